From an optimization exercise on the open Yosys and OpenROAD flow, aimed at small area and a short achievable clock period; shortcuts taken in it are not production practice.
The RTL was checked by simulation tests, not by an equivalence proof against the original design.
Order is by start time. A run may have started before the one above it ended, and the first run may already hold edits.
The series may have gaps, and a smaller design here may also do less where the tests do not look.
No activity file was given, so power comes from the tool's default toggle rates.

==> flow/design.v <==
module node
#(
    parameter DATA_WIDTH = 8,
    parameter LOW_MUX = 1,  
    parameter HI_MUX = 1  
)(
    input [DATA_WIDTH-1:0] data_a,
    input [DATA_WIDTH-1:0] data_b,
    output reg [DATA_WIDTH-1:0] data_hi,
    output reg [DATA_WIDTH-1:0] data_lo
);
    reg sel0;
    always @(*)
    begin : comparator
        if(data_a < data_b) begin
            sel0 = 1'b0;  
        end else begin
            sel0 = 1'b1;  
        end
    end
    always @(*)
    begin : mux_lo_hi
        data_lo = {DATA_WIDTH{1'b0}};
        data_hi = {DATA_WIDTH{1'b0}};
        case (sel0)
            1'b0 :
            begin
                if(LOW_MUX == 1)
                    data_lo = data_a;
                if(HI_MUX == 1)
                    data_hi = data_b;
            end
            1'b1 :
            begin
                if(LOW_MUX == 1)
                    data_lo = data_b;
                if(HI_MUX == 1)
                    data_hi = data_a;
            end
            default :
            begin
                data_lo = {DATA_WIDTH{1'b0}};
                data_hi = {DATA_WIDTH{1'b0}};
            end
        endcase
    end
endmodule
module dff_3_pipe
#(
    parameter DATA_WIDTH = 8
)(
    input clk,
    input rst_n,
    input [DATA_WIDTH-1:0] d0,
    input [DATA_WIDTH-1:0] d1,
    input [DATA_WIDTH-1:0] d2,
    output reg [DATA_WIDTH-1:0] q0,
    output reg [DATA_WIDTH-1:0] q1,
    output reg [DATA_WIDTH-1:0] q2
);
always @(posedge clk or negedge rst_n)
begin : register_bank_3u
    if(~rst_n) begin
        q0 <= {DATA_WIDTH{1'b0}};
        q1 <= {DATA_WIDTH{1'b0}};
        q2 <= {DATA_WIDTH{1'b0}};
    end else begin
        q0 <= d0;
        q1 <= d1;
        q2 <= d2;
    end
end
endmodule
module common_network
#(
    parameter DATA_WIDTH = 8
)(
    input [DATA_WIDTH-1:0] x2_y1,
    input [DATA_WIDTH-1:0] x2_y0,
    input [DATA_WIDTH-1:0] x2_ym1,
    input [DATA_WIDTH-1:0] x1_y1,
    input [DATA_WIDTH-1:0] x1_y0,
    input [DATA_WIDTH-1:0] x1_ym1,
    input [DATA_WIDTH-1:0] x0_y1,
    input [DATA_WIDTH-1:0] x0_y0,
    input [DATA_WIDTH-1:0] x0_ym1,
    input [DATA_WIDTH-1:0] xm1_y1,
    input [DATA_WIDTH-1:0] xm1_y0,
    input [DATA_WIDTH-1:0] xm1_ym1,
    output [DATA_WIDTH-1:0] c3l,
    output [DATA_WIDTH-1:0] c3h,
    output [DATA_WIDTH-1:0] c3m,
    output [DATA_WIDTH-1:0] c2l,
    output [DATA_WIDTH-1:0] c2h,
    output [DATA_WIDTH-1:0] c2m,
    output [DATA_WIDTH-1:0] c1l,
    output [DATA_WIDTH-1:0] c1h,
    output [DATA_WIDTH-1:0] c1m,
    output [DATA_WIDTH-1:0] c0h,
    output [DATA_WIDTH-1:0] c0m,
    output [DATA_WIDTH-1:0] c0l
);
    wire [DATA_WIDTH-1:0] node_u0_hi;
    wire [DATA_WIDTH-1:0] node_u0_lo;
    wire [DATA_WIDTH-1:0] node_u1_hi;
    wire [DATA_WIDTH-1:0] node_u1_lo;
    wire [DATA_WIDTH-1:0] node_u2_hi;
    wire [DATA_WIDTH-1:0] node_u2_lo;
    wire [DATA_WIDTH-1:0] node_u3_hi;
    wire [DATA_WIDTH-1:0] node_u3_lo;
    wire [DATA_WIDTH-1:0] node_u4_hi;
    wire [DATA_WIDTH-1:0] node_u4_lo;
    wire [DATA_WIDTH-1:0] node_u5_hi;
    wire [DATA_WIDTH-1:0] node_u5_lo;
    wire [DATA_WIDTH-1:0] node_u6_hi;
    wire [DATA_WIDTH-1:0] node_u6_lo;
    wire [DATA_WIDTH-1:0] node_u7_hi;
    wire [DATA_WIDTH-1:0] node_u7_lo;
    wire [DATA_WIDTH-1:0] node_u8_hi;
    wire [DATA_WIDTH-1:0] node_u8_lo;
    wire [DATA_WIDTH-1:0] node_u9_hi;
    wire [DATA_WIDTH-1:0] node_u9_lo;
    wire [DATA_WIDTH-1:0] node_u10_hi;
    wire [DATA_WIDTH-1:0] node_u10_lo;
    wire [DATA_WIDTH-1:0] node_u11_hi;
    wire [DATA_WIDTH-1:0] node_u11_lo;
    wire [DATA_WIDTH-1:0] node_u12_hi;
    wire [DATA_WIDTH-1:0] node_u12_lo;
    assign c3l = node_u4_lo;
    assign c3h = node_u8_hi;
    assign c3m = node_u8_lo;
    assign c2l = node_u5_lo;
    assign c2h = node_u9_hi;
    assign c2m = node_u9_lo;
    assign c1l = node_u6_lo;
    assign c1h = node_u10_hi;
    assign c1m = node_u10_lo;
    assign c0h = node_u11_hi;
    assign c0m = node_u11_lo;
    assign c0l = node_u7_lo;
    node
    #(
        .DATA_WIDTH(DATA_WIDTH),
        .LOW_MUX(1),  
        .HI_MUX(1)  
    ) node_u0 (
        .data_a(x2_y1),
        .data_b(x2_y0),
        .data_hi(node_u0_hi),
        .data_lo(node_u0_lo)
    );
    node
    #(
        .DATA_WIDTH(DATA_WIDTH),
        .LOW_MUX(1),  
        .HI_MUX(1)  
    ) node_u1 (
        .data_a(x1_y1),
        .data_b(x1_y0),
        .data_hi(node_u1_hi),
        .data_lo(node_u1_lo)
    );
    node
    #(
        .DATA_WIDTH(DATA_WIDTH),
        .LOW_MUX(1),  
        .HI_MUX(1)  
    ) node_u2 (
        .data_a(x0_y1),
        .data_b(x0_y0),
        .data_hi(node_u2_hi),
        .data_lo(node_u2_lo)
    );
    node
    #(
        .DATA_WIDTH(DATA_WIDTH),
        .LOW_MUX(1),  
        .HI_MUX(1)  
    ) node_u3 (
        .data_a(xm1_y1),
        .data_b(xm1_y0),
        .data_hi(node_u3_hi),
        .data_lo(node_u3_lo)
    );
    node
    #(
        .DATA_WIDTH(DATA_WIDTH),
        .LOW_MUX(1),  
        .HI_MUX(1)  
    ) node_u4 (
        .data_a(node_u0_lo),
        .data_b(x2_ym1),
        .data_hi(node_u4_hi),
        .data_lo(node_u4_lo)
    );
    node
    #(
        .DATA_WIDTH(DATA_WIDTH),
        .LOW_MUX(1),  
        .HI_MUX(1)  
    ) node_u5 (
        .data_a(node_u1_lo),
        .data_b(x1_ym1),
        .data_hi(node_u5_hi),
        .data_lo(node_u5_lo)
    );
    node
    #(
        .DATA_WIDTH(DATA_WIDTH),
        .LOW_MUX(1),  
        .HI_MUX(1)  
    ) node_u6 (
        .data_a(node_u2_lo),
        .data_b(x0_ym1),
        .data_hi(node_u6_hi),
        .data_lo(node_u6_lo)
    );
    node
    #(
        .DATA_WIDTH(DATA_WIDTH),
        .LOW_MUX(1),  
        .HI_MUX(1)  
    ) node_u7 (
        .data_a(node_u3_lo),
        .data_b(xm1_ym1),
        .data_hi(node_u7_hi),
        .data_lo(node_u7_lo)
    );
    node
    #(
        .DATA_WIDTH(DATA_WIDTH),
        .LOW_MUX(1),  
        .HI_MUX(1)  
    ) node_u8 (
        .data_a(node_u0_hi),
        .data_b(node_u4_hi),
        .data_hi(node_u8_hi),
        .data_lo(node_u8_lo)
    );
    node
    #(
        .DATA_WIDTH(DATA_WIDTH),
        .LOW_MUX(1),  
        .HI_MUX(1)  
    ) node_u9 (
        .data_a(node_u1_hi),
        .data_b(node_u5_hi),
        .data_hi(node_u9_hi),
        .data_lo(node_u9_lo)
    );
    node
    #(
        .DATA_WIDTH(DATA_WIDTH),
        .LOW_MUX(1),  
        .HI_MUX(1)  
    ) node_u10 (
        .data_a(node_u2_hi),
        .data_b(node_u6_hi),
        .data_hi(node_u10_hi),
        .data_lo(node_u10_lo)
    );
    node
    #(
        .DATA_WIDTH(DATA_WIDTH),
        .LOW_MUX(1),  
        .HI_MUX(1)  
    ) node_u11 (
        .data_a(node_u3_hi),
        .data_b(node_u7_hi),
        .data_hi(node_u11_hi),
        .data_lo(node_u11_lo)
    );
endmodule
module pixel_network
#(
    parameter DATA_WIDTH = 8
)(
    input [DATA_WIDTH-1:0] c3h,
    input [DATA_WIDTH-1:0] c3m,
    input [DATA_WIDTH-1:0] c3l,
    input [DATA_WIDTH-1:0] c2h,
    input [DATA_WIDTH-1:0] c2m,
    input [DATA_WIDTH-1:0] c2l,
    input [DATA_WIDTH-1:0] c1h,
    input [DATA_WIDTH-1:0] c1m,
    input [DATA_WIDTH-1:0] c1l,
    output [DATA_WIDTH-1:0] median
);
    wire [DATA_WIDTH-1:0] node_u0_lo;
    wire [DATA_WIDTH-1:0] node_u1_hi;
    wire [DATA_WIDTH-1:0] node_u1_lo;
    wire [DATA_WIDTH-1:0] node_u2_hi;
    wire [DATA_WIDTH-1:0] node_u3_lo;
    wire [DATA_WIDTH-1:0] node_u4_hi;
    wire [DATA_WIDTH-1:0] node_u5_hi;
    wire [DATA_WIDTH-1:0] node_u6_lo;
    wire [DATA_WIDTH-1:0] node_u7_hi;
    wire [DATA_WIDTH-1:0] node_u7_lo;
    wire [DATA_WIDTH-1:0] node_u8_hi;
    node
    #(
        .DATA_WIDTH(DATA_WIDTH),
        .LOW_MUX(1),  
        .HI_MUX(0)  
    ) node_u0 (
        .data_a(c3h),
        .data_b(c2h),
        .data_lo(node_u0_lo)
    );
    node
    #(
        .DATA_WIDTH(DATA_WIDTH),
        .LOW_MUX(1),  
        .HI_MUX(1)  
    ) node_u1 (
        .data_a(c3m),
        .data_b(c2m),
        .data_hi(node_u1_hi),
        .data_lo(node_u1_lo)
    );
    node
    #(
        .DATA_WIDTH(DATA_WIDTH),
        .LOW_MUX(0),  
        .HI_MUX(1)  
    ) node_u2 (
        .data_a(c2l),
        .data_b(c1l),
        .data_hi(node_u2_hi)
    );
    node
    #(
        .DATA_WIDTH(DATA_WIDTH),
        .LOW_MUX(1),  
        .HI_MUX(0)  
    ) node_u3 (
        .data_a(node_u0_lo),
        .data_b(c1h),
        .data_lo(node_u3_lo)
    );
    node
    #(
        .DATA_WIDTH(DATA_WIDTH),
        .LOW_MUX(0),  
        .HI_MUX(1)  
    ) node_u4 (
        .data_a(node_u1_lo),
        .data_b(c1m),
        .data_hi(node_u4_hi)
    );
    node
    #(
        .DATA_WIDTH(DATA_WIDTH),
        .LOW_MUX(0),  
        .HI_MUX(1)  
    ) node_u5 (
        .data_a(c3l),
        .data_b(node_u2_hi),
        .data_hi(node_u5_hi)
    );
    node
    #(
        .DATA_WIDTH(DATA_WIDTH),
        .LOW_MUX(1),  
        .HI_MUX(0)  
    ) node_u6 (
        .data_a(node_u1_hi),
        .data_b(node_u4_hi),
        .data_lo(node_u6_lo)
    );
    node
    #(
        .DATA_WIDTH(DATA_WIDTH),
        .LOW_MUX(1),  
        .HI_MUX(1)  
    ) node_u7 (
        .data_a(node_u3_lo),
        .data_b(node_u6_lo),
        .data_hi(node_u7_hi),
        .data_lo(node_u7_lo)
    );
    node
    #(
        .DATA_WIDTH(DATA_WIDTH),
        .LOW_MUX(0),  
        .HI_MUX(1)  
    ) node_u8 (
        .data_a(node_u7_lo),
        .data_b(node_u5_hi),
        .data_hi(node_u8_hi)
    );
    node
    #(
        .DATA_WIDTH(DATA_WIDTH),
        .LOW_MUX(1),  
        .HI_MUX(0)  
    ) node_u9 (
        .data_a(node_u7_hi),
        .data_b(node_u8_hi),
        .data_lo(median)
    );
endmodule
module state_machine
#(
    parameter LUT_ADDR_WIDTH = 10,
    parameter IMG_WIDTH = 234,
    parameter IMG_HEIGHT = 234
)(
    input clk,  
    input rst_n,  
    output reg [LUT_ADDR_WIDTH-1:0] raddr_a,
    output reg [LUT_ADDR_WIDTH-1:0] raddr_b,
    output reg [LUT_ADDR_WIDTH-1:0] raddr_c,
    output reg [LUT_ADDR_WIDTH-1:0] waddr,
    output reg [1:0] window_line_counter,
    output reg [9:0] window_column_counter,
    output reg [9:0] memory_shift
);
    reg valid;
    always @(posedge clk or negedge rst_n)
    begin : out_memory_counter
        if(~rst_n) begin
            waddr <= {LUT_ADDR_WIDTH{1'b0}};
        end else if(valid) begin
            waddr <= waddr + 1'b1;
        end
    end
    always @(posedge clk or negedge rst_n)
    begin : addr_counter
        if(~rst_n) begin
            window_column_counter <= 10'd0;
            window_line_counter <= 2'b00;
            valid <= 1'b0;
            raddr_a <= {LUT_ADDR_WIDTH{1'b0}};
            raddr_b <= {LUT_ADDR_WIDTH{1'b0}};
            raddr_c <= {LUT_ADDR_WIDTH{1'b0}};
        end else begin
            if(window_column_counter != ((IMG_WIDTH/4)-1)) begin
                window_column_counter <= window_column_counter + 1'b1;
                valid <= 1'b1;
                raddr_a <= raddr_a + 1'b1;
                raddr_b <= raddr_b + 1'b1;
                raddr_c <= raddr_c + 1'b1;
            end else begin
                window_column_counter <= 10'd0;
                case (window_line_counter)
                    2'b00 :
                    begin
                        raddr_a <= raddr_a + 1'b1;
                        raddr_b <= raddr_b - window_column_counter;
                        raddr_c <= raddr_c - window_column_counter;
                        window_line_counter <= window_line_counter + 1'b1;
                    end
                    2'b01 :
                    begin
                        raddr_b <= raddr_b + 1'b1;
                        raddr_a <= raddr_a - window_column_counter;
                        raddr_c <= raddr_c - window_column_counter;
                        window_line_counter <= window_line_counter + 1'b1;
                    end
                    2'b10 :
                    begin
                        raddr_b <= raddr_b - window_column_counter;
                        raddr_a <= raddr_a - window_column_counter;
                        raddr_c <= raddr_c + 1'b1;
                        window_line_counter <= 2'b00;
                    end
                    default :
                    begin
                        raddr_a <= {LUT_ADDR_WIDTH{1'b0}};
                        raddr_b <= {LUT_ADDR_WIDTH{1'b0}};
                        raddr_c <= {LUT_ADDR_WIDTH{1'b0}};
                    end
                endcase
            end
        end
    end
endmodule
module median
#(
    parameter MEM_DATA_WIDTH = 32,
    parameter LUT_ADDR_WIDTH = 10,  
    parameter MEM_ADDR_WIDTH = 10,  
    parameter PIXEL_DATA_WIDTH = 8,
    parameter IMG_WIDTH  = 320,
    parameter IMG_HEIGHT = 320
)(
    input clk,  
    input rst_n,  
    input [31:0] word0,
    input [31:0] word1,
    input [31:0] word2,
    output [PIXEL_DATA_WIDTH-1:0] pixel1,
    output [PIXEL_DATA_WIDTH-1:0] pixel2,
    output [PIXEL_DATA_WIDTH-1:0] pixel3,
    output [PIXEL_DATA_WIDTH-1:0] pixel4,
    output [LUT_ADDR_WIDTH-1:0] raddr_a,
    output [LUT_ADDR_WIDTH-1:0] raddr_b,
    output [LUT_ADDR_WIDTH-1:0] raddr_c,
    output [MEM_ADDR_WIDTH-1:0] waddr
);
    wire [PIXEL_DATA_WIDTH-1:0] x2_y1;
    wire [PIXEL_DATA_WIDTH-1:0] x2_y0;
    wire [PIXEL_DATA_WIDTH-1:0] x2_ym1;
    wire [PIXEL_DATA_WIDTH-1:0] x1_y1;
    wire [PIXEL_DATA_WIDTH-1:0] x1_y0;
    wire [PIXEL_DATA_WIDTH-1:0] x1_ym1;
    wire [PIXEL_DATA_WIDTH-1:0] x0_y1;
    wire [PIXEL_DATA_WIDTH-1:0] x0_y0;
    wire [PIXEL_DATA_WIDTH-1:0] x0_ym1;
    wire [PIXEL_DATA_WIDTH-1:0] xm1_y1;
    wire [PIXEL_DATA_WIDTH-1:0] xm1_y0;
    wire [PIXEL_DATA_WIDTH-1:0] xm1_ym1;
    assign x2_y1   = word0[PIXEL_DATA_WIDTH-1:0];
    assign x2_y0   = word1[PIXEL_DATA_WIDTH-1:0];
    assign x2_ym1  = word2[PIXEL_DATA_WIDTH-1:0];
    assign x1_y1   = word0[(PIXEL_DATA_WIDTH*2)-1:PIXEL_DATA_WIDTH];
    assign x1_y0   = word1[(PIXEL_DATA_WIDTH*2)-1:PIXEL_DATA_WIDTH];
    assign x1_ym1  = word2[(PIXEL_DATA_WIDTH*2)-1:PIXEL_DATA_WIDTH];
    assign x0_y1   = word0[(PIXEL_DATA_WIDTH*3)-1:(PIXEL_DATA_WIDTH*2)];
    assign x0_y0   = word1[(PIXEL_DATA_WIDTH*3)-1:(PIXEL_DATA_WIDTH*2)];
    assign x0_ym1  = word2[(PIXEL_DATA_WIDTH*3)-1:(PIXEL_DATA_WIDTH*2)];
    assign xm1_y1  = word0[(PIXEL_DATA_WIDTH*4)-1:(PIXEL_DATA_WIDTH*3)];
    assign xm1_y0  = word1[(PIXEL_DATA_WIDTH*4)-1:(PIXEL_DATA_WIDTH*3)];
    assign xm1_ym1 = word2[(PIXEL_DATA_WIDTH*4)-1:(PIXEL_DATA_WIDTH*3)];
    wire [PIXEL_DATA_WIDTH-1:0] c3l;
    wire [PIXEL_DATA_WIDTH-1:0] c3h;
    wire [PIXEL_DATA_WIDTH-1:0] c3m;
    wire [PIXEL_DATA_WIDTH-1:0] c3l_reg;
    wire [PIXEL_DATA_WIDTH-1:0] c3h_reg;
    wire [PIXEL_DATA_WIDTH-1:0] c3m_reg;
    wire [PIXEL_DATA_WIDTH-1:0] c2l;
    wire [PIXEL_DATA_WIDTH-1:0] c2h;
    wire [PIXEL_DATA_WIDTH-1:0] c2m;
    wire [PIXEL_DATA_WIDTH-1:0] c2l_reg;
    wire [PIXEL_DATA_WIDTH-1:0] c2h_reg;
    wire [PIXEL_DATA_WIDTH-1:0] c2m_reg;
    wire [PIXEL_DATA_WIDTH-1:0] c1l;
    wire [PIXEL_DATA_WIDTH-1:0] c1h;
    wire [PIXEL_DATA_WIDTH-1:0] c1m;
    wire [PIXEL_DATA_WIDTH-1:0] c0h;
    wire [PIXEL_DATA_WIDTH-1:0] c0m;
    wire [PIXEL_DATA_WIDTH-1:0] c0l;
    wire [PIXEL_DATA_WIDTH-1:0] p1_sig;
    wire [PIXEL_DATA_WIDTH-1:0] p2_sig;
    wire [PIXEL_DATA_WIDTH-1:0] p3_sig;
    state_machine
    #(
        .LUT_ADDR_WIDTH(LUT_ADDR_WIDTH),
        .IMG_WIDTH(IMG_WIDTH),
        .IMG_HEIGHT(IMG_HEIGHT)
    ) window_contol (
        .clk(clk),  
        .rst_n(rst_n),  
        .raddr_a(raddr_a),
        .raddr_b(raddr_b),
        .raddr_c(raddr_c),
        .waddr(waddr)
    );
    common_network
    #(
        .DATA_WIDTH(PIXEL_DATA_WIDTH)
    ) common_network_u0 (
        .x2_y1(x2_y1),
        .x2_y0(x2_y0),
        .x2_ym1(x2_ym1),
        .x1_y1(x1_y1),
        .x1_y0(x1_y0),
        .x1_ym1(x1_ym1),
        .x0_y1(x0_y1),
        .x0_y0(x0_y0),
        .x0_ym1(x0_ym1),
        .xm1_y1(xm1_y1),
        .xm1_y0(xm1_y0),
        .xm1_ym1(xm1_ym1),
        .c3l(c3l),
        .c3h(c3h),
        .c3m(c3m),
        .c2l(c2l),
        .c2h(c2h),
        .c2m(c2m),
        .c1l(c1l),
        .c1h(c1h),
        .c1m(c1m),
        .c0h(c0h),
        .c0m(c0m),
        .c0l(c0l)
    );
    dff_3_pipe
    #(
        .DATA_WIDTH(PIXEL_DATA_WIDTH)
    ) dff_c3_pipe (
        .clk(clk),
        .rst_n(rst_n),
        .d0(c3h),
        .d1(c3m),
        .d2(c3l),
        .q0(c3h_reg),
        .q1(c3m_reg),
        .q2(c3l_reg)
    );
    dff_3_pipe
    #(
        .DATA_WIDTH(PIXEL_DATA_WIDTH)
    ) dff_c2_pipe (
        .clk(clk),
        .rst_n(rst_n),
        .d0(c2h),
        .d1(c2m),
        .d2(c2l),
        .q0(c2h_reg),
        .q1(c2m_reg),
        .q2(c2l_reg)
    );
    dff_3_pipe
    #(
        .DATA_WIDTH(PIXEL_DATA_WIDTH)
    ) dff_out_pipe (
        .clk(clk),
        .rst_n(rst_n),
        .d0(p1_sig),
        .d1(p2_sig),
        .d2(p3_sig),
        .q0(pixel1),
        .q1(pixel2),
        .q2(pixel3)
    );
    pixel_network
    #(
        .DATA_WIDTH(PIXEL_DATA_WIDTH)
    ) pixel_network_u0 (
        .c3h(c1h),
        .c3m(c1m),
        .c3l(c1l),
        .c2h(c0h),
        .c2m(c0m),
        .c2l(c0l),
        .c1h(c3h_reg),
        .c1m(c3m_reg),
        .c1l(c3l_reg),
        .median(p1_sig)
    );
    pixel_network
    #(
        .DATA_WIDTH(PIXEL_DATA_WIDTH)
    ) pixel_network_u1 (
        .c3h(c2h),
        .c3m(c2m),
        .c3l(c2l),
        .c2h(c1h),
        .c2m(c1m),
        .c2l(c1l),
        .c1h(c0h),
        .c1m(c0m),
        .c1l(c0l),
        .median(p2_sig)
    );
    pixel_network
    #(
        .DATA_WIDTH(PIXEL_DATA_WIDTH)
    ) pixel_network_u2 (
        .c3h(c3h),
        .c3m(c3m),
        .c3l(c3l),
        .c2h(c2h),
        .c2m(c2m),
        .c2l(c2l),
        .c1h(c1h),
        .c1m(c1m),
        .c1l(c1l),
        .median(p3_sig)
    );
    pixel_network
    #(
        .DATA_WIDTH(PIXEL_DATA_WIDTH)
    ) pixel_network_u3 (
        .c3h(c0h),
        .c3m(c0m),
        .c3l(c0l),
        .c2h(c3h_reg),
        .c2m(c3m_reg),
        .c2l(c3l_reg),
        .c1h(c2h_reg),
        .c1m(c2m_reg),
        .c1l(c2l_reg),
        .median(pixel4)
    );
endmodule
==> flow/run.sh <==
#!/bin/bash
# synth_recipe.tcl (not shown) runs the flow's synth.tcl, then flattens the netlist and writes it again
# the make line also repeats each setting of config.mk as NAME=value (left out here)
make -C /OpenROAD-flow-scripts/flow DESIGN_CONFIG=/design/flow/config.mk WORK_HOME=/design/flow/orfs CLKGATE_MAP_FILE= SYNTH_SCRIPT=/design/flow/synth_recipe.tcl finish
==> flow/config.mk <==
export PLATFORM = sky130hd
export DESIGN_NAME = median
export DESIGN_NICKNAME = median
export VERILOG_FILES = /design/flow/design.v
export SDC_FILE = /design/flow/constraint.sdc
export NUM_CORES = 4
export LEC_CHECK = 0
export CAP_MARGIN = 20
export CORE_MARGIN = 2
export CORE_UTILIZATION = 40
export SLEW_MARGIN = 20
==> flow/constraint.sdc <==
create_clock -name core_clock -period 26.0 [get_ports {clk}]
set_input_delay 5.2000 -clock core_clock [delete_from_list [all_inputs] [get_ports {clk}]]
set_output_delay 5.2000 -clock core_clock [all_outputs]
set_load 0.01 [all_outputs]
==> results of run 1 <==
## area by class of cell
cell class | instances | area, um^2 | area share [%]
diodes | 2 | 5.00 | 0.0189
clock buffers | 19 | 443 | 1.67
clock inverters | 13 | 203 | 0.765
inverters | 320 | 1200 | 4.53
multi-input cells | 2421 | 17900 | 67.7
flip-flops and latches | 125 | 3130 | 11.8
well taps | 748 | 936 | 3.53
repair buffers | 292 | 2650 | 9.99
## cell usage after synthesis, types with 20 or more instances
library cell  instances  area share [%]
o211ai_1             21            0.70
a21o_1              128             4.3
o21ai_1              20            0.45
o22ai_1              33            0.92
o21ai_0             187             4.2
nor3_1               42            0.94
nor2_1              299             5.0
nand2_1             226             3.8
nand3_1              55             1.2
inv_1               319             5.3
nand2b_1             29            0.81
a21oi_1             263             5.9
xnor2_1              48             1.9
a211oi_1             24            0.80
nand4_1              36             1.0
clkbuf_1             67             1.1
mux2_2               43             2.2
ha_1                375              21
dfrtp_1             125              14
mux2i_1             198             8.9
and3_1               21            0.59
nor2b_1              28            0.78
o21a_1               40             1.3
## how the worst max path moves through the flow
stage,from,endpoint,slack [ns],depth (start not counted)
2_1_floorplan,word1[31],pixel4[0],0.06,81
5_1_grt,word1[31],pixel4[0],-0.23,78
6_report,word1[30],pixel4[0],0.57,80
3_5_place_dp,word1[30],pixel4[0],-0.26,77
3_3_place_gp,word1[31],pixel4[0],0.13,77
4_1_cts,word1[30],pixel4[0],0.005,78
## logic make-up after synthesis
family | count (synthesis) | synth area share [%]
AO/OA/AOI/OAI | 905 | 26.7
AND/OR/NAND/NOR | 816 | 16.7
buffers and inverters | 409 | 7.03
adder cells (fa/ha/maj) | 389 | 21.7
multiplexers | 245 | 11.3
flip-flops | 125 | 14.0
XOR/XNOR | 66 | 2.58
## critical path: cells and delay by family
family | cells | cell delay (ns)
AND/OR/NAND/NOR | 12 | 1.83
buffers and inverters | 12 | 2.44
AO/OA/AOI/OAI | 41 | 7.10
multiplexers | 6 | 1.28
adder cells (fa/ha/maj) | 9 | 2.34
## routing by layer
metal	share of wire, %	global-route usage, %	routed length (um)	vias to the layer above
met5	0	0	0	-
met4	5.1	13.6	4130	0
met3	6.7	3.90	5380	190
met2	45	44.9	36100	915
met1	43	35.9	35000	10900
li1	-	-	-	11200
## state kept, by name (all words and copies together), names as in the netlist
name                                 count
window_contol.raddr_b                   10
window_contol.raddr_c                   10
window_contol.raddr_a                   10
dff_c2_pipe.q2                           8
dff_c2_pipe.q1                           8
dff_out_pipe.q2                          8
window_contol.window_column_counter     10
window_contol.waddr                     10
dff_c3_pipe.q2                           8
dff_c3_pipe.q1                           8
dff_out_pipe.q0                          8
window_contol.valid                      1
window_contol.window_line_counter        2
dff_c2_pipe.q0                           8
dff_out_pipe.q1                          8
dff_c3_pipe.q0                           8
## metrics by stage
step / setup WS (ns) / utilization (%) / cell area [um^2]
3_5_place_dp: -0.255 / 46.2 / 25500
6_report: 0.572 / 48.0 / 26500
2_1_floorplan: 0.0586 / - / 22400
5_1_grt: -0.233 / 48.0 / 26500
4_1_cts: 0.00547 / 47.5 / 26200
3_3_place_gp: 0.131 / 46.2 / 25500
## what timing repair did
item,4_1_cts,5_1_grt
pin swaps,0,10
setup buffers,1,15
setup endpoints to repair,8,9
resized for setup,8,48
gates cloned,0,2
hold buffers,0,0
==> results by group, run 1 <==
Logic synthesis
  • Net count after synthesis: between 3000 and 4000
  • Post-Syn Area: 0.0224 mm^2
  • Synth Flop Type: dfrtp_1
  • Number of synthesized flops with an enable pin: 0
  • Sequential area share after synthesis: between 10% and 20%
  • Gate Count Post-Synth: approximately 3000
  • Yosys cell types: approximately 110
  • Mapped Avg Cell Area: about 7.6 um^2
  • Yosys warnings: 5
  • Yosys reg bits: roughly 130
  • Synth async-reset ratio: 100%

Setup path
  • Critical Path AT: 20.23 ns
  • RR Endpoint: dff_out_pipe.q0[0]$_DFF_PN0_
  • Slack of the worst reg-to-reg path: approximately 16 ns
  • Crit path largest cell delay: 0.53 ns
  • CP max FO: 8
  • CP max-delay cell: clkdlybuf4s50_1
  • Critical path class: in -> out
  • Crit-path most repeated cell: a21o_1
  • CP Capture Type: output port
  • Worst Reg-to-Reg Cells: 39
  • Crit start category: primary input
  • Crit path required time: approximately 21 ns
  • R2R Path Start: dff_c3_pipe.q1[2]$_DFF_PN0_

STA
  • Slew Viols, Final: 0
  • Max Clock Freq: just under 40 MHz
  • Final Hold Viols: 0
  • Slew HR: 24.7%
  • Final worst-path cycle share: a little over nine tenths
  • Setup_tns: 0 ns
  • WHS: around 0.48 ns
  • RSZ-0062 raised after global routing: true
  • Final setup fails: 0
  • Clock skew: between 0.01 and 0.015 ns
  • Min Tclk post-route: between 20 and 30 ns
  • Least-Margin Pin Slew: ~1.1 ns

Layout
  • Share of cells above drive strength 1: under 10%
  • Most frequent cells in the layout: ha_1 (375), inv_1 (319), nor2_1 (298), a21oi_1 (252), nand2_1 (225)
  • Leading cell type in the layout, fill and taps excluded: ha_1
  • Nets: approximately 3700
  • Fillers: between 5000 and 6000
  • Final non-filler cell total: approximately 3900
  • Area delta synth->final: 18.4%

Clock tree
  • Max Buffers Root-to-Sink: 2
  • Register clock-pin slew on the reported worst setup and hold paths: 0.06 ns
  • CTS tree: built
  • Clock latency (worst-skew pair): between 0.4 and 0.5 ns
  • TritonCTS buffer count: 17
  • Root buf cell: clkbuf_16
  • H-tree depth: 4
  • Clk sink count: between 100 and 150

Floorplanning
  • Num rows: 86
  • Die width: approximately 240 um
  • Die height: between 200 and 250 um
  • IO Pins: between 150 and 200
  • Die area: a little under 0.06 mm^2
  • Core footprint: 0.0552 mm^2
  • Initial Util: 40.6%

Drt
  • Via-to-Cell Ratio: about 5.9
  • Antenna viol nets, final: 0
  • Wire per inst: 20.4 um
  • First-pass DRT Iterations: 8
  • DRC Markers: 0
  • Drt first-iter violations: about 1500
  • Final Routed Wirelength: approximately 80 mm
  • Vias: 23100

GRT
  • GRT Overall Usage: 27.7%
  • First-pass GRT wire length: approximately 120 mm
  • Vias in the first global route: between 20000 and 25000
  • Initial antenna violation count: 2
  • Largest net degree at the start of global routing: 64
  • GRT overflow: 0

Worst hold path
  • Hold Startpoint: window_contol.waddr[9]$_DFFE_PN0P_
  • Hold Path Class: reg -> reg
  • Hold depth: 1
  • Worst Hold Path EP: window_contol.waddr[9]$_DFFE_PN0P_

Placed design
  • GP Congestion: about 1.0
  • HPWL Detailed: about 67 mm
  • PortBufs: 169
  • Cells after DPL: 3887

Status
  • Status: timing/DRC/antenna clean

Flow run
  • Maximum capacitance violations: 0
Power of run 1 is left out: the tool's default activity adds up to more than one toggle a clock period on the data nets, which glitch-free logic cannot reach.
==> run 2, diff against run 1 <==
==> flow/design.v (replaced) <==
module sort3
#(
    parameter DATA_WIDTH = 8
)(
    input  [DATA_WIDTH-1:0] v0,
    input  [DATA_WIDTH-1:0] v1,
    input  [DATA_WIDTH-1:0] v2,
    output [DATA_WIDTH-1:0] lo,
    output [DATA_WIDTH-1:0] mid,
    output [DATA_WIDTH-1:0] hi
);
    wire c01; lt8 u_c01 (.a(v1), .b(v0), .y(c01));
    wire c02; lt8 u_c02 (.a(v2), .b(v0), .y(c02));
    wire c12; lt8 u_c12 (.a(v2), .b(v1), .y(c12));
    assign lo  = ({DATA_WIDTH{~c01 & ~c02}} & v0) |
                 ({DATA_WIDTH{ c01 & ~c12}} & v1) |
                 ({DATA_WIDTH{ c02 &  c12}} & v2);
    assign mid = ({DATA_WIDTH{c01 ^ c02}}   & v0) |
                 ({DATA_WIDTH{c01 ~^ c12}}  & v1) |
                 ({DATA_WIDTH{c02 ^ c12}}   & v2);
    assign hi  = ({DATA_WIDTH{ c01 &  c02}} & v0) |
                 ({DATA_WIDTH{~c01 &  c12}} & v1) |
                 ({DATA_WIDTH{~c02 & ~c12}} & v2);
endmodule
module lt8
#(
    parameter DATA_WIDTH = 8
)(
    input  [DATA_WIDTH-1:0] a,
    input  [DATA_WIDTH-1:0] b,
    output y
);
    wire [DATA_WIDTH:0] c;
    assign c[0] = 1'b0;
    genvar i;
    generate
        for (i = 0; i < DATA_WIDTH; i = i + 1) begin : bit_lt
            assign c[i+1] = (~a[i] & b[i]) | (~a[i] & c[i]) | (b[i] & c[i]);
        end
    endgenerate
    assign y = c[DATA_WIDTH];
endmodule
module dff_3_pipe
#(
    parameter DATA_WIDTH = 8
)(
    input clk,
    input rst_n,
    input [DATA_WIDTH-1:0] d,
    output reg [DATA_WIDTH-1:0] q
);
    always @(posedge clk or negedge rst_n) begin
        if (~rst_n)
            q <= {DATA_WIDTH{1'b0}};
        else
            q <= d;
    end
endmodule
module common_network
#(
    parameter DATA_WIDTH = 8
)(
    input  [DATA_WIDTH-1:0] p1,
    input  [DATA_WIDTH-1:0] p2,
    input  [DATA_WIDTH-1:0] p3,
    input  [DATA_WIDTH-1:0] q1,
    input  [DATA_WIDTH-1:0] q2,
    input  [DATA_WIDTH-1:0] q3,
    output [DATA_WIDTH-1:0] s1,
    output [DATA_WIDTH-1:0] s2,
    output [DATA_WIDTH-1:0] s3,
    output [DATA_WIDTH-1:0] s4
);
    wire l_sw, h_sw, m_sw;
    lt8 #(.DATA_WIDTH(DATA_WIDTH)) u_l_sw (.a(p1), .b(q1), .y(l_sw));
    lt8 #(.DATA_WIDTH(DATA_WIDTH)) u_h_sw (.a(q3), .b(p3), .y(h_sw));
    lt8 #(.DATA_WIDTH(DATA_WIDTH)) u_m_sw (.a(q2), .b(p2), .y(m_sw));
    wire [DATA_WIDTH-1:0] l  = l_sw ? q1 : p1;
    wire [DATA_WIDTH-1:0] h  = h_sw ? q3 : p3;
    wire [DATA_WIDTH-1:0] ml = m_sw ? q2 : p2;
    wire [DATA_WIDTH-1:0] mh = m_sw ? p2 : q2;
    wire lm, hm, hl;
    lt8 #(.DATA_WIDTH(DATA_WIDTH)) u_lm (.a(ml), .b(l),  .y(lm));    
    lt8 #(.DATA_WIDTH(DATA_WIDTH)) u_hm (.a(h),  .b(mh), .y(hm));    
    lt8 #(.DATA_WIDTH(DATA_WIDTH)) u_hl (.a(h),  .b(l),  .y(hl));    
    wire sw = hl & lm & hm;
    assign s1 = lm ? ml : l;
    assign s4 = hm ? mh : h;
    assign s2 = sw ? h : (lm ? l : ml);
    assign s3 = sw ? l : (hm ? h : mh);
endmodule
module pixel_network
#(
    parameter DATA_WIDTH = 8
)(
    input  [DATA_WIDTH-1:0] s1,
    input  [DATA_WIDTH-1:0] s2,
    input  [DATA_WIDTH-1:0] s3,
    input  [DATA_WIDTH-1:0] s4,
    input  [DATA_WIDTH-1:0] x,
    input  [DATA_WIDTH-1:0] y,
    input  [DATA_WIDTH-1:0] z,
    output [DATA_WIDTH-1:0] median
);
    wire z1; lt8 u_z1 (.a(z), .b(s1), .y(z1));
    wire y2; lt8 u_y2 (.a(y), .b(s2), .y(y2));
    wire z2; lt8 u_z2 (.a(z), .b(s2), .y(z2));
    wire x3; lt8 u_x3 (.a(x), .b(s3), .y(x3));
    wire y3; lt8 u_y3 (.a(y), .b(s3), .y(y3));
    wire x4; lt8 u_x4 (.a(x), .b(s4), .y(x4));
    wire sel_s1 = z1;
    wire sel_s2 = ~z1 &  y2 & ~z2;
    wire sel_z  = ~z1 &  y2 &  z2;
    wire sel_s3 = ~y2 &  x3 & ~y3;
    wire sel_y  = ~y2 &  x3 &  y3;
    wire sel_s4 = ~x3 & ~x4;
    wire sel_x  = ~x3 &  x4;
    assign median = ({DATA_WIDTH{sel_s1}} & s1) |
                    ({DATA_WIDTH{sel_s2}} & s2) |
                    ({DATA_WIDTH{sel_s3}} & s3) |
                    ({DATA_WIDTH{sel_s4}} & s4) |
                    ({DATA_WIDTH{sel_x }} & x ) |
                    ({DATA_WIDTH{sel_y }} & y ) |
                    ({DATA_WIDTH{sel_z }} & z );
endmodule
module pixel_network_raw
#(
    parameter DATA_WIDTH = 8
)(
    input  [DATA_WIDTH-1:0] s1,
    input  [DATA_WIDTH-1:0] s2,
    input  [DATA_WIDTH-1:0] s3,
    input  [DATA_WIDTH-1:0] s4,
    input  [DATA_WIDTH-1:0] v0,
    input  [DATA_WIDTH-1:0] v1,
    input  [DATA_WIDTH-1:0] v2,
    output [DATA_WIDTH-1:0] median
);
    wire c01; lt8 u_c01 (.a(v1), .b(v0), .y(c01));
    wire c02; lt8 u_c02 (.a(v2), .b(v0), .y(c02));
    wire c12; lt8 u_c12 (.a(v2), .b(v1), .y(c12));
    wire r0_lo = ~c01 & ~c02;
    wire r1_lo =  c01 & ~c12;
    wire r2_lo =  c02 &  c12;
    wire r0_hi =  c01 &  c02;
    wire r1_hi = ~c01 &  c12;
    wire r2_hi = ~c02 & ~c12;
    wire r0_md = ~r0_lo & ~r0_hi;
    wire r1_md = ~r1_lo & ~r1_hi;
    wire r2_md = ~r2_lo & ~r2_hi;
    wire [2:0] b1; lt8 u_b1_0 (.a(v0), .b(s1), .y(b1[0])); lt8 u_b1_1 (.a(v1), .b(s1), .y(b1[1])); lt8 u_b1_2 (.a(v2), .b(s1), .y(b1[2]));
    wire [2:0] b2; lt8 u_b2_0 (.a(v0), .b(s2), .y(b2[0])); lt8 u_b2_1 (.a(v1), .b(s2), .y(b2[1])); lt8 u_b2_2 (.a(v2), .b(s2), .y(b2[2]));
    wire [2:0] b3; lt8 u_b3_0 (.a(v0), .b(s3), .y(b3[0])); lt8 u_b3_1 (.a(v1), .b(s3), .y(b3[1])); lt8 u_b3_2 (.a(v2), .b(s3), .y(b3[2]));
    wire [2:0] b4; lt8 u_b4_0 (.a(v0), .b(s4), .y(b4[0])); lt8 u_b4_1 (.a(v1), .b(s4), .y(b4[1])); lt8 u_b4_2 (.a(v2), .b(s4), .y(b4[2]));
    wire z1 = &b1;
    wire y2 = (b2[0] & b2[1]) | (b2[0] & b2[2]) | (b2[1] & b2[2]);
    wire z2 = &b2;
    wire x3 = |b3;
    wire y3 = (b3[0] & b3[1]) | (b3[0] & b3[2]) | (b3[1] & b3[2]);
    wire x4 = |b4;
    wire sel_s1 = z1;
    wire sel_s2 = ~z1 &  y2 & ~z2;
    wire sel_z  = ~z1 &  y2 &  z2;
    wire sel_s3 = ~y2 &  x3 & ~y3;
    wire sel_y  = ~y2 &  x3 &  y3;
    wire sel_s4 = ~x3 & ~x4;
    wire sel_x  = ~x3 &  x4;
    wire e0 = (sel_x & r0_lo) | (sel_y & r0_md) | (sel_z & r0_hi);
    wire e1 = (sel_x & r1_lo) | (sel_y & r1_md) | (sel_z & r1_hi);
    wire e2 = (sel_x & r2_lo) | (sel_y & r2_md) | (sel_z & r2_hi);
    assign median = ({DATA_WIDTH{e0    }} & v0) |
                    ({DATA_WIDTH{e1    }} & v1) |
                    ({DATA_WIDTH{e2    }} & v2) |
                    ({DATA_WIDTH{sel_s1}} & s1) |
                    ({DATA_WIDTH{sel_s2}} & s2) |
                    ({DATA_WIDTH{sel_s3}} & s3) |
                    ({DATA_WIDTH{sel_s4}} & s4);
endmodule
module state_machine
(
    input clk,
    input rst_n,
    output [9:0] raddr_a,
    output [9:0] raddr_b,
    output [9:0] raddr_c,
    output [9:0] waddr
);
    reg [3:0] cc_lo;    
    reg [2:0] cc_hi;    
    reg [1:0] lc;       
    reg [5:0] rc_hi;    
    reg [5:0] wa_hi;    
    reg       valid;
    wire wrap = &cc_lo;                  
    wire eol  = wrap & cc_hi[2];         
    always @(posedge clk or negedge rst_n) begin
        if (~rst_n) begin
            cc_lo <= 4'd0;
            cc_hi <= 3'd0;
            lc    <= 2'd0;
            rc_hi <= 6'd0;
            wa_hi <= 6'd0;
            valid <= 1'b0;
        end else begin
            valid <= 1'b1;
            cc_lo <= cc_lo + 1'b1;
            if (wrap) begin
                cc_hi <= eol ? 3'd0 : cc_hi + 1'b1;
                rc_hi <= rc_hi + ((eol & ~lc[1]) ? 6'b111100 : 6'b000001);
            end
            if (eol)
                lc <= {lc[0], ~lc[1] & ~lc[0]};
            if (valid & (cc_lo == 4'd0))
                wa_hi <= wa_hi + 1'b1;
        end
    end
    assign raddr_c = {rc_hi, cc_lo};
    assign raddr_a = {rc_hi + ((lc[1] | lc[0]) ? 6'd5 : 6'd0), cc_lo};
    assign raddr_b = {rc_hi + (lc[1] ? 6'd5 : 6'd0), cc_lo};
    assign waddr   = {wa_hi, valid ? cc_lo - 1'b1 : 4'd0};
endmodule
module median
(
    input clk,
    input rst_n,
    input [31:0] word0,
    input [31:0] word1,
    input [31:0] word2,
    output [7:0] pixel1,
    output [7:0] pixel2,
    output [7:0] pixel3,
    output [7:0] pixel4,
    output [9:0] raddr_a,
    output [9:0] raddr_b,
    output [9:0] raddr_c,
    output [9:0] waddr
);
    state_machine window_control (
        .clk(clk), .rst_n(rst_n),
        .raddr_a(raddr_a), .raddr_b(raddr_b), .raddr_c(raddr_c),
        .waddr(waddr)
    );
    wire [7:0] a_lo, a_md, a_hi, b_lo, b_md, b_hi;
    wire [7:0] c_lo, c_md, c_hi, d_lo, d_md, d_hi;
    sort3 sort_a (.v0(word0[31:24]), .v1(word1[31:24]), .v2(word2[31:24]), .lo(a_lo), .mid(a_md), .hi(a_hi));
    sort3 sort_b (.v0(word0[23:16]), .v1(word1[23:16]), .v2(word2[23:16]), .lo(b_lo), .mid(b_md), .hi(b_hi));
    sort3 sort_c (.v0(word0[15:8]),  .v1(word1[15:8]),  .v2(word2[15:8]),  .lo(c_lo), .mid(c_md), .hi(c_hi));
    sort3 sort_d (.v0(word0[7:0]),   .v1(word1[7:0]),   .v2(word2[7:0]),   .lo(d_lo), .mid(d_md), .hi(d_hi));
    wire [7:0] x1, x2, x3, x4, y1, y2, y3, y4;
    common_network pair_ab (.p1(a_lo), .p2(a_md), .p3(a_hi), .q1(b_lo), .q2(b_md), .q3(b_hi),
                            .s1(x1), .s2(x2), .s3(x3), .s4(x4));
    common_network pair_cd (.p1(c_lo), .p2(c_md), .p3(c_hi), .q1(d_lo), .q2(d_md), .q3(d_hi),
                            .s1(y1), .s2(y2), .s3(y3), .s4(y4));
    wire [23:0] d_reg;
    wire [31:0] y_reg;
    dff_3_pipe #(.DATA_WIDTH(24)) store_d (.clk(clk), .rst_n(rst_n), .d({d_hi, d_md, d_lo}), .q(d_reg));
    dff_3_pipe #(.DATA_WIDTH(32)) store_y (.clk(clk), .rst_n(rst_n), .d({y4, y3, y2, y1}), .q(y_reg));
    wire [7:0] p1, p2, p3;
    pixel_network med_p1 (.s1(x1), .s2(x2), .s3(x3), .s4(x4), .x(d_reg[7:0]), .y(d_reg[15:8]), .z(d_reg[23:16]), .median(p1));
    pixel_network med_p2 (.s1(x1), .s2(x2), .s3(x3), .s4(x4), .x(c_lo), .y(c_md), .z(c_hi), .median(p2));
    pixel_network med_p3 (.s1(y1), .s2(y2), .s3(y3), .s4(y4), .x(b_lo), .y(b_md), .z(b_hi), .median(p3));
    dff_3_pipe #(.DATA_WIDTH(24)) out_pipe (.clk(clk), .rst_n(rst_n), .d({p1, p2, p3}), .q({pixel1, pixel2, pixel3}));
    pixel_network_raw med_p4 (.s1(y_reg[7:0]), .s2(y_reg[15:8]), .s3(y_reg[23:16]), .s4(y_reg[31:24]),
        .v0(word0[31:24]), .v1(word1[31:24]), .v2(word2[31:24]), .median(pixel4));
endmodule
==> results by group, run 2 <==
Setup path
  • Crit path largest cell delay: 1.03 ns
  • Worst Reg-to-Reg Cells: 10
  • CP bufs+invs: 6
  • Crit start category: primary input
  • CP delay by family, top: compound AO/OA/AOI/OAI gates
  • CP max FO: 22
  • Critical path depth in cells: 40
  • CP Capture Type: register
  • Critical Path AT: 16.41 ns
  • Crit-path most repeated cell: a21oi_1
  • Crit path required time: ~26 ns
  • Critical path class: in -> reg
  • CP max-delay cell: a222oi_1

Flow run
  • Maximum capacitance violations: 0

STA
  • Slew Viols, Final: 0
  • Final setup fails: 0
  • Least-Margin Pin Slew: between 1 and 1.5 ns
  • Final worst-path cycle share: roughly 62%
  • RSZ-0062 raised after global routing: false
  • Min Tclk post-route: approximately 16 ns
  • WHS: 0.498 ns
  • Slew HR: ~16%
  • Max Clock Freq: 61.9 MHz
  • Clock skew: between 0.015 and 0.02 ns
  • Final Hold Viols: 0
  • Setup_tns: 0 ns

Floorplanning
  • Die area: just over 0.04 mm^2
  • Core footprint: approximately 0.039 mm^2
  • IO Pins: 170
  • Initial Util: between 40 and 50%
  • Die height: ~200 um
  • Num rows: 72
  • Die width: 202 um

Pwr
  • P_leak: 7.39 nW
  • PwrDens: roughly 130 mW/mm^2
  • Peak VDD IR: approximately 0.047 mV

Logic synthesis
  • Yosys warnings: 3
  • Area share of the largest cell type after synthesis: between 10% and 20%
  • Gate Count Post-Synth: roughly 2100
  • Sequential area share after synthesis: 16.3%
  • Synth async-reset ratio: 100%
  • Net count after synthesis: roughly 2200
  • Yosys reg bits: slightly above 100
  • Synth Flop Type: dfrtp_1
  • Number of synthesized flops with an enable pin: 0
  • Yosys cell types: ~110
  • Largest area contributor in the netlist: dfrtp_1
  • Most common cell in the netlist: nand2_1
  • Post-Syn Area: between 0.015 and 0.02 mm^2
  • Top cells by count, synth: nand2_1 (226), a21oi_1 (143), nor2_1 (140)
  • Top cells by area, synth: dfrtp_1 (16%), mux2i_1 (6.6%), maj3_1 (5.6%)
  • Mapped Avg Cell Area: roughly 7.5 um^2

Layout
  • Area delta synth->final: 15.7%
  • Most frequent cells in the layout: nand2_1 (226), clkdlybuf4s50_1 (168), a21oi_1 (141), nor2_1 (139), inv_1 (138)
  • Nets: between 2000 and 2500
  • Share of cells above drive strength 1: under 10%
  • Fillers: about 3900
  • Leading cell type in the layout, fill and taps excluded: nand2_1
  • Max FFs per register: 32
  • Largest registers: store_y.q (32), out_pipe.q (24), store_d.q (24)
  • Top reg by flops: store_y.q

Clock tree
  • Max Buffers Root-to-Sink: 2
  • Clock latency (worst-skew pair): just under 0.4 ns
  • Post-CTS setup buffers: 0
  • H-tree depth: 3
  • CTS tree: built
  • CTS resizes: 0
  • CTS Hold Bufs: 0
  • Clk sink count: around 100
  • TritonCTS buffer count: 9
  • Root buf cell: clkbuf_16
  • Register clock-pin slew on the reported worst setup and hold paths: about 0.090 ns

Placed design
  • GP Congestion: between 1 and 1.5
  • HPWL Detailed: about 61 mm
  • PortBufs: roughly 170

GRT
  • First-pass GRT wire length: 112 mm
  • GRT overflow: 0
  • GRT Overall Usage: a little over a third
  • Initial antenna violation count: 2
  • Largest net degree at the start of global routing: between 60 and 70
  • Vias in the first global route: between 15000 and 20000

Status
  • Status: timing/DRC/antenna clean

Drt
  • Wire per inst: between 20 and 30 um
  • First-pass DRT Iterations: 8
  • Final Routed Wirelength: 75.3 mm
  • Drt first-iter violations: about 2400
  • DRC Markers: 0
  • Via-to-Cell Ratio: 6.84
  • Antenna viol nets, final: 0
  • Vias: roughly 19000

Worst hold path
  • Hold Path Class: reg -> reg
  • Hold depth: 1
## run 2: changes by cell type in the layout (fill, tap and decap cells not counted), sizes merged, moves of 30 or more
cell | previous run | this run
a222oi | 3 | 51
xnor2 | 48 | 18
o21ai | 209 | 135
a221o | 9 | 42
buf | 123 | 44
a21oi | 264 | 144
nor2 | 300 | 140
maj3 | 11 | 98
a21o | 128 | 20
ha | 375 | 21
inv | 325 | 145
mux2i | 200 | 106
a22oi | 4 | 57
## run 2: cells by family after synthesis
family / after synthesis / share of synthesized area [%]
compound gates: 806 / 37.7
xor+xnor: 29 / 1.86
fa+ha+maj: 119 / 8.01
buf+inv: 253 / 6.95
flops: 102 / 16.3
mux: 142 / 9.39
other cells: 1 / 0.0239
simple gates: 654 / 19.8
## run 2: final timing paths
path / endpoint / slack [ns] / start
setup / recovery: out_pipe.q[11]$_DFF_PN0_ / 9.85 / word2[24]
hold / removal: window_control.wa_hi[5]$_DFFE_PN0P_ / 0.50 / window_control.wa_hi[5]$_DFFE_PN0P_
setup reg to reg: out_pipe.q[18]$_DFF_PN0_ / 22.94 / store_d.q[0]$_DFF_PN0_
hold reg to reg: window_control.wa_hi[5]$_DFFE_PN0P_ / 0.50 / window_control.wa_hi[5]$_DFFE_PN0P_
max in group asynchronous: store_d.q[9]$_DFF_PN0_ / 19.98 / rst_n
min in group asynchronous: window_control.cc_lo[0]$_DFF_PN0_ / 4.76 / rst_n
## run 2: power by group
part	internal, mW	total (mW)	switching, mW	leakage (nW)
registers	0.218	0.276	0.0583	1.23
clock network	0.0758	0.145	0.0693	0.145
logic	0.730	1.98	1.25	6.02
## run 2: layer usage
layer  part of all wire, %  GRT usage [%]
met3                   8.2           4.74
met2                    45           58.4
met1                    41           46.4
met5                 0.024              0
met4                   5.4           17.9
## run 2: through the flow
stage | setup slack, ns | util, % | instance area, um^2 | total power, mW | std cells
after floorplan | 11.82 | - | 15700 | 1.54 | 2106
after global placement | 9.88 | 46.1 | 17800 | 2.17 | 2727
after detailed placement | 9.92 | 46.1 | 17800 | 2.18 | 2727
after CTS | 10.24 | 46.9 | 18100 | 2.33 | 2742
after global routing | 9.42 | 47.0 | 18200 | 2.52 | 2745
final | 9.85 | 47.0 | 18200 | 2.40 | 2745
## run 2: area by class of cell
cell class	instances	area, um^2	area share [%]
repair buffers	214	2020	11.1
multi-input cells	1751	12100	66.6
inverters	144	541	2.98
diodes	1	2.50	0.0138
clock buffers	9	225	1.24
well taps	518	648	3.57
clock inverters	6	80.1	0.441
flip-flops and latches	102	2550	14.1
==> run 3, diff against run 2 <==
==> flow/design.v (replaced) <==
module sel3
(
    input  [7:0] v0,
    input  [7:0] v1,
    input  [7:0] v2,
    input  c01,
    input  c02,
    input  c12,
    output [7:0] lo,
    output [7:0] mid,
    output [7:0] hi
);
    assign lo  = ({8{~c01 & ~c02}} & v0) |
                 ({8{ c01 & ~c12}} & v1) |
                 ({8{ c02 &  c12}} & v2);
    assign mid = ({8{c01 ^ c02}}   & v0) |
                 ({8{c01 ~^ c12}}  & v1) |
                 ({8{c02 ^ c12}}   & v2);
    assign hi  = ({8{ c01 &  c02}} & v0) |
                 ({8{~c01 &  c12}} & v1) |
                 ({8{~c02 & ~c12}} & v2);
endmodule
module sort3
(
    input  [7:0] v0,
    input  [7:0] v1,
    input  [7:0] v2,
    output [7:0] lo,
    output [7:0] mid,
    output [7:0] hi
);
    wire c01, c02, c12;
    lt8 u_c01 (.a(v1), .b(v0), .y(c01));
    lt8 u_c02 (.a(v2), .b(v0), .y(c02));
    lt8 u_c12 (.a(v2), .b(v1), .y(c12));
    sel3 u_sel (.v0(v0), .v1(v1), .v2(v2), .c01(c01), .c02(c02), .c12(c12),
                .lo(lo), .mid(mid), .hi(hi));
endmodule
module lt8
(
    input  [7:0] a,
    input  [7:0] b,
    output y
);
    wire [8:0] c;
    assign c[0] = 1'b0;
    genvar i;
    generate
        for (i = 0; i < 8; i = i + 1) begin : bit_lt
            assign c[i+1] = (~a[i] & b[i]) | (~a[i] & c[i]) | (b[i] & c[i]);
        end
    endgenerate
    assign y = c[8];
endmodule
module lt8f
(
    input  [7:0] a,
    input  [7:0] b,
    output y
);
    wire [7:0] l0 = ~a & b;
    wire [7:0] g0 = a & ~b;
    wire [3:0] l1, g1;
    wire [1:0] l2, g2;
    genvar i;
    generate
        for (i = 0; i < 4; i = i + 1) begin : lvl1
            assign l1[i] = l0[2*i+1] | (~g0[2*i+1] & l0[2*i]);
            assign g1[i] = g0[2*i+1] | (~l0[2*i+1] & g0[2*i]);
        end
        for (i = 0; i < 2; i = i + 1) begin : lvl2
            assign l2[i] = l1[2*i+1] | (~g1[2*i+1] & l1[2*i]);
            assign g2[i] = g1[2*i+1] | (~l1[2*i+1] & g1[2*i]);
        end
    endgenerate
    assign y = l2[1] | (~g2[1] & l2[0]);
endmodule
module common_network
(
    input  [7:0] p1,
    input  [7:0] p2,
    input  [7:0] p3,
    input  [7:0] q1,
    input  [7:0] q2,
    input  [7:0] q3,
    output [7:0] s1,
    output [7:0] s2,
    output [7:0] s3,
    output [7:0] s4
);
    wire l_sw, h_sw, m_sw;
    lt8 u_l_sw (.a(p1), .b(q1), .y(l_sw));
    lt8 u_h_sw (.a(q3), .b(p3), .y(h_sw));
    lt8 u_m_sw (.a(q2), .b(p2), .y(m_sw));
    wire [7:0] l  = l_sw ? q1 : p1;
    wire [7:0] h  = h_sw ? q3 : p3;
    wire [7:0] ml = m_sw ? q2 : p2;
    wire [7:0] mh = m_sw ? p2 : q2;
    wire lm, hm, hl;
    lt8 u_lm (.a(ml), .b(l),  .y(lm));    
    lt8 u_hm (.a(h),  .b(mh), .y(hm));    
    lt8 u_hl (.a(h),  .b(l),  .y(hl));    
    wire sw = hl & lm & hm;
    assign s1 = lm ? ml : l;
    assign s4 = hm ? mh : h;
    assign s2 = sw ? h : (lm ? l : ml);
    assign s3 = sw ? l : (hm ? h : mh);
endmodule
module pixel_network
(
    input  [7:0] s1,
    input  [7:0] s2,
    input  [7:0] s3,
    input  [7:0] s4,
    input  [7:0] x,
    input  [7:0] y,
    input  [7:0] z,
    output [7:0] median
);
    wire z1, y2, z2, x3, y3, x4;
    lt8 u_z1 (.a(z), .b(s1), .y(z1));
    lt8 u_y2 (.a(y), .b(s2), .y(y2));
    lt8 u_z2 (.a(z), .b(s2), .y(z2));
    lt8 u_x3 (.a(x), .b(s3), .y(x3));
    lt8 u_y3 (.a(y), .b(s3), .y(y3));
    lt8 u_x4 (.a(x), .b(s4), .y(x4));
    wire sel_s1 = z1;
    wire sel_s2 = ~z1 &  y2 & ~z2;
    wire sel_z  = ~z1 &  y2 &  z2;
    wire sel_s3 = ~y2 &  x3 & ~y3;
    wire sel_y  = ~y2 &  x3 &  y3;
    wire sel_s4 = ~x3 & ~x4;
    wire sel_x  = ~x3 &  x4;
    assign median = ({8{sel_s1}} & s1) |
                    ({8{sel_s2}} & s2) |
                    ({8{sel_s3}} & s3) |
                    ({8{sel_s4}} & s4) |
                    ({8{sel_x }} & x ) |
                    ({8{sel_y }} & y ) |
                    ({8{sel_z }} & z ) ;
endmodule
module pixel_network_raw
(
    input  [7:0] s1,
    input  [7:0] s2,
    input  [7:0] s3,
    input  [7:0] s4,
    input  [7:0] v0,
    input  [7:0] v1,
    input  [7:0] v2,
    output [7:0] median,
    output c01,
    output c02,
    output c12
);
    lt8f u_c01 (.a(v1), .b(v0), .y(c01));
    lt8f u_c02 (.a(v2), .b(v0), .y(c02));
    lt8f u_c12 (.a(v2), .b(v1), .y(c12));
    wire r0_lo = ~c01 & ~c02;
    wire r1_lo =  c01 & ~c12;
    wire r2_lo =  c02 &  c12;
    wire r0_hi =  c01 &  c02;
    wire r1_hi = ~c01 &  c12;
    wire r2_hi = ~c02 & ~c12;
    wire r0_md = ~r0_lo & ~r0_hi;
    wire r1_md = ~r1_lo & ~r1_hi;
    wire r2_md = ~r2_lo & ~r2_hi;
    wire [2:0] b1, b2, b3, b4;
    lt8f u_b10 (.a(v0), .b(s1), .y(b1[0]));
    lt8f u_b11 (.a(v1), .b(s1), .y(b1[1]));
    lt8f u_b12 (.a(v2), .b(s1), .y(b1[2]));
    lt8f u_b20 (.a(v0), .b(s2), .y(b2[0]));
    lt8f u_b21 (.a(v1), .b(s2), .y(b2[1]));
    lt8f u_b22 (.a(v2), .b(s2), .y(b2[2]));
    lt8f u_b30 (.a(v0), .b(s3), .y(b3[0]));
    lt8f u_b31 (.a(v1), .b(s3), .y(b3[1]));
    lt8f u_b32 (.a(v2), .b(s3), .y(b3[2]));
    lt8f u_b40 (.a(v0), .b(s4), .y(b4[0]));
    lt8f u_b41 (.a(v1), .b(s4), .y(b4[1]));
    lt8f u_b42 (.a(v2), .b(s4), .y(b4[2]));
    wire z1 = &b1;
    wire y2 = (b2[0] & b2[1]) | (b2[0] & b2[2]) | (b2[1] & b2[2]);
    wire z2 = &b2;
    wire x3 = |b3;
    wire y3 = (b3[0] & b3[1]) | (b3[0] & b3[2]) | (b3[1] & b3[2]);
    wire x4 = |b4;
    wire sel_s1 = z1;
    wire sel_s2 = ~z1 &  y2 & ~z2;
    wire sel_z  = ~z1 &  y2 &  z2;
    wire sel_s3 = ~y2 &  x3 & ~y3;
    wire sel_y  = ~y2 &  x3 &  y3;
    wire sel_s4 = ~x3 & ~x4;
    wire sel_x  = ~x3 &  x4;
    wire e0 = (sel_x & r0_lo) | (sel_y & r0_md) | (sel_z & r0_hi);
    wire e1 = (sel_x & r1_lo) | (sel_y & r1_md) | (sel_z & r1_hi);
    wire e2 = (sel_x & r2_lo) | (sel_y & r2_md) | (sel_z & r2_hi);
    assign median = ({8{e0    }} & v0) |
                    ({8{e1    }} & v1) |
                    ({8{e2    }} & v2) |
                    ({8{sel_s1}} & s1) |
                    ({8{sel_s2}} & s2) |
                    ({8{sel_s3}} & s3) |
                    ({8{sel_s4}} & s4);
endmodule
module state_machine
(
    input  [3:0] cc_lo,      
    input  [2:0] cc_hi,      
    input  [1:0] lc,
    input  [5:0] rc_hi,      
    input  [5:0] wa_hi,      
    input        valid,
    output [3:0] cc_lo_n,
    output [2:0] cc_hi_n,
    output [1:0] lc_n,
    output [5:0] rc_hi_n,
    output [5:0] wa_hi_n,
    output [9:0] raddr_a,
    output [9:0] raddr_b,
    output [9:0] raddr_c,
    output [9:0] waddr
);
    wire wrap = &cc_lo;                  
    wire eol  = wrap & cc_hi[2];         
    assign cc_lo_n = cc_lo + 1'b1;
    assign cc_hi_n = wrap ? (eol ? 3'd0 : cc_hi + 1'b1) : cc_hi;
    assign rc_hi_n = wrap ? rc_hi + ((eol & ~lc[1]) ? 6'b111100 : 6'b000001) : rc_hi;
    assign lc_n    = eol ? {lc[0], ~lc[1] & ~lc[0]} : lc;
    assign wa_hi_n = (valid & (cc_lo == 4'd0)) ? wa_hi + 1'b1 : wa_hi;
    assign raddr_c = {rc_hi, cc_lo};
    assign raddr_a = {rc_hi + ((lc[1] | lc[0]) ? 6'd5 : 6'd0), cc_lo};
    assign raddr_b = {rc_hi + (lc[1] ? 6'd5 : 6'd0), cc_lo};
    assign waddr   = {wa_hi, valid ? cc_lo - 1'b1 : 4'd0};
endmodule
module median
(
    input clk,
    input rst_n,
    input [31:0] word0,
    input [31:0] word1,
    input [31:0] word2,
    output reg [7:0] pixel1,
    output reg [7:0] pixel2,
    output reg [7:0] pixel3,
    output [7:0] pixel4,
    output [9:0] raddr_a,
    output [9:0] raddr_b,
    output [9:0] raddr_c,
    output [9:0] waddr
);
    reg [3:0] cc_lo;
    reg [2:0] cc_hi;
    reg [1:0] lc;
    reg [5:0] rc_hi;
    reg [5:0] wa_hi;
    reg       valid;
    wire [3:0] cc_lo_n;
    wire [2:0] cc_hi_n;
    wire [1:0] lc_n;
    wire [5:0] rc_hi_n;
    wire [5:0] wa_hi_n;
    state_machine window_control (
        .cc_lo(cc_lo), .cc_hi(cc_hi), .lc(lc), .rc_hi(rc_hi), .wa_hi(wa_hi), .valid(valid),
        .cc_lo_n(cc_lo_n), .cc_hi_n(cc_hi_n), .lc_n(lc_n), .rc_hi_n(rc_hi_n), .wa_hi_n(wa_hi_n),
        .raddr_a(raddr_a), .raddr_b(raddr_b), .raddr_c(raddr_c), .waddr(waddr)
    );
    always @(posedge clk or negedge rst_n) begin
        if (~rst_n) begin
            cc_lo <= 4'd0;
            cc_hi <= 3'd0;
            lc    <= 2'd0;
            rc_hi <= 6'd0;
            wa_hi <= 6'd0;
            valid <= 1'b0;
        end else begin
            cc_lo <= cc_lo_n;
            cc_hi <= cc_hi_n;
            lc    <= lc_n;
            rc_hi <= rc_hi_n;
            wa_hi <= wa_hi_n;
            valid <= 1'b1;
        end
    end
    reg [7:0] d_lo_r, d_md_r, d_hi_r;
    reg [7:0] y1_r, y2_r, y3_r, y4_r;
    wire a01, a02, a12;
    pixel_network_raw med_p4 (
        .s1(y1_r), .s2(y2_r), .s3(y3_r), .s4(y4_r),
        .v0(word0[31:24]), .v1(word1[31:24]), .v2(word2[31:24]),
        .median(pixel4), .c01(a01), .c02(a02), .c12(a12)
    );
    wire [7:0] a_lo, a_md, a_hi, b_lo, b_md, b_hi;
    wire [7:0] c_lo, c_md, c_hi, d_lo, d_md, d_hi;
    sel3  sort_a (.v0(word0[31:24]), .v1(word1[31:24]), .v2(word2[31:24]),
                  .c01(a01), .c02(a02), .c12(a12), .lo(a_lo), .mid(a_md), .hi(a_hi));
    sort3 sort_b (.v0(word0[23:16]), .v1(word1[23:16]), .v2(word2[23:16]), .lo(b_lo), .mid(b_md), .hi(b_hi));
    sort3 sort_c (.v0(word0[15:8]),  .v1(word1[15:8]),  .v2(word2[15:8]),  .lo(c_lo), .mid(c_md), .hi(c_hi));
    sort3 sort_d (.v0(word0[7:0]),   .v1(word1[7:0]),   .v2(word2[7:0]),   .lo(d_lo), .mid(d_md), .hi(d_hi));
    wire [7:0] x1, x2, x3, x4, y1, y2, y3, y4;
    common_network pair_ab (.p1(a_lo), .p2(a_md), .p3(a_hi), .q1(b_lo), .q2(b_md), .q3(b_hi),
                            .s1(x1), .s2(x2), .s3(x3), .s4(x4));
    common_network pair_cd (.p1(c_lo), .p2(c_md), .p3(c_hi), .q1(d_lo), .q2(d_md), .q3(d_hi),
                            .s1(y1), .s2(y2), .s3(y3), .s4(y4));
    wire [7:0] p1, p2, p3;
    pixel_network med_p1 (.s1(x1), .s2(x2), .s3(x3), .s4(x4), .x(d_lo_r), .y(d_md_r), .z(d_hi_r), .median(p1));
    pixel_network med_p2 (.s1(x1), .s2(x2), .s3(x3), .s4(x4), .x(c_lo), .y(c_md), .z(c_hi), .median(p2));
    pixel_network med_p3 (.s1(y1), .s2(y2), .s3(y3), .s4(y4), .x(b_lo), .y(b_md), .z(b_hi), .median(p3));
    always @(posedge clk or negedge rst_n) begin
        if (~rst_n) begin
            d_lo_r <= 8'd0;
            d_md_r <= 8'd0;
            d_hi_r <= 8'd0;
            y1_r   <= 8'd0;
            y2_r   <= 8'd0;
            y3_r   <= 8'd0;
            y4_r   <= 8'd0;
            pixel1 <= 8'd0;
            pixel2 <= 8'd0;
            pixel3 <= 8'd0;
        end else begin
            d_lo_r <= d_lo;
            d_md_r <= d_md;
            d_hi_r <= d_hi;
            y1_r   <= y1;
            y2_r   <= y2;
            y3_r   <= y3;
            y4_r   <= y4;
            pixel1 <= p1;
            pixel2 <= p2;
            pixel3 <= p3;
        end
    end
endmodule
==> flow/config.mk (replaced) <==
export PLATFORM = sky130hd
export DESIGN_NAME = median
export DESIGN_NICKNAME = median
export VERILOG_FILES = /design/flow/design.v
export SDC_FILE = /design/flow/constraint.sdc
export NUM_CORES = 4
export LEC_CHECK = 0
export CAP_MARGIN = 60
export CORE_MARGIN = 2
export CORE_UTILIZATION = 60
export SLEW_MARGIN = 60
==> results by group, run 3 <==
Logic synthesis
  • Most common cell in the netlist: nand2_1
  • Largest area contributor in the netlist: dfrtp_1
  • Synth async-reset ratio: 100%
  • Top cells by area, synth: dfrtp_1 (16%), maj3_1 (8.5%), nand2_1 (6.4%)
  • Top cells by count, synth: nand2_1 (266), a21oi_1 (153), nor2_1 (143)
  • Yosys reg bits: roughly 100
  • Yosys cell types: ~100
  • Compound-cell area share of the yosys netlist: about a third
  • Post-Synth Adder-Cell Area: between 10% and 20%
  • Gate Count Post-Synth: approximately 2100
  • Number of synthesized flops with an enable pin: 0
  • Sequential area share after synthesis: between 10% and 20%
  • Area share of the largest cell type after synthesis: 16.5%
  • XOR/XNOR Fraction of Synth Area: under 10%
  • Multiplexer share of the synthesized area: under 10%
  • Yosys warnings: 1
  • Post-Synth Simple-Gate Area: between 20% and 30%
  • Net count after synthesis: ~2200
  • Largest family of logic cells by synthesized area: compound AO/OA/AOI/OAI gates
  • Post-Syn Area: about 0.015 mm^2
  • Synth Flop Type: dfrtp_1
  • Mapped Avg Cell Area: about 7.3 um^2

Drt
  • Antenna viol nets, final: 0
  • First-pass DRT Iterations: 11
  • Wire per inst: approximately 26 um
  • Drt first-iter violations: about 3500
  • Final Routed Wirelength: roughly 67 mm
  • Vias: 19700
  • Via-to-Cell Ratio: about 7.6
  • DRC Markers: 0

STA
  • Final setup fails: 0
  • Final worst-path cycle share: around three fifths
  • Slew Viols, Final: 0
  • Setup_tns: 0 ns
  • WHS: between 0.4 and 0.5 ns
  • Min Tclk post-route: ~16 ns
  • Max Clock Freq: around 63 MHz
  • Slew HR: roughly 55%
  • RSZ-0062 raised after global routing: false
  • Final Hold Viols: 0
  • Least-Margin Pin Slew: between 0.6 and 0.7 ns
  • Clock skew: between 0.015 and 0.02 ns

Pwr
  • Peak VDD IR: ~0.14 mV
  • Clock power frac: roughly 5.5%
  • Combinational power share: ~83%
  • PwrDens: about 140 mW/mm^2
  • Switching power: between 1 and 1.5 mW
  • Flop pwr share: approximately 12%
  • Switching Fraction: a little under three fifths
  • P_leak: between 7 and 8 nW
  • Internal: approximately 1.0 mW

Layout
  • Share of cells above drive strength 1: 10.1%
  • Nets: 2374
  • Area delta synth->final: 17.8%
  • Most frequent cells in the layout: nand2_1 (265), clkdlybuf4s50_1 (167), a21oi_1 (142), nor2_1 (134), inv_1 (133)
  • Leading cell type in the layout, fill and taps excluded: nand2_1

Clock tree
  • Clock latency (worst-skew pair): roughly 0.37 ns
  • CTS Hold Bufs: 0
  • Register clock-pin slew on the reported worst setup and hold paths: approximately 0.080 ns
  • Root buf cell: clkbuf_16
  • Clk sink count: about 100
  • H-tree depth: 3
  • Max Buffers Root-to-Sink: 2
  • TritonCTS buffer count: 9
  • CTS tree: built
  • Post-CTS setup buffers: 0
  • CTS resizes: 0

Floorplanning
  • Die area: ~0.027 mm^2
  • IO Pins: 170
  • Initial Util: between 60% and 70%
  • Core footprint: between 0.02 and 0.03 mm^2
  • Die width: around 160 um
  • Num rows: between 50 and 60
  • Die height: between 150 and 200 um

Setup path
  • CP bufs+invs: 4
  • CP delay by family, top: compound AO/OA/AOI/OAI gates
  • Critical Path AT: approximately 16 ns
  • CP max-delay cell: clkdlybuf4s50_1
  • Critical path class: in -> reg
  • CP max FO: 15
  • Crit path largest cell delay: 0.68 ns
  • Crit-path most repeated cell: maj3_1
  • Crit start category: primary input
  • Crit path required time: 26.26 ns
  • CP Capture Type: register

GRT
  • Vias in the first global route: 17500
  • GRT Overall Usage: 47.9%
  • First-pass GRT wire length: approximately 100 mm
  • GRT overflow: 0
  • Largest net degree at the start of global routing: 80
  • Initial antenna violation count: 6

Status
  • Status: timing/DRC/antenna clean

Placed design
  • PortBufs: 169
  • HPWL Detailed: between 50 and 60 mm
  • GP Congestion: between 1 and 1.5

Flow run
  • Maximum capacitance violations: 0

Worst hold path
  • Hold Path Class: reg -> reg
==> run 3: changes by cell type after synthesis, sizes merged, moves of 12 or more <==
cell,change
clkbuf,+15
nand2,+40
maj3,+51
a222oi,-12
o21a,-13
nor3,+14
o21ai,-13
mux2i,-43
o22ai,-17
a21o,+12
==> run 3: final cells by class <==
class | instances | area (um^2)
Inverter | 137 | 515
Antenna cell | 4 | 10.0
Fill cell | 2048 | 7020
Sequential cell | 102 | 2550
Multi-Input combinational cell | 1773 | 12300
Clock buffer | 10 | 229
Clock inverter | 6 | 55.1
Tap cell | 330 | 413
Timing Repair Buffer | 232 | 2120
==> run 3: power groups by stage <==
stage,combinational [mW],clock [mW],sequential [mW]
finish,2.05,0.137,0.283
global route,2.14,0.143,0.284
CTS,1.92,0.136,0.278
detailed placement,1.91,0,0.280
global placement,1.83,0,0.279
floorplan,1.30,0,0.265
==> run 3: cells by family after synthesis <==
family | Yosys count
AO/OA/AOI/OAI | 754
AND/OR/NAND/NOR | 722
buffers and inverters | 252
adder cells (fa/ha/maj) | 170
flip-flops | 102
multiplexers | 94
XOR/XNOR | 32
other | 1
==> run 3: path summary, 6_finish.rpt <==
path                       slack, ns  depth (start not counted)                  from              endpoint
min in group asynchronous       4.76                          1                 rst_n  wa_hi[5]$_DFFE_PN0P_
max in group asynchronous      20.32                          3                 rst_n   d_lo_r[5]$_DFF_PN0_
max                            10.17                         40             word1[24]   pixel2[0]$_DFF_PN0_
min                             0.48                          1  wa_hi[5]$_DFFE_PN0P_  wa_hi[5]$_DFFE_PN0P_
min reg2reg                     0.48                          1  wa_hi[5]$_DFFE_PN0P_  wa_hi[5]$_DFFE_PN0P_
max reg2reg                    22.39                         11   d_md_r[0]$_DFF_PN0_   pixel1[6]$_DFF_PN0_
==> run 3: layer usage <==
| layer | part of all wire [%] | wire (um) | global-route usage, % |
|---|---|---|---|
| met1 | 37 | 25000 | 64.0 |
| met2 | 40 | 27000 | 68.4 |
| met3 | 17 | 11300 | 18.2 |
| met4 | 5.6 | 3780 | 21.1 |
| met5 | 0.043 | 29 | 0 |
==> run 3: per-stage QoR <==
step           setup WS [ns]  power (mW)  util (%)  cells  area [um^2]
2_1_floorplan          11.75        1.56         -   2127        15500
3_3_place_gp            9.74        2.10      68.5   2543        17300
3_5_place_dp            9.91        2.19      70.3   2564        17800
4_1_cts                10.27        2.34      71.4   2580        18000
5_1_grt                 9.50        2.57      72.2   2591        18200
6_report               10.17        2.47      72.2   2594        18200
==> run 4, diff against run 3 <==
--- a/flow/config.mk
+++ b/flow/config.mk
@@ -9,3 +9,4 @@
 export CORE_MARGIN = 2
 export CORE_UTILIZATION = 60
 export SLEW_MARGIN = 60
+export SYNTH_HIERARCHICAL = 1
==> results by group, run 4 <==
Status
  • Status: timing/DRC/antenna clean

Setup path
  • CP max FO: 26
  • RR Endpoint: pixel1[7]$_DFF_PN0_
  • Worst Reg-to-Reg Cells: 8
  • Critical Path Start: word1[31]
  • CP Cell Sequence: clkdlybuf4s50_1 > buf_4 > inv_1 > maj3_2 > a211o_1 > o211ai_2 > inv_1 > ha_1 > nor4b_4 > buf_2 > o31ai_1 > nand4_1 > clkdlybuf4s50_1
  • Critical Path AT: around 8.7 ns
  • R2R Path Start: d_md_r[3]$_DFF_PN0_
  • CP Capture Type: output port
  • Crit start category: primary input
  • Critical path class: in -> out
  • Crit path required time: 20.80 ns
  • Crit path largest cell delay: 0.59 ns
  • CP max-delay cell: clkdlybuf4s50_1
  • Slack of the worst reg-to-reg path: about 23 ns

Layout
  • Nets: ~2400
  • Fillers: 2349
  • N_diodes: 0
  • Leading cell type in the layout, fill and taps excluded: inv_1
  • Core Util, Final: between 60% and 70%
  • Share of cells above drive strength 1: approximately 17%
  • Area delta synth->final: 12.2%
  • Most frequent cells in the layout: inv_1 (413), a222oi_1 (150), clkdlybuf4s50_1 (147), nand2b_1 (136), nor2_1 (105)
  • Final non-filler cell total: between 2000 and 3000

Clock tree
  • Register clock-pin slew on the reported worst setup and hold paths: roughly 0.08 ns
  • Clk sink count: ~100
  • Post-CTS setup buffers: 0
  • Clock latency (worst-skew pair): 0.37 ns
  • Root buf cell: clkbuf_16
  • H-tree depth: 3
  • TritonCTS buffer count: 9
  • CTS resizes: 0
  • CTS Hold Bufs: 0
  • CTS tree: built
  • Max Buffers Root-to-Sink: 2

Drt
  • Wire per inst: about 23 um
  • DRC Markers: 0
  • Met3 wire length: ~5.8 mm
  • DRT met1 WL: roughly 22 mm
  • Via-to-Cell Ratio: 6.89
  • Final Routed Wirelength: between 50 and 60 mm
  • Vias: around 18000
  • Met2 wire length: around 27 mm
  • Drt first-iter violations: 2640
  • First-pass DRT Iterations: 13
  • Antenna viol nets, final: 0
  • Top sig layer: met4

STA
  • Max Clock Freq: between 70 and 80 MHz
  • Least-Margin Pin Slew: between 0.6 and 0.7 ns
  • Setup_tns: 0 ns
  • Worst setup margin: approximately 12 ns
  • Min Tclk post-route: 13.85 ns
  • Final Hold Viols: 0
  • Slew HR: between 50% and 60%
  • RSZ-0062 raised after global routing: false
  • Slew Viols, Final: 0
  • Final worst-path cycle share: 53.3%
  • Clock skew: around 0.016 ns
  • Final setup fails: 0

Placed design
  • GP Congestion: about 1.1
  • Cells after DPL: 2584
  • PortBufs: around 170
  • HPWL Detailed: about 45 mm
  • DP Worst Slack: about 12 ns

Logic synthesis
  • Top cells by count, synth: inv_1 (413), a222oi_1 (150), nand2b_1 (136)
  • Yosys cell types: slightly above 60
  • Mapped Avg Cell Area: between 7 and 8 um^2
  • Top cells by area, synth: dfrtp_1 (15%), inv_1 (9.1%), a222oi_1 (8.8%)
  • Gate Count Post-Synth: between 2000 and 2500
  • Synth Flop Type: dfrtp_1
  • Sequential area share after synthesis: between 10% and 20%
  • Area share of the largest cell type after synthesis: 15.0%
  • Yosys reg bits: between 100 and 150
  • Largest area contributor in the netlist: dfrtp_1
  • Yosys warnings: 7
  • Number of synthesized flops with an enable pin: 0
  • Synth async-reset ratio: 100%
  • Post-Syn Area: 0.0170 mm^2
  • Net count after synthesis: approximately 2300
  • Most common cell in the netlist: inv_1

Floorplanning
  • Die width: 172 um
  • IO Pins: 170
  • Die height: around 170 um
  • Die area: approximately 0.030 mm^2
  • Core footprint: between 0.02 and 0.03 mm^2
  • Num rows: 61
  • Initial Util: approximately three fifths

GRT
  • First-pass GRT wire length: just over 90 mm
  • Initial antenna violation count: 0
  • GRT Overall Usage: around 40%
  • GRT overflow: 0
  • Largest net degree at the start of global routing: 53
  • Vias in the first global route: between 15000 and 20000

Worst hold path
  • Hold depth: 1
  • Hold Path Class: reg -> reg
  • Hold Startpoint: wa_hi[5]$_DFF_PN0_
  • Worst Hold Path EP: wa_hi[5]$_DFF_PN0_

Flow run
  • Maximum capacitance violations: 0
[run 4: cell types whose count changed after synthesis, moves of 93 or more]
| cell | previous run | this run |
|---|---|---|
| a222oi_1 | 39 | 150 |
| nand2b_1 | 31 | 136 |
| nand2_1 | 266 | 47 |
| a21oi_1 | 153 | 54 |
| inv_1 | 133 | 413 |
| maj3_1 | 132 | 39 |
| o21ai_0 | 103 | 9 |
[run 4: critical path: cells and delay by family]
kind | cells | cell delay [ns]
buf+inv | 6 | 1.84
simple gates | 2 | 0.28
compound gates | 3 | 0.72
fa+ha+maj | 2 | 0.61
[run 4: through the flow]
stage	cell area, um^2	hold slack (ns)
after floorplan	17000	0.443
after global placement	18600	0.457
after detailed placement	18600	0.463
after CTS	18900	0.479
after global routing	19000	0.498
final	19000	0.474
[run 4: worst max-delay path by stage]
stage | end | cells after the start
floorplan | pixel4[0] | 9
global placement | pixel4[0] | 11
detailed placement | pixel4[5] | 12
CTS | pixel4[5] | 12
global route | pixel4[1] | 12
finish | pixel4[5] | 13
[run 4: per-module statistics from Yosys (local to each module, per instance), a selection]
module | area (um^2) | cells | flops+latches
lt8f | 169 | 26 | 0
pixel_network | 463 | 49 | 0
lt8 | 125 | 20 | 0
sel3 | 482 | 65 | 0
common_network | 997 | 108 | 0
state_machine | 913 | 123 | 0
pixel_network_raw | 777 | 106 | 0
median | 2560 | 103 | 102
[run 4: cell families after synthesis]
logic type      after synthesis  share of synthesized area (%)
compound gates              625                           31.8
xor+xnor                     22                           1.14
fa+ha+maj                    98                           6.53
buf+inv                     604                           15.4
flops                       102                           15.0
mux                         202                           14.2
other cells                   1                         0.0221
simple gates                471                           15.8
[run 4: metal layers]
metal | up-vias | global-route usage, %
met4 | 0 | 27.5
met5 | - | 0
met2 | 1150 | 66.1
li1 | 8080 | -
met3 | 304 | 7.53
met1 | 8408 | 47.5
[run 4: final cells by class]
type                    count  area, um^2  area share (%)
clock buffers               9         225            1.18
well taps                 378         473            2.48
clock inverters             7        81.3           0.427
inverters                 491        1840            9.68
flip-flops and latches    102        2550            13.4
multi-input cells        1419       12100            63.4
repair buffers            197        1800            9.47
Power of run 4 is not shown: the default activity estimate is doubtful for this run.
==> run 5, diff against run 4 <==
==> flow/flow/run.sh (new file) <==
#!/bin/bash
set -euo pipefail
cd "$(dirname "${BASH_SOURCE[0]}")/.."
WORK=$(pwd)
rm -rf "$WORK/orfs_scripts"
cp -r "$FLOW_HOME/scripts" "$WORK/orfs_scripts"
cp "$WORK/flow/abc.script" "$WORK/orfs_scripts/abc_speed.script"
export SCRIPTS_DIR="$WORK/orfs_scripts"
export BUFFER_PORTS_ARGS="-buffer_cell sky130_fd_sc_hd__buf_2"
export SETUP_SLACK_MARGIN=12
export TNS_END_PERCENT=0
bash standard.sh > "$WORK/flow_make.log" 2>&1
==> flow/flow/abc.script (new file) <==
&get -n
&st
&dch -f
&nf -p -a -R 30
&put
buffer -c
topo
stime -c
upsize -c
dnsize -c
==> flow/standard.sh (new file) <==
#!/bin/bash
# synth_recipe.tcl (not shown) runs the flow's synth.tcl, then flattens the netlist and writes it again
# the make line also repeats each setting of config.mk as NAME=value (left out here)
make -C /OpenROAD-flow-scripts/flow DESIGN_CONFIG=/design/flow/config.mk WORK_HOME=/design/flow/orfs CLKGATE_MAP_FILE= SYNTH_SCRIPT=/design/flow/synth_recipe.tcl "${@:-finish}"
==> flow/config.mk (replaced) <==
export PLATFORM = sky130hd
export DESIGN_NAME = median
export DESIGN_NICKNAME = median
export VERILOG_FILES = /design/flow/design.v
export SDC_FILE = /design/flow/constraint.sdc
export NUM_CORES = 4
export LEC_CHECK = 0
export CAP_MARGIN = 20
export CORE_MARGIN = 2
export CORE_UTILIZATION = 60
export SLEW_MARGIN = 20
removed: flow/run.sh
==> results by group, run 5 <==
Status
  • Status: timing/DRC/antenna clean

STA
  • RSZ-0062 raised after global routing: true
  • Final Hold Viols: 0
  • Setup_tns: 0 ns
  • Least-Margin Pin Slew: 1.01 ns
  • Final setup fails: 0
  • Min Tclk post-route: 13.90 ns
  • Final worst-path cycle share: 53.5%
  • WHS: about 0.48 ns
  • Max Clock Freq: ~72 MHz
  • Worst setup margin: ~12 ns
  • Clock skew: 0.0137 ns
  • Slew HR: between 30% and 40%
  • Slew Viols, Final: 0

Layout
  • Share of cells above drive strength 1: roughly a fifth
  • Most frequent cells in the layout: nand2_1 (254), buf_2 (168), a21oi_1 (143), nor2_1 (122), inv_1 (120)
  • Area delta synth->final: 16.1%
  • N_diodes: 0
  • Leading cell type in the layout, fill and taps excluded: nand2_1
  • Nets: between 2000 and 2500

Floorplanning
  • Die area: approximately 0.022 mm^2
  • Num rows: 53
  • Core footprint: between 0.02 and 0.025 mm^2
  • Die width: between 100 and 150 um
  • Die height: 150 um
  • Initial Util: 60.8%
  • IO Pins: between 150 and 200

Drt
  • Met3 wire length: between 7 and 8 mm
  • DRT met1 WL: roughly 19 mm
  • First-pass DRT Iterations: 12
  • DRC Markers: 0
  • Top sig layer: met5
  • Antenna viol nets, final: 0
  • Vias: 16400
  • Final Routed Wirelength: 51.3 mm
  • Drt first-iter violations: 3056
  • Met2 wire length: about 22 mm
  • Wire per inst: roughly 23 um
  • Via-to-Cell Ratio: around 7.4

Logic synthesis
  • Post-Synth Adder-Cell Area: ~6.6%
  • Yosys warnings: 1
  • Top cells by count, synth: nand2_1 (259), a21oi_1 (153), nor2_1 (130)
  • Post-Synth Simple-Gate Area: between 10% and 20%
  • Largest family of logic cells by synthesized area: compound AO/OA/AOI/OAI gates
  • Synth Flop Type: dfrtp_1
  • Number of synthesized flops with an enable pin: 0
  • Yosys reg bits: about 100
  • Multiplexer share of the synthesized area: 3.45%
  • Sequential area share after synthesis: roughly a fifth
  • XOR/XNOR Fraction of Synth Area: around 1.4%
  • Synth async-reset ratio: between 90% and 100%
  • Area share of the largest cell type after synthesis: between 20 and 25%
  • Post-Syn Area: around 0.013 mm^2
  • Gate Count Post-Synth: between 1500 and 2000
  • Compound-cell area share of the yosys netlist: between 40% and 50%
  • Net count after synthesis: between 1500 and 2000
  • Mapped Avg Cell Area: ~7.1 um^2
  • Most common cell in the netlist: nand2_1
  • Top cells by area, synth: dfrtp_1 (20%), nand2_1 (7.6%), a22oi_1 (6.7%)
  • Yosys cell types: 67
  • Largest area contributor in the netlist: dfrtp_1

Clock tree
  • Clock latency (worst-skew pair): around 0.37 ns
  • Max Buffers Root-to-Sink: 2
  • Clk sink count: slightly above 100
  • CTS Hold Bufs: 0
  • CTS tree: built
  • TritonCTS buffer count: 9
  • H-tree depth: 3
  • Root buf cell: clkbuf_16
  • Register clock-pin slew on the reported worst setup and hold paths: ~0.07 ns

Pwr
  • PwrDens: between 100 and 150 mW/mm^2
  • Overall Power: 1.96 mW
  • Peak VDD IR: 0.0680 mV
  • P_leak: 6.38 nW

Worst hold path
  • Hold Path Class: reg -> reg

Placed design
  • PortBufs: around 170
  • HPWL Detailed: just under 40 mm
  • DP Worst Slack: between 10 and 15 ns
  • GP Congestion: 1.04

GRT
  • Largest net degree at the start of global routing: 56
  • First-pass GRT wire length: 77.0 mm
  • GRT overflow: 0
  • Initial antenna violation count: 1
  • GRT Overall Usage: 43.4%
  • Vias in the first global route: roughly 14000

Setup path
  • Crit path required time: around 21 ns
  • Crit start category: primary input
  • CP max FO: 10
  • Critical path class: in -> out
  • Critical Path AT: around 8.7 ns
  • CP Capture Type: output port

Flow run
  • Maximum capacitance violations: 0
[run 5: cell count changes in the layout (fill, tap and decap cells not counted), sizes merged, moves of 108 or more]
cell | before | now
buf | 49 | 222
clkdlybuf4s50 | 147 | 0
mux2 | 122 | 12
nand2b | 136 | 28
inv | 456 | 123
nand2 | 51 | 261
[run 5: per-stage QoR]
| stage | instances | cell area, um^2 | utilization [%] |
|---|---|---|---|
| final | 2223 | 14800 | 70.6 |
| after global placement | 2164 | 13700 | 65.3 |
| after CTS | 2197 | 14300 | 68.3 |
| after detailed placement | 2165 | 13700 | 65.4 |
| after global routing | 2223 | 14800 | 70.6 |
| after floorplan | 1788 | 12700 | - |
[run 5: cell type report]
| type | instances | area, um^2 |
|---|---|---|
| well taps | 275 | 344 |
| clock inverters | 7 | 126 |
| clock buffers | 9 | 225 |
| inverters | 125 | 474 |
| multi-input cells | 1481 | 9810 |
| repair buffers | 224 | 1260 |
| fillers | 1787 | 6160 |
| flip-flops and latches | 102 | 2550 |
[run 5: timing repair]
item / in CTS / in global routing
pin swaps: 7 / 16
cloned: 2 / 5
resized for setup: 33 / 70
setup buffers: 14 / 20
setup endpoints to repair: 32 / 32
[run 5: logic make-up after synthesis]
family / count (synthesis)
xor+xnor: 21
buf+inv: 212
flops: 102
mux: 42
other cells: 1
compound gates: 764
fa+ha+maj: 77
simple gates: 569
[run 5: power by group]
| group | total [mW] | switching [mW] | internal [mW] |
|---|---|---|---|
| clock network | 0.157 | 0.0693 | 0.0876 |
| logic | 1.52 | 0.956 | 0.562 |
| registers | 0.288 | 0.0724 | 0.216 |
[run 5: path summary, 6_finish.rpt]
| check | startpoint | end | slack, ns | cells past startpoint |
|---|---|---|---|---|
| min in group asynchronous | rst_n | y1_r[5]$_DFF_PN0_ | 4.88 | 1 |
| max in group asynchronous | rst_n | d_md_r[1]$_DFF_PN0_ | 20.00 | 2 |
| hold reg to reg | wa_hi[5]$_DFFE_PN0P_ | wa_hi[5]$_DFFE_PN0P_ | 0.48 | 1 |
| setup reg to reg | d_lo_r[0]$_DFF_PN0_ | pixel1[2]$_DFF_PN0_ | 22.40 | 12 |
| hold / removal | wa_hi[5]$_DFFE_PN0P_ | wa_hi[5]$_DFFE_PN0P_ | 0.48 | 1 |
| setup / recovery | word0[26] | pixel4[7] | 12.10 | 15 |
[run 5: critical path, stage by stage]
cell	delay, ns
buf_2	0.19
clkinvlp_4	0.22
o22ai_1	0.20
a21oi_1	0.06
a21oi_1	0.25
a21oi_1	0.07
a221oi_1	0.26
o2bb2ai_1	0.14
maj3_1	0.36
maj3_1	0.38
maj3_1	0.45
nor3b_4	0.44
a222oi_1	0.23
nand3_1	0.12
buf_2	0.13
[run 5: routing by layer]
metal	track usage [%]	vias to the layer above
met2	65.8	1486
met1	59.1	7457
li1	-	7215
met3	10.9	246
met5	0	-
met4	18.3	2
==> run 6, diff against run 5 <==
==> flow/flow/run.sh (replaced) <==
#!/bin/bash
set -euo pipefail
cd "$(dirname "${BASH_SOURCE[0]}")/.."
WORK=$(pwd)
rm -rf "$WORK/orfs_scripts"
cp -r "$FLOW_HOME/scripts" "$WORK/orfs_scripts"
cp "$WORK/flow/abc.script" "$WORK/orfs_scripts/abc_speed.script"
export SCRIPTS_DIR="$WORK/orfs_scripts"
export BUFFER_PORTS_ARGS="-buffer_cell sky130_fd_sc_hd__buf_1"
export SETUP_SLACK_MARGIN=12.5
export TNS_END_PERCENT=0
bash standard.sh > "$WORK/flow_make.log" 2>&1
==> flow/flow/abc.script (replaced) <==
&get -n
&st
&dch -f
&nf -p
&put
buffer -c
topo
stime -c
upsize -c
dnsize -c
==> results by group, run 6 <==
Status
  • Status: timing/DRC/antenna clean

Placed design
  • PortBufs: approximately 170
  • DP Worst Slack: 10.99 ns
  • HPWL Detailed: 41.5 mm
  • Placed Area: 0.0140 mm^2
  • GP Congestion: 1.10

Logic synthesis
  • Area share of the largest cell type after synthesis: approximately a fifth
  • Yosys warnings: 1
  • Yosys cell types: 78
  • Multiplexer share of the synthesized area: a little under 6%
  • Largest area contributor in the netlist: dfrtp_1
  • Net count after synthesis: around 1900
  • Post-Synth Adder-Cell Area: 3.69%
  • Top cells by area, synth: dfrtp_1 (19%), nand2_1 (7.0%), a22oi_1 (5.8%)
  • Compound-cell area share of the yosys netlist: between 40% and 50%
  • Largest family of logic cells by synthesized area: compound AO/OA/AOI/OAI gates
  • Post-Syn Area: 0.0133 mm^2
  • Yosys reg bits: 102
  • Mapped Avg Cell Area: 7.30 um^2
  • Most common cell in the netlist: nand2_1
  • Synth Flop Type: dfrtp_1
  • Top cells by count, synth: nand2_1 (249), inv_1 (120), a21oi_1 (112)
  • Gate Count Post-Synth: 1822
  • Post-Synth Simple-Gate Area: approximately a fifth
  • XOR/XNOR Fraction of Synth Area: under 10%
  • Number of synthesized flops with an enable pin: 0
  • Sequential area share after synthesis: between 10% and 20%
  • Synth async-reset ratio: 100%

GRT
  • Initial antenna violation count: 0
  • GRT Overall Usage: between 40% and 50%
  • M1 GR Usage: between 50 and 60%
  • Largest net degree at the start of global routing: 58
  • GRT overflow: 0
  • Met2 global-route usage: 65.4%
  • Gr busiest metal: met2
  • Grt met3 use: about 16%
  • First-pass GRT wire length: 82.6 mm
  • Vias in the first global route: between 10000 and 15000

Worst hold path
  • Worst Hold Path EP: wa_hi[5]$_DFFE_PN0P_
  • Hold Path Class: reg -> reg
  • Hold depth: 1
  • Hold Startpoint: wa_hi[5]$_DFFE_PN0P_

Flow run
  • Maximum capacitance violations: 0

Setup path
  • CP bufs+invs: 2
  • CP Capture Type: output port
  • RR Endpoint: pixel1[5]$_DFF_PN0_
  • Critical Path AT: 8.27 ns
  • CP Cell Sequence: clkbuf_2 > nor2b_1 > maj3_1 > maj3_1 > o21ai_0 > o221a_2 > a221oi_1 > a221oi_1 > o22ai_1 > o2111a_2 > nor2_2 > a22oi_2 > nand2_4 > a22oi_1 > nand3_1 > buf_1
  • Slack of the worst reg-to-reg path: around 23 ns
  • Worst Reg-to-Reg Cells: 11
  • Crit start category: primary input
  • Crit path largest cell delay: about 0.41 ns
  • Crit path required time: around 21 ns
  • CP max-delay cell: maj3_1
  • CP delay by family, top: compound AO/OA/AOI/OAI gates
  • CP max FO: 10
  • R2R Path Start: d_lo_r[2]$_DFF_PN0_
  • Critical path class: in -> out

Clock tree
  • Root buf cell: clkbuf_16
  • Register clock-pin slew on the reported worst setup and hold paths: ~0.060 ns
  • H-tree depth: 3
  • Clk sink count: just over 100
  • TritonCTS buffer count: 9
  • CTS tree: built
  • Max Buffers Root-to-Sink: 2
  • Clock latency (worst-skew pair): 0.36 ns

Pwr
  • P_leak: 6.04 nW
  • Switching power: 1.19 mW
  • Flop pwr share: roughly 14%
  • Switching Fraction: approximately 57%
  • Clock power frac: roughly 6.4%
  • Peak VDD IR: a little under 0.07 mV
  • Combinational power share: around four fifths
  • PwrDens: roughly 140 mW/mm^2
  • Internal: about 0.9 mW

STA
  • Final setup fails: 0
  • Worst setup margin: about 13 ns
  • Max Clock Freq: roughly 74 MHz
  • Final Hold Viols: 0
  • Setup_tns: 0 ns
  • Clock skew: roughly 0.01 ns
  • RSZ-0062 raised after global routing: true
  • Slew HR: 22.6%
  • Final worst-path cycle share: about 52%
  • Least-Margin Pin Slew: 1.15 ns
  • Min Tclk post-route: 13.47 ns
  • Slew Viols, Final: 0

Drt
  • Vias: roughly 17000
  • DRC Markers: 0
  • Via-to-Cell Ratio: between 7 and 8
  • Wire per inst: 24.4 um
  • Final Routed Wirelength: about 55 mm
  • Drt first-iter violations: approximately 3300
  • Antenna viol nets, final: 0
  • First-pass DRT Iterations: 12

Layout
  • Area delta synth->final: 12.1%
  • Share of cells above drive strength 1: 9.40%
  • Most frequent cells in the layout: nand2_1 (245), buf_1 (158), inv_1 (120), a21oi_1 (102), dfrtp_1 (102)
  • N_diodes: 0
  • Nets: around 2100
  • Leading cell type in the layout, fill and taps excluded: nand2_1
  • Core Util, Final: 68.5%
  • Multi-input gate area: 0.0102 mm^2
  • Fin area: between 0.01 and 0.015 mm^2
  • FF+latch area: approximately 0.0026 mm^2
  • Fillers: 1884

Floorplanning
  • Core footprint: 0.0218 mm^2
  • Die width: 153 um
  • Die area: approximately 0.023 mm^2
  • Initial Util: between 60% and 70%
  • IO Pins: 170
  • Die height: 153 um
  • Num rows: 54
-- run 6: area by class of cell --
cell class | count | share of cell area [%]
multi-input combinational | 1514 | 68.5
sequential | 102 | 17.1
timing repair buffer | 220 | 6.92
inverter | 126 | 3.21
tap | 280 | 2.35
clock buffer | 10 | 1.54
clock inverter | 6 | 0.378
-- run 6: worst register-to-register path: cells and delay by family, from the launching register on --
| family | cells | cell delay (ns) |
|---|---|---|
| adder cells (fa/ha/maj) | 4 | 1.25 |
| AO/OA/AOI/OAI | 4 | 1.00 |
| flip-flops | 1 | 0.42 |
| AND/OR/NAND/NOR | 2 | 0.32 |
| buffers and inverters | 1 | 0.12 |
-- run 6: cells by family after synthesis --
| family | Yosys count |
|---|---|
| other | 1 |
| XOR/XNOR | 27 |
| flip-flops | 102 |
| adder cells (fa/ha/maj) | 43 |
| AO/OA/AOI/OAI | 770 |
| buffers and inverters | 209 |
| multiplexers | 74 |
| AND/OR/NAND/NOR | 596 |
-- run 6: worst max path at each step --
stage | depth (start not counted) | startpoint | to | slack, ns
after global placement | 35 | word0[24] | pixel1[5]$_DFF_PN0_ | 11.21
after floorplan | 14 | word0[24] | pixel4[0] | 12.67
final | 16 | word1[24] | pixel4[7] | 12.53
after global routing | 36 | word1[26] | pixel2[5]$_DFF_PN0_ | 12.36
after detailed placement | 35 | word0[24] | pixel1[5]$_DFF_PN0_ | 10.99
after CTS | 16 | word1[24] | pixel4[1] | 12.32
-- run 6: through the flow --
| step | hold slack (ns) | cells | total power [mW] |
|---|---|---|---|
| floorplan | 0.454 | 1822 | 1.34 |
| global placement | 0.455 | 2206 | 1.75 |
| detailed placement | 0.455 | 2207 | 1.76 |
| CTS | 0.468 | 2225 | 1.92 |
| global route | 0.508 | 2258 | 2.17 |
| finish | 0.461 | 2258 | 2.08 |
-- run 6: power groups by stage --
stage	registers (mW)	logic [mW]	clock network, mW
2_1_floorplan	0.269	1.07	0
5_1_grt	0.298	1.73	0.139
4_1_cts	0.287	1.50	0.134
6_report	0.296	1.65	0.133
3_3_place_gp	0.290	1.46	0
3_5_place_dp	0.290	1.47	0
-- run 6: what timing repair did --
item                                    CTS  global route
hold buffers                              0             0
setup buffers                             2            30
gates resized for setup                  23            64
pin swaps                                 1            24
endpoints found under the setup margin   32            32
cloned                                    0             3
-- run 6: per-layer routing --
layer  vias up  part of all wire (%)  wire length [um]
li1       7418                     -                 -
met1      7809                    36             20100
met2      1539                    42             23000
met3       291                    17              9430
met4         0                   4.8              2630
met5         -                     0                 0

-- port drivers added, routing unchanged --
The results above use ideal ports. As a check the final layouts listed here were re-extracted and re-timed, cells and wires unchanged.
Step 1 sets driving cells, clkbuf_16 on the clock port and buf_2 on the other inputs (assumed; they add their load-dependent delay and slew).
Step 2 times the ports against the registers' clock, not the clock port: input delays grow and output delays shrink by t, the midpoint of the rising clock arrivals with the driver on.
Three values: ideal, step 1, step 2; two values: the first two.
| run | shift t [ns] | setup slack, ns | latest minus earliest clock arrival (ns) | worst data-port slew with drivers (ns) |
|---|---|---|---|---|
| run 1 | 0.512 | 0.572 / 0.547 / 0.547 | 0.014 / 0.014 | 0.06 |
| run 2 | 0.428 | 9.854 / 9.880 / 9.451 | 0.019 / 0.019 | 0.04 |
| run 3 | 0.414 | 10.168 / 10.199 / 9.785 | 0.021 / 0.022 | 0.05 |
| run 4 | 0.409 | 12.155 / 12.128 / 12.128 | 0.021 / 0.021 | 0.04 |
| run 5 | 0.410 | 12.096 / 12.076 / 11.715 | 0.015 / 0.015 | 0.03 |
| run 6 | 0.404 | 12.525 / 12.503 / 12.265 | 0.019 / 0.019 | 0.04 |
After both steps setup and hold are still met in every run listed. The setup slack of run 2, which loses most, moves by +0.026 ns with the drivers and by -0.403 ns with both steps.
